Source: an optimization exercise on an open RTL-to-GDS flow (aim: small area). Production flows keep margins and buffers that such runs may drop.
RTL that was checked went through simulation tests only; none was proved equivalent to the original.
Order is by start time. A run may have started before the one above it ended, and the first run may already hold edits.
Not every run is shown, and edits may drop behaviour that the tests do not exercise.
Only the layout flow was run in run 3; the RTL was not checked for function there.
Power figures rest on the tool's default switching activity, not on a simulated workload.

$ cat design/flow/design.v
module NoTone(clk, wave);
	input clk;
	output reg wave;
	 always@ (posedge clk)
		begin
			wave <= 1'b0;
		end
endmodule
module A(clk, rst, wave);
	 input clk;
	 input rst;
	 output reg wave;
	 reg [10:0] count;
	 always@ (posedge clk)
	 begin
		if (rst)
		begin
			wave <= 1'b0;
			count <= 0;
		end
		else
		begin
		count <= count + 1'b1;
		if (count == 1135)
		begin
			wave <= !wave;
			count <= 0;
		end
		end
	 end
endmodule
module B(clk, rst, wave);
	 input clk;
	 input rst;
	 output reg wave;
	 reg [10:0] count;
	 always@ (posedge clk)
	 begin
		if (rst)
		begin
			wave <= 1'b0;
			count <= 0;
		end
		else
		begin
		count <= count + 1'b1;
		if (count == 1011)
		begin
			wave <= !wave;
			count <= 0;
		end
		end
	 end
endmodule
module C(clk, rst, wave);
	 input clk;
	 input rst;
	 output reg wave;
	 reg [10:0] count;
	 always@ (posedge clk)
	 begin
		if (rst)
		begin
			wave <= 1'b0;
			count <= 0;
		end
		else
		begin
		count <= count + 1'b1;
		if (count == 1910)
		begin
			wave <= !wave;
			count <= 0;
		end
		end
	 end
endmodule
module D(clk, rst, wave);
	 input clk;
	 input rst;
	 output reg wave;
	 reg [10:0] count;
	 always@ (posedge clk)
	 begin
		if (rst)
		begin
			wave <= 1'b0;
			count <= 0;
		end
		else
		begin
		count <= count + 1'b1;
		if (count == 1702)
		begin
			wave <= !wave;
			count <= 0;
		end
		end
	 end
endmodule
module E(clk, rst, wave);
	 input clk;
	 input rst;
	 output reg wave;
	 reg [10:0] count;
	 always@ (posedge clk)
	 begin
		if (rst)
		begin
			wave <= 1'b0;
			count <= 0;
		end
		else
		begin
		count <= count + 1'b1;
		if (count == 1516)
		begin
			wave <= !wave;
			count <= 0;
		end
		end
	 end
endmodule
module F(clk, rst, wave);
	 input clk;
	 input rst;
	 output reg wave;
	 reg [10:0] count;
	 always@ (posedge clk)
	 begin
		if (rst)
		begin
			wave <= 1'b0;
			count <= 0;
		end
		else
		begin
		count <= count + 1'b1;
		if (count == 1431)
		begin
			wave <= !wave;
			count <= 0;
		end
		end
	 end
endmodule
module G(clk, rst, wave);
    input clk;
	 input rst;
	 output reg wave;
	 reg [10:0] count;
	 always@ (posedge clk)
	 begin
		if (rst)
		begin
			wave <= 1'b0;
			count <= 0;
		end
		else
		begin
		count <= count + 1'b1;
		if (count == 1275)
		begin
			wave <= !wave;
			count <= 0;
		end
		end
	 end
endmodule
module B4F(clk, rst, wave);
	 input clk;
	 input rst;
	 output reg wave;
	 reg [10:0] count;
	 always@ (posedge clk)
	 begin
		if (rst)
		begin
			wave <= 1'b0;
			count <= 0;
		end
		else
		begin
		count <= count + 1'b1;
		if (count == 1072)
		begin
			wave <= !wave;
			count <= 0;
		end
		end
	 end
endmodule
module C5(clk, rst, wave);
    input clk;
	 input rst;
	 output reg wave;
	 reg [10:0] count;
	 always@ (posedge clk)
	 begin
		if (rst)
		begin
			wave <= 1'b0;
			count <= 0;
		end
		else
		begin
		count <= count + 1'b1;
		if (count == 955)
		begin
			wave <= !wave;
			count <= 0;
		end
		end
	 end
endmodule
module C5S(clk, rst, wave);
    input clk;
	 input rst;
	 output reg wave;
	 reg [10:0] count;
	 always@ (posedge clk)
	 begin
		if (rst)
		begin
			wave <= 1'b0;
			count <= 0;
		end
		else
		begin
		count <= count + 1'b1;
		if (count == 901)
		begin
			wave <= !wave;
			count <= 0;
		end
		end
	 end
endmodule
module D5(clk, rst, wave);
    input clk;
	 input rst;
	 output reg wave;
	 reg [10:0] count;
	 always@ (posedge clk)
	 begin
		if (rst)
		begin
			wave <= 1'b0;
			count <= 0;
		end
		else
		begin
		count <= count + 1'b1;
		if (count == 850)
		begin
			wave <= !wave;
			count <= 0;
		end
		end
	 end
endmodule
module G4S(clk, rst, wave);
    input clk;
	 input rst;
	 output reg wave;
	 reg [10:0] count;
	 always@ (posedge clk)
	 begin
		if (rst)
		begin
			wave <= 1'b0;
			count <= 0;
		end
		else
		begin
		count <= count + 1'b1;
		if (count == 1203)
		begin
			wave <= !wave;
			count <= 0;
		end
		end
	 end
endmodule
module FSM(S, tone, clk, rst, out);
	input clk;
	input rst;
	input [3:0] S;
	input [12:0] tone;
	output reg out;
   reg [5:0]   state;
   reg [19:0]  count;
   always @ (posedge clk)
     begin
	if (rst)
	  begin
	     state <= 6'b1;
	     count <= 20'b0;
	     out <= 1'b0;
	  end
	else if (S[3] == 1'b0)
	  begin
	     case (S)
	       1: out <= tone[1];
	       2: out <= tone[2];
	       3: out <= tone[3];
	       4: out <= tone[4];
	       5: out <= tone[5];
	       6: out <= tone[6];
	       7: out <= tone[7];
	       default: out <= tone[0];
	     endcase  
	  end  
	else
	  begin  
	     case (state)
	       1:  
		 if (count < 20'd1000000)
		   begin
		      count <= count + {19'b0, 1'b1};
		      out <= tone[0]; 
		   end
		 else
		   begin
		      count <= 20'b0;
		      state = 2;
		   end
	       2:  
		 if (count < 20'd500000)
		   begin
		      count <= count + {19'b0, 1'b1};
		      out <= tone[11];
		   end
		 else
		   begin
		      count <= 20'b0;
		      state = 3;
		   end
	       3:  
		 if (count < 20'd500000)
		   begin
		      count <= count + {19'b0, 1'b1};
		      out <= tone[10];
		   end
		 else
		   begin
		      count <= 20'b0;
		      state = 4;
		   end
	       4:  
		 if (count < 20'd1000000)
		   begin
		      count <= count + {19'b0, 1'b1};
		      out <= tone[9];
		   end
		 else
		   begin
		      count <= 20'b0;
		      state = 5;
		   end
	       5:  
		 if (count < 20'd500000)
		   begin
		      count <= count + {19'b0, 1'b1};
		      out <= tone[2];
		   end
		 else
		   begin
		      count <= 20'b0;
		      state = 7;
		   end
	       7:  
		 if (count < 20'd500000)
		   begin
		      count <= count + {19'b0, 1'b1};
		      out <= tone[8];
		   end
		 else
		   begin
		      count <= 20'b0;
		      state = 8;
		   end
	       8:  
		 if (count < 20'd1000000)
		   begin
		      count <= count + {19'b0, 1'b1};
		      out <= tone[1];
		   end
		 else
		   begin
		      count <= 20'b0;
		      state = 9;
		   end
	       9:  
		 if (count < 20'd500000)
		   begin
		      count <= count + {19'b0, 1'b1};
		      out <= tone[12];
		   end
		 else
		   begin
		      count <= 20'b0;
		      state = 10;
		   end
	       10:  
		 if (count < 20'd500000)
		   begin
		      count <= count + {19'b0, 1'b1};
		      out <= tone[7];
		   end
		 else
		   begin
		      count <= 20'b0;
		      state = 11;
		   end
	       11:  
		 if (count < 20'd166667)
		   begin
		      count <= count + {19'b0, 1'b1};
		      out <= tone[6];
		   end
		 else
		   begin
		      count <= 20'b0;
		      state = 12;
		   end
	       12:  
		 if (count < 20'd166667)
		   begin
		      count <= count + {19'b0, 1'b1};
		      out <= tone[7];
		   end
		 else
		   begin
		      count <= 20'b0;
		      state = 13;
		   end
	       13:  
		 if (count < 20'd166667)
		   begin
		      count <= count + {19'b0, 1'b1};
		      out <= tone[6];
		   end
		 else
		   begin
		      count <= 20'b0;
		      state = 14;
		   end
	       14:  
		 if (count < 20'd250000)
		   begin
		      count <= count + {19'b0, 1'b1};
		      out <= tone[5];
		   end
		 else
		   begin
		      count <= 20'b0;
		      state = 15;
		   end
	       15:  
		 if (count < 20'd250000)
		   begin
		      count <= count + {19'b0, 1'b1};
		      out <= tone[6];
		   end
		 else
		   begin
		      count <= 20'b0;
		      state = 16;
		   end
	       16:  
		 if (count < 20'd500000)
		   begin
		      count <= count + {19'b0, 1'b1};
		      out <= tone[7];
		   end
		 else
		   begin
		      count <= 20'b0;
		      state = 17;
		   end
	       17:  
		 if (count < 20'd500000)
		   begin
		      count <= count + {19'b0, 1'b1};
		      out <= tone[6];
		   end
		 else
		   begin
		      count <= 20'b0;
		      state = 18;
		   end
	       18:  
		 if (count < 20'd500000)
		   begin
		      count <= count + {19'b0, 1'b1};
		      out <= tone[5];
		   end
		 else
		   begin
		      count <= 20'b0;
		      state = 19;
		   end
	       19:  
		 if (count < 20'd500000)
		   begin
		      count <= count + {19'b0, 1'b1};
		      out <= tone[0];
		   end
		 else
		   begin
		      count <= 20'b0;
		      state = 20;
		   end
	       20:  
		 if (count < 20'd500000)
		   begin
		      count <= count + {19'b0, 1'b1};
		      out <= tone[11];
		   end
		 else
		   begin
		      count <= 20'b0;
		      state = 21;
		   end
	       21:  
		 if (count < 20'd500000)
		   begin
		      count <= count + {19'b0, 1'b1};
		      out <= tone[10];
		   end
		 else
		   begin
		      count <= 20'b0;
		      state = 22;
		   end
	       22:  
		 if (count < 20'd1000000)
		   begin
		      count <= count + {19'b0, 1'b1};
		      out <= tone[9];
		   end
		 else
		   begin
		      count <= 20'b0;
		      state = 23;
		   end
	       23:  
		 if (count < 20'd500000)
		   begin
		      count <= count + {19'b0, 1'b1};
		      out <= tone[2];
		   end
		 else
		   begin
		      count <= 20'b0;
		      state = 24;
		   end
	       24:  
		 if (count < 20'd500000)
		   begin
		      count <= count + {19'b0, 1'b1};
		      out <= tone[8];
		   end
		 else
		   begin
		      count <= 20'b0;
		      state = 25;
		   end
	       25:  
		 if (count < 20'd500000)
		   begin
		      count <= count + {19'b0, 1'b1};
		      out <= tone[1];
		   end
		 else
		   begin
		      count <= 20'b0;
		      state = 26;
		   end
	       26:  
		 if (count < 20'd250000)
		   begin
		      count <= count + {19'b0, 1'b1};
		      out <= tone[0];
		   end
		 else
		   begin
		      count <= 20'b0;
		      state = 27;
		   end
	       27:  
		 if (count < 20'd250000)
		   begin
		      count <= count + {19'b0, 1'b1};
		      out <= tone[1];
		   end
		 else
		   begin
		      count <= 20'b0;
		      state = 28;
		   end
	       28:  
		 if (count < 20'd500000)
		   begin
		      count <= count + {19'b0, 1'b1};
		      out <= tone[7];
		   end
		 else
		   begin
		      count <= 20'b0;
		      state = 29;
		   end
	       29:  
		 if (count < 20'd500000)
		   begin
		      count <= count + {19'b0, 1'b1};
		      out <= tone[6];
		   end
		 else
		   begin
		      count <= 20'b0;
		      state = 30;
		   end
	       30:  
		 if (count < 20'd166667)
		   begin
		      count <= count + {19'b0, 1'b1};
		      out <= tone[5];
		   end
		 else
		   begin
		      count <= 20'b0;
		      state = 31;
		   end
	       31:  
		 if (count < 20'd166667)
		   begin
		      count <= count + {19'b0, 1'b1};
		      out <= tone[6];
		   end
		 else
		   begin
		      count <= 20'b0;
		      state = 32;
		   end
	       32:  
		 if (count < 20'd166667)
		   begin
		      count <= count + {19'b0, 1'b1};
		      out <= tone[5];
		   end
		 else
		   begin
		      count <= 20'b0;
		      state = 33;
		   end
	       33:  
		 if (count < 20'd250000)
		   begin
		      count <= count + {19'b0, 1'b1};
		      out <= tone[4];
		   end
		 else
		   begin
		      count <= 20'b0;
		      state = 34;
		   end
	       34:  
		 if (count < 20'd250000)
		   begin
		      count <= count + {19'b0, 1'b1};
		      out <= tone[5];
		   end
		 else
		   begin
		      count <= 20'b0;
		      state = 35;
		   end
	       35:  
		 if (count < 20'd500000)
		   begin
		      count <= count + {19'b0, 1'b1};
		      out <= tone[6];
		   end
		 else
		   begin
		      count <= 20'b0;
		      state = 36;
		   end
	       36:  
		 if (count < 20'd500000)
		   begin
		      count <= count + {19'b0, 1'b1};
		      out <= tone[5];
		   end
		 else
		   begin
		      count <= 20'b0;
		      state = 37;
		   end
	       37:  
		 if (count < 20'd1000000)
		   begin
		      count <= count + {19'b0, 1'b1};
		      out <= tone[4];
		   end
		 else
		   begin
		      count <= 20'b0;
		      state = 1;
		   end
	       default: out <= tone[0];
	     endcase  
	  end  
     end  
endmodule  
module ToneGenerator (S, clk, rst, out);
   input [3:0] S;
   input       clk;
   input       rst;
   output 	  out;
   wire [12:0] tone;
   NoTone U0(.clk(clk),.wave(tone[0]));
   A	U1(.clk(clk),.rst(rst),.wave(tone[1]));
   B 	U2(.clk(clk),.rst(rst),.wave(tone[2]));
   C 	U3(.clk(clk),.rst(rst),.wave(tone[3]));
   D 	U4(.clk(clk),.rst(rst),.wave(tone[4]));
   E 	U5(.clk(clk),.rst(rst),.wave(tone[5]));
   F 	U6(.clk(clk),.rst(rst),.wave(tone[6]));
   G 	U7(.clk(clk),.rst(rst),.wave(tone[7]));
   B4F 	U8(.clk(clk),.rst(rst),.wave(tone[8]));
   C5		U9(.clk(clk),.rst(rst),.wave(tone[9]));
   C5S	U10(.clk(clk),.rst(rst),.wave(tone[10]));
   D5 	U11(.clk(clk),.rst(rst),.wave(tone[11]));
   G4S 	U12(.clk(clk),.rst(rst),.wave(tone[12]));
	FSM U14 (.S(S),.clk(clk),.rst(rst),.tone(tone),.out(out));
endmodule  
$ cat design/flow/run.sh
#!/bin/bash
# synth_recipe.tcl (not shown) runs the flow's synth.tcl, then flattens the netlist and writes it again
# the make line also repeats each setting of config.mk as NAME=value (left out here)
make -C /OpenROAD-flow-scripts/flow DESIGN_CONFIG=/design/flow/config.mk WORK_HOME=/design/flow/orfs CLKGATE_MAP_FILE= SYNTH_SCRIPT=/design/flow/synth_recipe.tcl finish
$ cat design/flow/config.mk
export PLATFORM = sky130hd
export DESIGN_NAME = ToneGenerator
export DESIGN_NICKNAME = ToneGenerator
export VERILOG_FILES = /design/flow/design.v
export SDC_FILE = /design/flow/constraint.sdc
export NUM_CORES = 4
export LEC_CHECK = 0
export CAP_MARGIN = 20
export CORE_MARGIN = 2
export CORE_UTILIZATION = 40
export SLEW_MARGIN = 20
$ cat design/flow/constraint.sdc
create_clock -name core_clock -period 20.0 [get_ports {clk}]
set_input_delay 4.0000 -clock core_clock [delete_from_list [all_inputs] [get_ports {clk}]]
set_output_delay 4.0000 -clock core_clock [all_outputs]
set_load 0.01 [all_outputs]
==> summary.txt, run 1 <==
- H-tree depth: 4
- Post_cts resized: 0
- CTS tree: yes
- GP Congestion: 0.7877
- Pre-CTS WS: 13.98 ns
- Slew @ Worst Pin: 0.9468 ns
- CTS buffer count: 17
- Total track usage: 0.1486
- Initial antenna violation count: 0
- PwrDens: 77.83 mW/mm^2
- First-pass GRT wire length: 27.42 mm
- Worst vdd ir: 0.04192 mV
- Asr flop ratio synth: 0
- WL per Instance: 12.58 um
- Post-DP HPWL: 10.33 mm
- Post-Synth Simple-Gate Area: 0.2799
- Critical Path Sink Type: flip-flop
- Finished Layout Cells: 1250
- Worst Slack Setup Final: 14.45 ns
- Max-slew violations: 0
- Antenna Nets Post-Route: 0
- Final setup violating endpoints: 0
- Die Wd: 149.0 um
- Compound-Gate Fraction of Synth Area: 0.1068
- Outcome: no timing/DRC/antenna violations
- DRC: 0
- Final #Nets: 987
- Largest family of logic cells by synthesized area: simple AND/OR/NAND/NOR gates
- Worst EP arrival: 5.83 ns
- DR vias: 6383
- Gr ovfl total: 0
- Core area: 0.02082 mm^2
- Post-Syn Instances: 981
- Synth unique cells: 80
- Via density: 5.106
- F_max: 180.3 MHz
- Crit path max fanout: 11
- Sequential share of the synthesized area: 0.4071
- # diodes: 0
- Clk buf depth: 2
- Starting DRT DRC Count: 385
- Type of the most critical hold path: reg2reg
- Vias in the first global route: 5911
- Pin count of the biggest net entering global routing: 45
- Full die area: 0.02220 mm^2
- Detailed Routing Iterations Pass 1: 5
- Port Buffers: 6
- P&R area growth vs syn: 9.048%
- Xor/xnor share of the synthesized area: 0.1271
- Starting density of the core: 0.4038
- Ys flop type: dfxtp_1
- Most frequent cells in the layout: nor2_1 (185), dfxtp_1 (171), nand3_1 (73)
- FILL cells: 2066
- Row count: 53
- Worst-skew pair later-pin latency: 0.43 ns
- Inst Count DP: 1218
- Setup tns final: 0 ns
- IO Pins: 7
- Mux cell area share after synthesis: 0.01220
- Adder-Cell Fraction of Synth Area: 0.02827
- Clock-pin slew on the worst setup and hold paths: 0.07 ns
- Skew final: 0.01120 ns
- Final Util: 0.4403
- DIE HEIGHT: 149.0 um
- Sink Count: 171
- Routed wire length: 15.72 mm
- Number of enable flip-flop cells after synthesis: 0
- Max-slew headroom: 0.3679
- Postcts setup bufs: 0
- Final clock period utilization by the worst path: 0.2773
- Unrepaired setup endpoints after global routing: no
- Syn nets: 1006
- Syn Std Cell Area: 0.008408 mm^2
- Pleak: 3.232 nW
- Hold Vio Cnt, Final: 0
- Crit path required time: 20.28 ns
- Max Cap Violations: 0
- Avg Cell Area, Syn: 8.571 um^2
- Commonest non-fill, non-tap cell in the layout: nor2_1
- Share of cells above drive strength 1: 0.06462
- Hold Buf Count CTS: 0
- Tmin final: 5.547 ns
- Crit Path Class: in2reg
- #FFs+latches synth: 171
- Root buf cell: clkbuf_16
- Setup crit start kind: primary input
- Yosys warning count: 14
-- kinds of logic (layout without fill, tap and decap cells) --
logic type,Yosys count,after routing
buffers and inverters,71,65
DFF,171,171
xor gates and xnor gates,122,122
and+or+nand+nor,471,471
AOI/OAI and AO/OA,118,118
adders and majority gates,19,19
muxes,9,9
-- area by class of cell --
class	count	area, um^2	share of cell area
Clock inverter	15	155.1	0.01692
Clock buffer	17	425.4	0.04640
Tap cell	275	344.1	0.03753
Sequential cell	171	3423	0.3734
Multi-Input combinational cell	739	4661	0.5083
Inverter	26	97.59	0.01064
Timing Repair Buffer	7	62.56	0.006823
-- metal layers --
layer	vias to the layer above	wire, um	global-route usage
met4	0	206	0.04714
met5	-	0	0
li1	3354	-	-
met2	87	7132	0.2376
met1	2926	7831	0.1978
met3	16	549	0.03670
-- path summary, 6_finish.rpt --
path | end | start | depth (start not counted) | slack [ns]
hold reg to reg | U7.count[0]$_SDFF_PP0_ | U7.count[0]$_SDFF_PP0_ | 1 | 0.44
hold / removal | U7.count[0]$_SDFF_PP0_ | U7.count[0]$_SDFF_PP0_ | 1 | 0.44
setup reg to reg | U14.state[0]$_SDFFE_PP1P_ | U14.state[0]$_SDFFE_PP1P_ | 6 | 17.03
setup / recovery | U14.count[8]$_SDFFE_PP0P_ | S[3] | 4 | 14.45
-- cells in the mapped netlist (all sizes together) (4+ instances only) --
library cell | number | area (um^2)
nand3 | 73 | 365.4
and2 | 5 | 31.28
and3 | 33 | 206.5
xor2 | 72 | 630.6
nand3b | 6 | 45.04
nand4 | 14 | 87.58
nor4bb | 4 | 40.04
o31ai | 8 | 65.06
xnor2 | 50 | 437.9
ha | 19 | 237.7
o21a | 6 | 45.04
nand2 | 48 | 182.7
or2 | 9 | 56.31
o21ai | 30 | 168.9
nor2b | 7 | 43.79
nor3b | 4 | 30.03
nor4b | 5 | 43.79
buf | 23 | 143.9
nand2b | 18 | 112.6
or3 | 11 | 68.82
a21oi | 25 | 125.1
inv | 26 | 97.59
or4 | 4 | 30.03
mux2i | 8 | 80.08
clkbuf | 22 | 82.58
dfxtp | 171 | 3423
nor4 | 9 | 71.32
o211ai | 9 | 67.56
nor3 | 21 | 110.1
and4 | 5 | 43.79
nor2 | 186 | 700.7
-- power breakdown --
group          total (mW)  switching (mW)  internal (mW)
clock               0.320           0.154          0.166
sequential          0.357         0.00979          0.348
combinational      0.0362          0.0211         0.0151
-- flip-flops by register name (all words and copies together), names as in the netlist, 6 cells and up --
signal and count:
U7.count 11, U2.count 11, U9.count 11, U14.state 6, U6.count 11, U10.count 11, U14.count 20, U5.count 11
U12.count 11, U11.count 11, U3.count 11, U8.count 11, U1.count 11, U4.count 11
-- critical path: stages --
cell and delay, ns:
clkdlybuf4s50_1 0.76, o211ai_1 0.22, o21ai_1 0.73, nor2_1 0.11
-- through the flow --
step,power (mW),hold WS (ns),cell area [um^2]
5_1_grt,0.7465,0.4570,9169
3_5_place_dp,0.4018,0.4310,8588
6_report,0.7136,0.4374,9169
2_1_floorplan,0.3938,0.4132,8408
3_3_place_gp,0.4014,0.4272,8588
4_1_cts,0.7242,0.4424,9169
==> run 2: changes to the inputs <==
==> design/flow/design.v (replaced) <==
module ToneGenerator (S, clk, rst, out);
   input [3:0] S;
   input       clk;
   input       rst;
   output reg  out;
   reg [3:0] c16;
   always @(posedge clk) c16 <= rst ? 4'd0 : c16 + 4'd1;
   wire w2  = c16[0];
   wire w4  = &c16[1:0];
   wire w8  = &c16[2:0];
   wire w16 = &c16;
   reg [2:0] c7a, c7b;
   wire w7a = c7a[2] & c7a[1];             
   wire w7b = c7b[2] & c7b[1];
   always @(posedge clk) begin
      c7a <= (rst | w7a) ? 3'd0 : c7a + 3'd1;
      if (rst | (w7a & w7b)) c7b <= 3'd0;
      else if (w7a) c7b <= c7b + 3'd1;
   end
   reg [1:0] c3;   wire w3   = c3[1];
   reg [3:0] c11;  wire w11  = c11[3] & c11[1];
   reg [3:0] c13;  wire w13  = c13[3] & c13[2];
   reg [4:0] c23;  wire w23  = c23[4] & c23[2] & c23[1];
   reg [4:0] c29;  wire w29  = &c29[4:2];
   reg [5:0] c37;  wire w37  = c37[5] & c37[2];
   reg [5:0] c41;  wire w41  = c41[5] & c41[3];
   reg [5:0] c43;  wire w43  = c43[5] & c43[3] & c43[1];
   reg [6:0] c71;  wire w71  = c71[6] & c71[2] & c71[1];
   reg [7:0] c131; wire w131 = c131[7] & c131[1];
   reg [7:0] c179; wire w179 = c179[7] & c179[5] & c179[4] & c179[1];
   reg [7:0] c239; wire w239 = c239[7] & c239[6] & c239[5] & c239[3] & c239[2] & c239[1];
   always @(posedge clk) begin
      c3   <= (rst | w3  ) ? 2'd0 : c3   + 2'd1;
      c11  <= (rst | w11 ) ? 4'd0 : c11  + 4'd1;
      c13  <= (rst | w13 ) ? 4'd0 : c13  + 4'd1;
      c23  <= (rst | w23 ) ? 5'd0 : c23  + 5'd1;
      c29  <= (rst | w29 ) ? 5'd0 : c29  + 5'd1;
      c37  <= (rst | w37 ) ? 6'd0 : c37  + 6'd1;
      c41  <= (rst | w41 ) ? 6'd0 : c41  + 6'd1;
      c43  <= (rst | w43 ) ? 6'd0 : c43  + 6'd1;
      c71  <= (rst | w71 ) ? 7'd0 : c71  + 7'd1;
      c131 <= (rst | w131) ? 8'd0 : c131 + 8'd1;
      c179 <= (rst | w179) ? 8'd0 : c179 + 8'd1;
      c239 <= (rst | w239) ? 8'd0 : c239 + 8'd1;
   end
   wire [12:1] tick;
   assign tick[1]  = w16 & w71;                  
   assign tick[2]  = w4 & w11 & w23;             
   assign tick[3]  = w3 & w7a & w7b & w13;       
   assign tick[4]  = w13 & w131;                 
   assign tick[5]  = w37 & w41;                  
   assign tick[6]  = w8 & w179;                  
   assign tick[7]  = w4 & w11 & w29;             
   assign tick[8]  = w29 & w37;                  
   assign tick[9]  = w4 & w239;                  
   assign tick[10] = w2 & w11 & w41;             
   assign tick[11] = w23 & w37;                  
   assign tick[12] = w4 & w7a & w43;             
   reg [12:1] wave;
   always @(posedge clk) wave <= rst ? 12'd0 : wave ^ tick;
   wire [15:0] tone = {3'b000, wave, 1'b0};
   reg [5:0]  note;
   reg [19:0] count;
   reg [3:0]  ntone;
   reg [1:0]  ncls;
   always @(*)
     case (note)
       0:  begin ntone = 0;  ncls = 0; end
       1:  begin ntone = 11; ncls = 1; end
       2:  begin ntone = 10; ncls = 1; end
       3:  begin ntone = 9;  ncls = 0; end
       4:  begin ntone = 2;  ncls = 1; end
       5:  begin ntone = 8;  ncls = 1; end
       6:  begin ntone = 1;  ncls = 0; end
       7:  begin ntone = 12; ncls = 1; end
       8:  begin ntone = 7;  ncls = 1; end
       9:  begin ntone = 6;  ncls = 3; end
       10: begin ntone = 7;  ncls = 3; end
       11: begin ntone = 6;  ncls = 3; end
       12: begin ntone = 5;  ncls = 2; end
       13: begin ntone = 6;  ncls = 2; end
       14: begin ntone = 7;  ncls = 1; end
       15: begin ntone = 6;  ncls = 1; end
       16: begin ntone = 5;  ncls = 1; end
       17: begin ntone = 0;  ncls = 1; end
       18: begin ntone = 11; ncls = 1; end
       19: begin ntone = 10; ncls = 1; end
       20: begin ntone = 9;  ncls = 0; end
       21: begin ntone = 2;  ncls = 1; end
       22: begin ntone = 8;  ncls = 1; end
       23: begin ntone = 1;  ncls = 1; end
       24: begin ntone = 0;  ncls = 2; end
       25: begin ntone = 1;  ncls = 2; end
       26: begin ntone = 7;  ncls = 1; end
       27: begin ntone = 6;  ncls = 1; end
       28: begin ntone = 5;  ncls = 3; end
       29: begin ntone = 6;  ncls = 3; end
       30: begin ntone = 5;  ncls = 3; end
       31: begin ntone = 4;  ncls = 2; end
       32: begin ntone = 5;  ncls = 2; end
       33: begin ntone = 6;  ncls = 1; end
       34: begin ntone = 5;  ncls = 1; end
       35: begin ntone = 4;  ncls = 0; end
       default: begin ntone = 4'bxxxx; ncls = 2'bxx; end
     endcase
   reg last;
   always @(*)
     case (ncls)
       0: last = &{count[19:16], count[14], count[9], count[6]};           
       1: last = &{count[18:15], count[13], count[8], count[5]};           
       2: last = &{count[17:14], count[12], count[7], count[4]};           
       default: last = &{count[17], count[15], count[11], count[9:8], count[3], count[1:0]};  
     endcase
   wire [3:0] sel = S[3] ? ntone : {1'b0, S[2:0]};
   always @(posedge clk) begin
      if (rst) begin
         note  <= 6'd0;
         count <= 20'd0;
         out   <= 1'b0;
      end else if (S[3] & last) begin
         count <= 20'd0;
         note  <= (note == 6'd35) ? 6'd0 : note + 6'd1;
      end else begin
         if (S[3]) count <= count + 20'd1;
         out <= tone[sel];
      end
   end
endmodule
==> run 2 against run 1 <==
Non-clock buffer count unchanged; synthesized area down 34%; clock skew down 0.0045 ns; sequential power down 26%; register-to-register slack better by 0.05 ns; sequential share of layout area up 1.1 points; global-route usage up 0.47 points; power down 10%; critical path depth up 6; worst hold slack worse by 0.011 ns; highest routed layer unchanged.
==> summary.txt, run 2 <==
- Seq pwr share: 0.411 (-0.090)
- Synth area leader: dfxtp_1
- R2R cell count: 12 (+6)
- Root buf cell: clkbuf_16
- Clock-pin slew on the worst setup and hold paths: 0.05 ns (-0.02 ns)
- Final #Nets: 643 (-35%)
- Met2 usage in global routing: 0.2552 (+0.01768)
- Synth unique cells: 69 (-14%)
- Sink Count: 124 (-27%)
- Initial antenna violation count: 0 (unchanged)
- Max FFs per register: 20 (unchanged)
- Top cells by count, synth: dfxtp_1 (124), nor2_1 (112), xor2_1 (40), nand2_1 (32), a21oi_1 (31)
- Worst-skew pair later-pin latency: 0.41 ns (-0.02 ns)
- Pin count of the biggest net entering global routing: 63 (+40%)
- Combinational share of power: 0.035 (-0.016)
- Pleak: 2.486 nW (-23%)
- Postcts setup bufs: 0 (unchanged)
- Hold Vio Cnt, Final: 0 (unchanged)
- Vias in the first global route: 4072 (-31%)
- Share of the synthesized area in the top cell type: 0.4449 (+0.03780)
- Most numerous cell in the Yosys netlist: dfxtp_1
- Unrepaired setup endpoints after global routing: no
- Die Wd: 122.1 um (-18%)
- Antenna Nets Post-Route: 0 (unchanged)
- Row count: 43 (-19%)
- Final hold slack: 0.4268 ns (-0.01065 ns)
- WL per Instance: 12.50 um (-0.62%)
- Starting density of the core: 0.4051 (+0.001271)
- Tmin final: 6.820 ns (+1.274 ns)
- Clock power frac: 0.554 (+0.106)
- Asr flop ratio synth: 0 (unchanged)
- Met1 Track Usage GR: 0.1806 (-0.01722)
- Largest Register: count
- Outcome: no timing/DRC/antenna violations
- #FFs+latches synth: 124 (-27%)
- DRC: 0 (unchanged)
- Setup crit start kind: primary input
- Most frequent cells in the layout: dfxtp_1 (124), nor2_1 (112), xor2_1 (40)
- Core area: 0.01377 mm^2 (-34%)
- Yosys warning count: 1 (-13)
- Worst EP arrival: 7.16 ns (+1.33 ns)
- Gr ovfl total: 0 (unchanged)
- Int Power: 0.5112 mW (-3.3%)
- Hold Buf Count CTS: 0 (unchanged)
- Total track usage: 0.1533 (+0.004652)
- GP Congestion: 0.7844 (-0.42%)
- Area contributors post-synth: dfxtp_1 (44%), nor2_1 (7.5%), xor2_1 (6.3%)
- CTS tree: yes
- Number of enable flip-flop cells after synthesis: 0 (unchanged)
- Clk buf depth: 2 (unchanged)
- Syn Std Cell Area: 0.005579 mm^2 (-34%)
- Busiest layer in global routing: met2
- Worst setup endpoint: ntone[0]$_DFF_P_
- Via density: 5.042 (-1.3%)
- Setup tns final: 0 ns (unchanged)
- Detailed Routing Iterations Pass 1: 4 (-1)
- Critical Path Sink Type: flip-flop
- First-pass GRT wire length: 18.16 mm (-34%)
- Full die area: 0.01491 mm^2 (-33%)
- DIE HEIGHT: 122.1 um (-18%)
- Ys flop type: dfxtp_1
- Critical path origin: S[3]
- Max-slew violations: 0 (unchanged)
- Reg2reg start: count[0]$_SDFFE_PP0P_
- Worst vdd ir: 0.07031 mV (+68%)
- Crit Path Class: in2reg
- Switching Share: 0.1999 (-0.05894)
- Final setup violating endpoints: 0 (unchanged)
- PwrDens: 99.01 mW/mm^2 (+27%)
- F_max: 146.6 MHz (-19%)
- Type of the most critical hold path: reg2reg
- Avg Cell Area, Syn: 9.176 um^2 (+7.1%)
- Sequential share of the synthesized area: 0.4449 (+0.03780)
- R2R Setup Slk: 17.08 ns (+0.05 ns)
- P&R area growth vs syn: 15.68%
- Largest registers: count x20, wave x12
- Crit path required time: 20.34 ns (+0.06 ns)
- CP max stage delay: 0.64 ns (-0.12 ns)
- IO Pins: 7 (unchanged)
- Crit-path slowest cell: clkdlybuf4s50_1
- Syn nets: 636 (-37%)
- P_sw: 0.1277 mW (-31%)
- DR vias: 4074 (-36%)
- Share of cells above drive strength 1: 0.08917 (+0.02456)
- Post-Syn Instances: 608 (-38%)
- Post_cts resized: 0 (unchanged)
- Slew @ Worst Pin: 0.6914 ns (-0.2554 ns)
- Met3 usage in global routing: 0.04448 (+0.007778)
- Crit path max fanout: 11 (unchanged)
- CP cell instances: clkdlybuf4s50_1, a21boi_2, o21bai_2, a32oi_4, mux2i_1, or2_1, ha_1, mux2_1, a221o_1, o211ai_2
- H-tree depth: 4 (unchanged)
- Post-DP HPWL: 6.824 mm (-34%)
- Skew final: 0.006685 ns (-0.004518 ns)
- # diodes: 0 (unchanged)
- Port Buffers: 6 (unchanged)
- R2R Path End: ntone[3]$_SDFF_PP0_
- Max-slew headroom: 0.5391 (+0.1711)
- Starting DRT DRC Count: 128 (-67%)
- CTS buffer count: 17 (unchanged)
- Routed wire length: 10.10 mm (-36%)
- Max Cap Violations: 0 (unchanged)
- Commonest non-fill, non-tap cell in the layout: dfxtp_1
- Final clock period utilization by the worst path: 0.3410 (+0.06369)
run 2: cell count changes after synthesis, moves of 13 or more:
cell     previous run  this run
xnor2_1            50        19
o21ai_0            24        11
nor2_1            185       112
buf_2              16         2
nand2_1            47        32
nand3_1            73        30
xor2_1             72        40
and3_1             33        14
dfxtp_1           171       124
run 2: final cells by class:
type	instances	area, um^2
fill	1305	7320
multi-input combinational	442	2918
sequential	124	2482
clock buffer	20	436.7
clock inverter	12	242.7
tap	180	225.2
inverter	23	86.33
timing repair buffer	7	62.56
run 2: critical path, delay by kind of cell:
kind                       cells  cell delay (ns)
AOI/OAI and AO/OA              5             1.31
buffers and inverters          1             0.64
muxes                          2             0.57
adders and majority gates      1             0.33
and+or+nand+nor                1             0.30
run 2: cells by family (layout without fill, tap and decap cells):
group / count (synthesis) / in the layout / share of synthesized area
adder cells (fa/ha/maj): 22 / 22 / 0.04934
XOR/XNOR: 59 / 59 / 0.09262
AND/OR/NAND/NOR: 270 / 270 / 0.2429
AO/OA/AOI/OAI: 76 / 76 / 0.1041
flip-flops: 124 / 124 / 0.4449
buffers and inverters: 42 / 62 / 0.03207
multiplexers: 15 / 15 / 0.03409
run 2: through the flow:
step / power [mW] / utilization / area [um^2] / std cells / worst slack, ns
3_5_place_dp: 0.2905 / 0.4192 / 5774 / 776 / 12.78
5_1_grt: 0.6632 / 0.4686 / 6454 / 808 / 12.96
4_1_cts: 0.6464 / 0.4686 / 6454 / 808 / 13.17
2_1_floorplan: 0.2844 / - / 5579 / 608 / 13.71
3_3_place_gp: 0.2886 / 0.4192 / 5774 / 776 / 12.87
6_report: 0.6389 / 0.4686 / 6454 / 808 / 13.18
run 2: worst min-delay path by stage:
stage                                  from  slack, ns           endpoint  depth (start not counted)
after CTS                  c3[0]$_SDFF_PP0_       0.43   c3[0]$_SDFF_PP0_                          1
final                      c3[0]$_SDFF_PP0_       0.43   c3[0]$_SDFF_PP0_                          1
after floorplan            c3[0]$_SDFF_PP0_       0.39   c3[0]$_SDFF_PP0_                          1
after detailed placement   c3[0]$_SDFF_PP0_       0.41   c3[0]$_SDFF_PP0_                          1
after global routing      c7a[0]$_SDFF_PP0_       0.45  c7a[0]$_SDFF_PP0_                          1
after global placement     c3[0]$_SDFF_PP0_       0.40   c3[0]$_SDFF_PP0_                          1
run 2: power groups by stage:
| stage | logic, mW | clock network, mW | registers [mW] |
|---|---|---|---|
| 3_5_place_dp | 0.0224 | 0 | 0.268 |
| 2_1_floorplan | 0.0183 | 0 | 0.266 |
| 4_1_cts | 0.0226 | 0.361 | 0.263 |
| 5_1_grt | 0.0258 | 0.373 | 0.264 |
| 6_report | 0.0222 | 0.354 | 0.263 |
| 3_3_place_gp | 0.0213 | 0 | 0.267 |
run 2: per-layer routing:
metal | wire length (um) | up-vias
li1 | - | 2113
met1 | 4735 | 1894
met2 | 4794 | 46
met3 | 316 | 21
met4 | 251 | 0
met5 | 0 | -
==> run 3: changes to the inputs <==
--- a/design/flow/design.v
+++ b/design/flow/design.v
@@ -11,36 +11,44 @@
    wire w16 = &c16;
-   reg [2:0] c7a, c7b;
-   wire w7a = c7a[2] & c7a[1];             
-   wire w7b = c7b[2] & c7b[1];
-   always @(posedge clk) begin
-      c7a <= (rst | w7a) ? 3'd0 : c7a + 3'd1;
-      if (rst | (w7a & w7b)) c7b <= 3'd0;
-      else if (w7a) c7b <= c7b + 3'd1;
-   end
-   reg [1:0] c3;   wire w3   = c3[1];
-   reg [3:0] c11;  wire w11  = c11[3] & c11[1];
-   reg [3:0] c13;  wire w13  = c13[3] & c13[2];
-   reg [4:0] c23;  wire w23  = c23[4] & c23[2] & c23[1];
-   reg [4:0] c29;  wire w29  = &c29[4:2];
-   reg [5:0] c37;  wire w37  = c37[5] & c37[2];
-   reg [5:0] c41;  wire w41  = c41[5] & c41[3];
-   reg [5:0] c43;  wire w43  = c43[5] & c43[3] & c43[1];
-   reg [6:0] c71;  wire w71  = c71[6] & c71[2] & c71[1];
-   reg [7:0] c131; wire w131 = c131[7] & c131[1];
-   reg [7:0] c179; wire w179 = c179[7] & c179[5] & c179[4] & c179[1];
-   reg [7:0] c239; wire w239 = c239[7] & c239[6] & c239[5] & c239[3] & c239[2] & c239[1];
-   always @(posedge clk) begin
-      c3   <= (rst | w3  ) ? 2'd0 : c3   + 2'd1;
-      c11  <= (rst | w11 ) ? 4'd0 : c11  + 4'd1;
-      c13  <= (rst | w13 ) ? 4'd0 : c13  + 4'd1;
-      c23  <= (rst | w23 ) ? 5'd0 : c23  + 5'd1;
-      c29  <= (rst | w29 ) ? 5'd0 : c29  + 5'd1;
-      c37  <= (rst | w37 ) ? 6'd0 : c37  + 6'd1;
-      c41  <= (rst | w41 ) ? 6'd0 : c41  + 6'd1;
-      c43  <= (rst | w43 ) ? 6'd0 : c43  + 6'd1;
-      c71  <= (rst | w71 ) ? 7'd0 : c71  + 7'd1;
-      c131 <= (rst | w131) ? 8'd0 : c131 + 8'd1;
-      c179 <= (rst | w179) ? 8'd0 : c179 + 8'd1;
-      c239 <= (rst | w239) ? 8'd0 : c239 + 8'd1;
-   end
+   reg  [1:0] c3;
+   wire w3 = c3[1];
+   always @(posedge clk) c3 <= (rst | w3) ? 2'd0 : {c3[0], ~c3[0]};
+   reg  [3:0] c11;
+   wire w11 = c11[2] & ~c11[3];
+   always @(posedge clk) c11 <= (rst | w11) ? 4'd0 : {~c11[2], c11[1], ~c11[0], (~c11[2] & ~c11[3]) | (c11[2] & ~c11[3]) | (c11[2] & c11[3])};
+   reg  [3:0] c13;
+   wire w13 = c13[0] & c13[1] & c13[3];
+   always @(posedge clk) c13 <= (rst | w13) ? 4'd0 : {~c13[2], ~c13[1], ~c13[0], (~c13[0] & c13[3]) | (c13[0] & ~c13[3])};
+   reg  [4:0] c23;
+   wire w23 = ~c23[1] & c23[2] & c23[4];
+   always @(posedge clk) c23 <= (rst | w23) ? 5'd0 : {~c23[3], ~c23[2], ~c23[1], ~c23[0], (~c23[1] & c23[4]) | (c23[1] & ~c23[4])};
+   reg  [4:0] c29;
+   wire w29 = c29[0] & c29[1] & c29[2] & c29[4];
+   always @(posedge clk) c29 <= (rst | w29) ? 5'd0 : {~c29[3], ~c29[2], ~c29[1], ~c29[0], (~c29[1] & c29[4]) | (c29[1] & ~c29[4])};
+   reg  [5:0] c37;
+   wire w37 = ~c37[0] & ~c37[1] & ~c37[2] & ~c37[3] & c37[5];
+   always @(posedge clk) c37 <= (rst | w37) ? 6'd0 : {~c37[4], ~c37[3], ~c37[2], ~c37[1], ~c37[0], (~c37[0] & c37[5]) | (c37[0] & ~c37[5])};
+   reg  [5:0] c41;
+   wire w41 = ~c41[1] & c41[2] & ~c41[3] & ~c41[5];
+   always @(posedge clk) c41 <= (rst | w41) ? 6'd0 : {~c41[4], ~c41[3], ~c41[2], ~c41[1], ~c41[0], (~c41[0] & c41[5]) | (c41[0] & ~c41[5])};
+   reg  [5:0] c43;
+   wire w43 = c43[0] & ~c43[3] & c43[4] & ~c43[5];
+   always @(posedge clk) c43 <= (rst | w43) ? 6'd0 : {~c43[4], ~c43[3], ~c43[2], ~c43[1], ~c43[0], (~c43[0] & c43[5]) | (c43[0] & ~c43[5])};
+   reg  [6:0] c71;
+   wire w71 = ~c71[0] & ~c71[1] & ~c71[3] & c71[6];
+   always @(posedge clk) c71 <= (rst | w71) ? 7'd0 : {~c71[5], ~c71[4], ~c71[3], ~c71[2], ~c71[1], ~c71[0], (~c71[1] & c71[6]) | (c71[1] & ~c71[6])};
+   reg  [7:0] c131;
+   wire w131 = ~c131[0] & ~c131[1] & c131[2] & c131[4] & c131[5] & c131[6];
+   always @(posedge clk) c131 <= (rst | w131) ? 8'd0 : {~c131[6], ~c131[5], ~c131[4], ~c131[3], ~c131[2], ~c131[1], ~c131[0], (~c131[2] & c131[7]) | (c131[2] & ~c131[7])};
+   reg  [7:0] c179;
+   wire w179 = ~c179[0] & c179[1] & c179[2] & c179[3] & c179[4] & ~c179[5] & c179[7];
+   always @(posedge clk) c179 <= (rst | w179) ? 8'd0 : {~c179[6], ~c179[5], ~c179[4], ~c179[3], ~c179[2], ~c179[1], ~c179[0], (~c179[2] & c179[7]) | (c179[2] & ~c179[7])};
+   reg  [7:0] c239;
+   wire w239 = c239[0] & c239[1] & ~c239[2] & ~c239[3] & ~c239[5] & ~c239[7];
+   always @(posedge clk) c239 <= (rst | w239) ? 8'd0 : {~c239[6], ~c239[5], ~c239[4], ~c239[3], ~c239[2], c239[1], ~c239[0], ~(c239[1] ^ c239[6] ^ c239[7])};
+   reg  [2:0] c7a;
+   wire w7a = c7a[1] & ~c7a[2];
+   always @(posedge clk) c7a <= (rst | w7a) ? 3'd0 : {~c7a[1], ~c7a[0], (~c7a[1] & ~c7a[2]) | (c7a[1] & ~c7a[2]) | (c7a[1] & c7a[2])};
+   reg  [2:0] c7b;
+   wire w7b = c7b[1] & ~c7b[2];
+   always @(posedge clk) if (rst | (w7a & w7b)) c7b <= 3'd0; else if (w7a) c7b <= {~c7b[1], ~c7b[0], (~c7b[1] & ~c7b[2]) | (c7b[1] & ~c7b[2]) | (c7b[1] & c7b[2])};
    wire [12:1] tick;
--- a/design/flow/config.mk
+++ b/design/flow/config.mk
@@ -7,2 +7,3 @@
 export LEC_CHECK = 0
+export ABC_AREA = 1
 export CAP_MARGIN = 20
==> run 3 against run 2 <==
First-iteration DRC count rose by 76%; non-clock buffer count up 1; global-route usage grew 0.27 points; sequential power grew 3%; design area shrank 11%; power decreased by 3.2%; still clean; synthesized area shrank 12%; register-to-register slack improved by 0.36 ns.
==> summary.txt, run 3 <==
- Area of the multi-input gates: 0.002115 mm^2 (-28%)
- Root buf cell: clkbuf_16
- Outcome: no timing/DRC/antenna violations
- DIE HEIGHT: 114.6 um (-6.2%)
- Commonest non-fill, non-tap cell in the layout: nor2_1
- Syn Std Cell Area: 0.004888 mm^2 (-12%)
- Type of the most critical hold path: reg2reg
- Synth unique cells: 34 (-51%)
- PwrDens: 107.8 mW/mm^2 (+8.9%)
- Final std cell area, no fill: 0.005741 mm^2 (-11%)
- Sink Count: 124 (unchanged)
- Port Buffers: 6 (unchanged)
- CP max stage delay: 0.74 ns (+0.10 ns)
- Hold Buf Count CTS: 0 (unchanged)
- Busiest layer in global routing: met2
- First-pass GRT wire length: 16.15 mm (-11%)
- Max FFs per register: 20 (unchanged)
- Full die area: 0.01312 mm^2 (-12%)
- Largest registers: count x20, wave x12
- Synth area leader: dfxtp_1
- Post_cts resized: 0 (unchanged)
- Skew final: 0.005030 ns (-0.001654 ns)
- CTS tree: yes
- Hold Vio Cnt, Final: 0 (unchanged)
- Ys flop type: dfxtp_1
- Met2 usage in global routing: 0.2363 (-0.01895)
- Met1 Track Usage GR: 0.1980 (+0.01738)
- Clock power frac: 0.518 (-0.036)
- Worst EP arrival: 6.61 ns (-0.55 ns)
- Switching Share: 0.2114 (+0.01144)
- Setup tns final: 0 ns (unchanged)
- Routed wire length: 9.335 mm (-7.6%)
- P&R area growth vs syn: 17.43%
- #FFs+latches synth: 124 (unchanged)
- Avg Cell Area, Syn: 7.872 um^2 (-14%)
- Placed Area: 0.005116 mm^2 (-11%)
- Worst-skew pair later-pin latency: 0.41 ns (about the same)
- IO Pins: 7 (unchanged)
- Final #Nets: 655 (+1.9%)
- Clock-pin slew on the worst setup and hold paths: 0.06 ns (about the same)
- Post-Syn Instances: 621 (+2.1%)
- Total track usage: 0.1559 (+0.002652)
- Clk buf depth: 2 (unchanged)
- Die Wd: 114.6 um (-6.2%)
- Crit path max fanout: 12 (+1)
- DRC: 0 (unchanged)
- P_sw: 0.1308 mW (+2.4%)
- WP buf/inv: 3 (+2)
- Critical path's top delay family: simple AND/OR/NAND/NOR gates
- Combinational share of power: 0.043 (+0.008)
- WL per Instance: 11.68 um (-6.5%)
- Post-DP HPWL: 6.613 mm (-3.1%)
- Max-slew headroom: 0.5488 (+0.009737)
- Seq pwr share: 0.439 (+0.028)
- Starting density of the core: 0.4087 (+0.003613)
- Setup crit start kind: primary input
- CTS buffer count: 17 (unchanged)
- Area contributors post-synth: dfxtp_1 (51%), nor2_1 (10%), nand2_1 (8.1%)
- Share of cells above drive strength 1: 0.08589 (-0.003282)
- Vias in the first global route: 3570 (-12%)
- Asr flop ratio synth: 0 (unchanged)
- Met3 usage in global routing: 0.05770 (+0.01323)
- Most frequent cells in the layout: nor2_1 (135), dfxtp_1 (124), nand2_1 (106)
- H-tree depth: 4 (unchanged)
- Largest Register: count
- # diodes: 0 (unchanged)
- Final setup violating endpoints: 0 (unchanged)
- Yosys warning count: 1 (unchanged)
- Crit path required time: 20.31 ns (-0.03 ns)
- Int Power: 0.4879 mW (-4.5%)
- Via density: 4.817 (-4.5%)
- F_max: 158.8 MHz (+8.3%)
- DR vias: 3849 (-5.5%)
- Max-slew violations: 0 (unchanged)
- Most used cell, CP: nand2_1
- Share of the synthesized area in the top cell type: 0.5078 (+0.06286)
- Pleak: 2.376 nW (-4.4%)
- Postcts setup bufs: 0 (unchanged)
- Slew @ Worst Pin: 0.6751 ns (-0.01624 ns)
- Sequential share of the synthesized area: 0.5078 (+0.06286)
- Critical Path Sink Type: flip-flop
- Detailed Routing Iterations Pass 1: 4 (unchanged)
- Unrepaired setup endpoints after global routing: no
- Final clock period utilization by the worst path: 0.3148 (-0.02620)
- Gr ovfl total: 0 (unchanged)
- Pin count of the biggest net entering global routing: 27 (-57%)
- CP cell instances: clkdlybuf4s50_1, inv_2, a21oi_4, nand2_4, nand2_1, nand3_1, ha_1, nor2_1, inv_1, nand4_1, nand2_1, nand2_1, nand3_1, nand3_1, nand2_1
- Worst vdd ir: 0.07678 mV (+9.2%)
- Antenna Nets Post-Route: 0 (unchanged)
- Final hold slack: 0.3797 ns (-0.04712 ns)
- GP Congestion: 0.8539 (+8.9%)
- Number of enable flip-flop cells after synthesis: 0 (unchanged)
- Row count: 40 (-7.0%)
- Initial antenna violation count: 0 (unchanged)
- Register Area: 0.002482 mm^2 (unchanged)
- Crit-path slowest cell: clkdlybuf4s50_1
- Syn nets: 636 (unchanged)
- Crit Path Class: in2reg
- Starting DRT DRC Count: 225 (+76%)
- Core area: 0.01196 mm^2 (-13%)
- Top cells by count, synth: nor2_1 (135), dfxtp_1 (124), nand2_1 (106), inv_1 (62), nand3_1 (31)
- Most numerous cell in the Yosys netlist: nor2_1
- FILL cells: 1142 (-12%)
- Tmin final: 6.296 ns (-0.5240 ns)
- Max Cap Violations: 0 (unchanged)
run 3: cell types whose count changed after synthesis, sizes merged, moves of 7 or more:
cell / change
nand2: +76
inv: +45
xor2: -29
nor2: +22
o21ai: +17
and3: -13
ha: -13
mux2i: -10
nand2b: -9
nand4b: -7
run 3: final cells by class:
class	count	area share
repair buffers	8	0.01308
clock inverters	11	0.02921
clock buffers	20	0.07956
multi-input cells	420	0.3684
inverters	69	0.04534
flip-flops and latches	124	0.4324
well taps	147	0.03204
run 3: path summary, 6_finish.rpt:
path	depth (start not counted)	slack (ns)	endpoint	from
max	15	13.70	ntone[0]$_DFF_P_	S[3]
min	1	0.38	c23[4]$_SDFF_PP0_	c23[3]$_SDFF_PP0_
max reg2reg	17	17.44	ntone[0]$_DFF_P_	count[0]$_SDFFE_PP0P_
min reg2reg	1	0.38	c23[4]$_SDFF_PP0_	c23[3]$_SDFF_PP0_
run 3: metrics by stage:
step	util	std cells	worst slack, ns	power (mW)
after CTS	0.4799	799	13.74	0.6268
after floorplan	-	621	14.43	0.2954
after global routing	0.4799	799	13.45	0.6441
after global placement	0.4277	768	13.42	0.3019
final	0.4799	799	13.70	0.6187
after detailed placement	0.4277	768	13.32	0.3036
run 3: power by group through the flow:
stage / registers, mW / logic (mW) / clock network, mW
4_1_cts: 0.272 / 0.0271 / 0.328
6_report: 0.272 / 0.0266 / 0.321
3_3_place_gp: 0.276 / 0.0258 / 0
2_1_floorplan: 0.275 / 0.0207 / 0
3_5_place_dp: 0.277 / 0.0270 / 0
5_1_grt: 0.273 / 0.0312 / 0.340
run 3: cell families (layout without fill, tap and decap cells):
| logic type | count (synthesis) | after routing | share of synthesized area |
|---|---|---|---|
| xor gates and xnor gates | 28 | 28 | 0.05017 |
| DFF | 124 | 124 | 0.5078 |
| and+or+nand+nor | 322 | 322 | 0.2874 |
| adders and majority gates | 9 | 9 | 0.02304 |
| buffers and inverters | 77 | 108 | 0.05963 |
| AOI/OAI and AO/OA | 61 | 61 | 0.07192 |
run 3: metal layers:
metal	share of wire	wire length [um]
met4	0.018	172
met3	0.043	405
met2	0.44	4101
met5	0	0
met1	0.50	4656
==> run 4: changes to the inputs <==
--- a/design/flow/design.v
+++ b/design/flow/design.v
@@ -71,44 +71,7 @@
    reg [19:0] count;
-   reg [3:0]  ntone;
-   reg [1:0]  ncls;
-   always @(*)
-     case (note)
-       0:  begin ntone = 0;  ncls = 0; end
-       1:  begin ntone = 11; ncls = 1; end
-       2:  begin ntone = 10; ncls = 1; end
-       3:  begin ntone = 9;  ncls = 0; end
-       4:  begin ntone = 2;  ncls = 1; end
-       5:  begin ntone = 8;  ncls = 1; end
-       6:  begin ntone = 1;  ncls = 0; end
-       7:  begin ntone = 12; ncls = 1; end
-       8:  begin ntone = 7;  ncls = 1; end
-       9:  begin ntone = 6;  ncls = 3; end
-       10: begin ntone = 7;  ncls = 3; end
-       11: begin ntone = 6;  ncls = 3; end
-       12: begin ntone = 5;  ncls = 2; end
-       13: begin ntone = 6;  ncls = 2; end
-       14: begin ntone = 7;  ncls = 1; end
-       15: begin ntone = 6;  ncls = 1; end
-       16: begin ntone = 5;  ncls = 1; end
-       17: begin ntone = 0;  ncls = 1; end
-       18: begin ntone = 11; ncls = 1; end
-       19: begin ntone = 10; ncls = 1; end
-       20: begin ntone = 9;  ncls = 0; end
-       21: begin ntone = 2;  ncls = 1; end
-       22: begin ntone = 8;  ncls = 1; end
-       23: begin ntone = 1;  ncls = 1; end
-       24: begin ntone = 0;  ncls = 2; end
-       25: begin ntone = 1;  ncls = 2; end
-       26: begin ntone = 7;  ncls = 1; end
-       27: begin ntone = 6;  ncls = 1; end
-       28: begin ntone = 5;  ncls = 3; end
-       29: begin ntone = 6;  ncls = 3; end
-       30: begin ntone = 5;  ncls = 3; end
-       31: begin ntone = 4;  ncls = 2; end
-       32: begin ntone = 5;  ncls = 2; end
-       33: begin ntone = 6;  ncls = 1; end
-       34: begin ntone = 5;  ncls = 1; end
-       35: begin ntone = 4;  ncls = 0; end
-       default: begin ntone = 4'bxxxx; ncls = 2'bxx; end
-     endcase
+   localparam [35:0] T0 = 36'h55695554a, T1 = 36'h22c2cef16,
+                     T2 = 36'hffc01ff80, T3 = 36'h0005c00ae,
+                     K0 = 36'h67cefcfb6, K1 = 36'h1f3003e00;
+   wire [3:0] ntone = {T3[note], T2[note], T1[note], T0[note]};
+   wire [1:0] ncls  = {K1[note], K0[note]};
    reg last;
==> design/flow/flow/run.sh (new file) <==
#!/bin/bash
# Own layout flow. The standard synthesis runs unchanged; then the
# combinational cells of its netlist are re-mapped for area with ABC while
# every register instance is kept as it is (same names and cells). Floorplan,
# placement, CTS and routing are the standard ones, with smaller clock-tree
# buffers, no dummy clock loads and buf_1 port buffers.
set -euo pipefail
W=$(pwd)
F=$W/flow
R=$W/orfs/results/$FLOW_PLATFORM/ToneGenerator/base
LIB=$FLOW_HOME/platforms/$FLOW_PLATFORM/lib/sky130_fd_sc_hd__tt_025C_1v80.lib
YOSYS=$(command -v yosys || echo /OpenROAD-flow-scripts/tools/install/yosys/bin/yosys)

bash standard.sh synth > $W/1_standard_synth.log 2>&1
cp $R/1_2_yosys.v $W/standard_netlist.v

sed -e "s|@LIB@|$LIB|g" -e "s|@IN@|$W/standard_netlist.v|" -e "s|@OUT@|$W/reopt_netlist.v|" \
    -e "s|@ABC@|$F/area.abc|" $F/reopt.ys > $W/reopt_run.ys
$YOSYS -s $W/reopt_run.ys > $W/2_reopt.log 2>&1
cp $W/reopt_netlist.v $R/1_2_yosys.v
rm -f $R/1_synth.odb $R/1_synth.sdc
bash standard.sh synth > $W/3_synth_odb.log 2>&1

export CTS_ARGS="$(cat $F/cts_args)"
export BUFFER_PORTS_ARGS="-buffer_cell sky130_fd_sc_hd__buf_1"
bash standard.sh finish > $W/4_finish.log 2>&1
==> design/flow/flow/area.abc (new file) <==
strash; balance -l; resub -K 6 -l; rewrite -l; resub -K 6 -N 2 -l; refactor -l; resub -K 8 -l; balance -l; resub -K 8 -N 2 -l; rewrite -l; resub -K 10 -l; rewrite -z -l; resub -K 10 -N 2 -l; balance -l; resub -K 12 -l; refactor -z -l; resub -K 12 -N 2 -l; rewrite -z -l; balance -l; dch -f; amap
==> design/flow/flow/cts_args (new file) <==
-sink_clustering_enable -repair_clock_nets -dont_use_dummy_load -buf_list sky130_fd_sc_hd__clkbuf_4 -sink_clustering_size 20
==> design/flow/flow/reopt.ys (new file) <==
read_liberty -ignore_miss_func @LIB@
blackbox sky130_fd_sc_hd__*df* sky130_fd_sc_hd__*dl* sky130_fd_sc_hd__*probe* sky130_fd_sc_hd__*lpflow*
read_verilog @IN@
hierarchy -top ToneGenerator
flatten
opt_clean
abc -liberty @LIB@ -dont_use *lpflow* -dont_use *probe* -script @ABC@
opt_clean -purge
hilomap -singleton -hicell sky130_fd_sc_hd__conb_1 HI -locell sky130_fd_sc_hd__conb_1 LO
splitnets
opt_clean -purge
hierarchy -top ToneGenerator
stat -liberty @LIB@
write_verilog -noattr -noexpr -nohex -nodec @OUT@
==> design/flow/standard.sh (new file) <==
#!/bin/bash
# synth_recipe.tcl (not shown) runs the flow's synth.tcl, then flattens the netlist and writes it again
# the make line also repeats each setting of config.mk as NAME=value (left out here)
make -C /OpenROAD-flow-scripts/flow DESIGN_CONFIG=/design/flow/config.mk WORK_HOME=/design/flow/orfs CLKGATE_MAP_FILE= SYNTH_SCRIPT=/design/flow/synth_recipe.tcl "${@:-finish}"
--- a/design/flow/config.mk
+++ b/design/flow/config.mk
@@ -7,3 +7,2 @@
 export LEC_CHECK = 0
-export ABC_AREA = 1
 export CAP_MARGIN = 20
removed: design/flow/run.sh
==> run 4 against run 3 <==
Synthesized area is 16% lower; worst hold slack worse by 0.0097 ns; critical path type unchanged; largest power group is now sequential cells; via count is 16% lower; highest routed layer unchanged; sequential share of layout area is 10 points higher; still clean on timing, DRC and antenna; largest cell class unchanged.
==> summary.txt, run 4 <==
- Hold Buf Count CTS: 0 (unchanged)
- Gr ovfl total: 0 (unchanged)
- Unrepaired setup endpoints after global routing: no
- Syn nets: 485 (-24%)
- PwrDens: 87.48 mW/mm^2 (-19%)
- Crit path max fanout: 4 (-8)
- Postcts setup bufs: 0 (unchanged)
- Int Power: 0.2971 mW (-39%)
- Seq pwr share: 0.664 (+0.225)
- Worst-skew pair later-pin latency: 0.50 ns (+0.09 ns)
- Clock power frac: 0.279 (-0.239)
- Root buf cell: clkbuf_4
- Outcome: no timing/DRC/antenna violations
- Tmin final: 6.458 ns (+0.1612 ns)
- Pre-CTS WS: 13.07 ns (-0.2431 ns)
- Total track usage: 0.1466 (-0.009321)
- WL per Instance: 11.51 um (-1.5%)
- DRC: 0 (unchanged)
- Avg Cell Area, Syn: 8.562 um^2 (+8.8%)
- Critical Path Sink Type: flip-flop
- Pleak: 1.608 nW (-32%)
- Antenna Nets Post-Route: 0 (unchanged)
- Setup crit start kind: primary input
- Row count: 36 (-10%)
- Switching Share: 0.2328 (+0.02140)
- CP cell instances: buf_1, nand2_1, clkinv_1, and3_1, nand2_1, clkinv_1, and3_1, nand2_1, nor3_1, and3_1, nand2_1, nor2_1, nand2_1, nor2_1, clkinv_1, nor3_1, and2_0, nor3_1
- Routed wire length: 7.318 mm (-22%)
- Max FFs per register: 20 (unchanged)
- Pin count of the biggest net entering global routing: 49 (+81%)
- First-pass GRT wire length: 13.11 mm (-19%)
- Max-slew violations: 0 (unchanged)
- Type of the most critical hold path: reg2reg
- DIE HEIGHT: 105.3 um (-8.1%)
- P_sw: 0.09014 mW (-31%)
- Largest Register: count
- CTS buffer count: 17 (unchanged)
- Worst EP arrival: 6.79 ns (+0.18 ns)
- Clock-pin slew on the worst setup and hold paths: 0.07 ns (about the same)
- Post-DP HPWL: 5.090 mm (-23%)
- Post_cts resized: 0 (unchanged)
- Most frequent cells in the layout: nor2_1 (143), dfxtp_1 (118), clkinv_1 (42)
- Worst Slack Setup Final: 13.54 ns (-0.1612 ns)
- Final #Nets: 511 (-22%)
- Crit Path Class: in2reg
- Initial antenna violation count: 0 (unchanged)
- Syn Std Cell Area: 0.004101 mm^2 (-16%)
- DR vias: 3242 (-16%)
- Detailed Routing Iterations Pass 1: 6 (+2)
- Commonest non-fill, non-tap cell in the layout: nor2_1
- Slew @ Worst Pin: 0.7863 ns (+0.1111 ns)
- P&R area growth vs syn: 7.932%
- Clk buf depth: 2 (unchanged)
- Final hold slack: 0.3700 ns (-0.009709 ns)
- Starting DRT DRC Count: 150 (-33%)
- Post-Syn Instances: 479 (-23%)
- H-tree depth: 4 (unchanged)
- Skew final: 0.02770 ns (+0.02267 ns)
- Combinational share of power: 0.057 (+0.014)
- IO Pins: 7 (unchanged)
- Final total power: 0.3873 mW (-37%)
- # diodes: 0 (unchanged)
- Die Wd: 105.3 um (-8.1%)
- Port Buffers: 6 (unchanged)
- GP Congestion: 0.9133 (+7.0%)
- CTS tree: yes
- Setup tns final: 0 ns (unchanged)
- Max-slew headroom: 0.4690 (-0.07986)
- Final setup violating endpoints: 0 (unchanged)
- Full die area: 0.01108 mm^2 (-16%)
- Max Cap Violations: 0 (unchanged)
- Crit-path slowest cell: nor3_1
- Hold Vio Cnt, Final: 0 (unchanged)
- Via density: 5.097 (+5.8%)
- Most used cell, CP: nand2_1
- Yosys warning count: 1 (unchanged)
- Vias in the first global route: 2946 (-17%)
- Core area: 0.009864 mm^2 (-18%)
- Worst vdd ir: 0.04380 mV (-43%)
- Share of cells above drive strength 1: 0.03777 (-0.04812)
- F_max: 154.9 MHz (-2.5%)
- Sink Count: 118 (-4.8%)
- Final clock period utilization by the worst path: 0.3229 (+0.008060)
- Crit path required time: 20.33 ns (+0.02 ns)
- Starting density of the core: 0.4158 (+0.007097)
- CP max stage delay: 0.35 ns (-0.39 ns)
- Largest registers: count x20, wave x12
-- run 4: changes by cell type in the layout (fill, tap and decap cells not counted), moves of 9 or more --
cell | before | now
clkbuf_4 | 0 | 17
xor2_1 | 11 | 0
xnor2_1 | 17 | 0
a211oi_1 | 0 | 24
inv_1 | 62 | 0
ha_1 | 9 | 0
nand3_1 | 31 | 9
clkbuf_16 | 17 | 0
nand2_1 | 106 | 29
nor3_1 | 12 | 28
a21oi_1 | 23 | 12
nand4_1 | 14 | 4
o21ai_0 | 25 | 14
clkinv_1 | 0 | 42
-- run 4: power groups by stage --
stage | Clock (mW) | Sequential (mW) | Combinational [mW]
after floorplan | 0 | 0.261 | 0.0166
after global placement | 0 | 0.262 | 0.0215
after detailed placement | 0 | 0.262 | 0.0225
after CTS | 0.113 | 0.257 | 0.0225
after global routing | 0.124 | 0.259 | 0.0261
final | 0.108 | 0.257 | 0.0222
-- run 4: per-stage QoR --
stage / utilization / instances / instance area, um^2
after floorplan: - / 479 / 4101
after global placement: 0.4358 / 619 / 4299
final: 0.4488 / 636 / 4427
after global routing: 0.4488 / 636 / 4427
after detailed placement: 0.4358 / 619 / 4299
after CTS: 0.4488 / 636 / 4427
-- run 4: path summary, 6_finish.rpt --
path | depth (start not counted) | to | start | slack, ns
setup / recovery | 18 | count[18]$_SDFFE_PP0P_ | S[3] | 13.54
hold / removal | 1 | c13[3]$_SDFF_PP0_ | c13[2]$_SDFF_PP0_ | 0.37
setup reg to reg | 13 | out$_SDFFE_PP0N_ | note[4]$_SDFFE_PP0P_ | 16.38
hold reg to reg | 1 | c13[3]$_SDFF_PP0_ | c13[2]$_SDFF_PP0_ | 0.37
-- run 4: critical path, delay by kind of cell --
kind	cells	cell delay, ns
buf+inv	4	0.40
simple gates	14	2.37
-- run 4: final cells by class --
class	count	area, um^2
flip-flops and latches	118	2362
well taps	133	166.4
fillers	961	5438
clock buffers	17	127.6
inverters	42	157.7
multi-input cells	319	1582
repair buffers	7	31.28
-- run 4: routing by layer --
layer | vias up | global-route usage | share of wire
met5 | - | 0 | 0
met2 | 78 | 0.2184 | 0.43
met1 | 1444 | 0.1921 | 0.50
met3 | 17 | 0.05999 | 0.061
li1 | 1703 | - | -
met4 | 0 | 0.04952 | 0.014
==> run 5: changes to the inputs <==
--- a/design/flow/design.v
+++ b/design/flow/design.v
@@ -68,10 +68,19 @@
    always @(posedge clk) wave <= rst ? 12'd0 : wave ^ tick;
-   wire [15:0] tone = {3'b000, wave, 1'b0};
    reg [5:0]  note;
    reg [19:0] count;
-   localparam [35:0] T0 = 36'h55695554a, T1 = 36'h22c2cef16,
-                     T2 = 36'hffc01ff80, T3 = 36'h0005c00ae,
-                     K0 = 36'h67cefcfb6, K1 = 36'h1f3003e00;
-   wire [3:0] ntone = {T3[note], T2[note], T1[note], T0[note]};
-   wire [1:0] ncls  = {K1[note], K0[note]};
+   wire [5:0] nnext;
+   assign nnext[0] = (~note[0]);
+   assign nnext[1] = (note[0] & ~note[1]) | (~note[0] & note[1]);
+   assign nnext[2] = (~note[0] & note[2]) | (~note[1] & note[2]) | (note[0] & note[1] & ~note[2] & ~note[5]);
+   assign nnext[3] = (~note[1] & note[3]) | (~note[0] & note[3]) | (~note[2] & note[3]) | (note[0] & note[1] & note[2] & ~note[3]);
+   assign nnext[4] = (~note[3] & note[4]) | (~note[1] & note[4]) | (~note[2] & note[4]) | (~note[0] & note[4]) | (note[0] & note[1] & note[2] & note[3] & ~note[4]);
+   assign nnext[5] = (~note[0] & note[5]) | (~note[1] & note[5]) | (note[0] & note[1] & note[2] & note[3] & note[4]);
+   wire [3:0] nsel;
+   assign nsel[0] = (~note[0] & note[1] & note[3]) | (~note[0] & note[5]) | (~note[0] & note[3] & ~note[4]) | (note[1] & note[2] & ~note[3] & ~note[4]) | (~note[0] & note[2] & note[3]) | (note[0] & note[1] & note[2] & ~note[3]) | (note[0] & ~note[1] & ~note[2] & note[3] & note[4]) | (~note[0] & ~note[1] & ~note[2] & ~note[3] & note[4]);
+   assign nsel[1] = (~note[1] & note[2] & ~note[3]) | (note[1] & note[3] & ~note[4]) | (note[0] & ~note[1] & note[2]) | (note[1] & ~note[2] & note[3]) | (~note[2] & note[3] & ~note[4]) | (note[0] & note[1] & ~note[4] & ~note[5]) | (note[0] & ~note[1] & note[5]) | (~note[0] & note[2] & ~note[3] & note[4]);
+   assign nsel[2] = ~((note[0] & ~note[3] & note[4]) | (~note[0] & ~note[3] & ~note[4] & ~note[5]) | (~note[1] & ~note[2] & note[3] & note[4]) | (note[1] & note[2] & ~note[3] & note[4]) | (note[0] & ~note[1] & note[2] & ~note[3]));
+   assign nsel[3] = (note[1] & ~note[2] & ~note[3] & ~note[5]) | (note[0] & ~note[3] & ~note[4] & ~note[5]) | (~note[0] & note[2] & ~note[3] & note[4]);
+   wire [1:0] ncls;
+   assign ncls[0] = ~((~note[3] & ~note[5]) | (note[1] & note[5]) | (note[1] & note[2] & ~note[4]) | (note[1] & ~note[2] & note[4]) | (note[0] & note[5]) | (~note[0] & ~note[1] & ~note[2] & note[3] & ~note[4]));
+   assign ncls[1] = (~note[1] & note[2] & note[3] & ~note[4]) | (~note[1] & ~note[2] & note[3] & note[4]) | (~note[0] & ~note[1] & ~note[2] & ~note[3] & ~note[4]) | (note[0] & note[1] & ~note[2] & ~note[3] & ~note[4]) | (~note[0] & ~note[1] & note[2] & ~note[3] & note[4]) | (note[0] & note[1] & note[2] & note[3] & note[4]) | (~note[0] & note[1] & note[2] & ~note[3] & ~note[4]);
    reg last;
@@ -79,8 +88,9 @@
      case (ncls)
-       0: last = &{count[19:16], count[14], count[9], count[6]};           
-       1: last = &{count[18:15], count[13], count[8], count[5]};           
-       2: last = &{count[17:14], count[12], count[7], count[4]};           
-       default: last = &{count[17], count[15], count[11], count[9:8], count[3], count[1:0]};  
+       2'd0: last = &{count[18], count[17], count[16], count[15], count[13], count[8], count[5]};  
+       2'd1: last = &{count[17], count[15], count[11], count[9], count[8], count[3], count[1], count[0]};  
+       2'd2: last = &{count[19], count[18], count[17], count[16], count[14], count[9], count[6]};  
+       default: last = &{count[17], count[16], count[15], count[14], count[12], count[7], count[4]};  
      endcase
-   wire [3:0] sel = S[3] ? ntone : {1'b0, S[2:0]};
+   wire [15:0] tmux = {wave[12], wave[9], 1'b0, wave[11], 1'b0, wave[8], 1'b0, wave[10], wave[7], wave[6], wave[5], wave[4], wave[3], wave[2], wave[1], 1'b0};
+   wire [3:0] sel = S[3] ? nsel : {1'b0, S[2:0]};
    always @(posedge clk) begin
@@ -92,6 +102,6 @@
          count <= 20'd0;
-         note  <= (note == 6'd35) ? 6'd0 : note + 6'd1;
+         note  <= nnext;
       end else begin
          if (S[3]) count <= count + 20'd1;
-         out <= tone[sel];
+         out <= tmux[sel];
       end
==> run 5 against run 4 <==
Largest cell class unchanged; wire length down 1.7%; design area fell by 0.57%; critical path type unchanged; clock-buffer cell count unchanged; register-to-register slack improved by 0.08 ns; worst hold slack got worse by 0.014 ns; synthesized area shrank 0.61%; global-route usage fell by 0.54 points; critical endpoint unchanged; clock power about the same.
==> summary.txt, run 5 <==
- Outcome: no timing/DRC/antenna violations
- Pin count of the biggest net entering global routing: 48 (-2.0%)
- H-tree depth: 4 (unchanged)
- R2R Setup Slk: 16.46 ns (+0.08 ns)
- Core area: 0.009819 mm^2 (-0.46%)
- GP Congestion: 0.8831 (-3.3%)
- PwrDens: 87.72 mW/mm^2 (+0.28%)
- Max-slew headroom: 0.4088 (-0.06013)
- Yosys warning count: 1 (unchanged)
- Setup crit start kind: primary input
- Post-Syn Instances: 473 (-1.3%)
- P&R area growth vs syn: 7.980% (about the same)
- Syn Std Cell Area: 0.004076 mm^2 (-0.61%)
- Vias in the first global route: 2859 (-3.0%)
- Slew @ Worst Pin: 0.8786 ns (+0.09238 ns)
- Postcts setup bufs: 0 (unchanged)
- Skew final: 0.04102 ns (+0.01333 ns)
- Max Cap Violations: 0 (unchanged)
- Final hold slack: 0.3559 ns (-0.01408 ns)
- Max-slew violations: 0 (unchanged)
- DRC: 0 (unchanged)
- Hold path start: c37[4]$_SDFF_PP0_
- WL per Instance: 11.42 um (-0.73%)
- Hold Vio Cnt, Final: 0 (unchanged)
- Worst vdd ir: 0.02962 mV (-32%)
- Avg Cell Area, Syn: 8.618 um^2 (+0.65%)
- F_max: 148.8 MHz (-3.9%)
- Starting DRT DRC Count: 131 (-13%)
- IO Pins: 7 (unchanged)
- Commonest non-fill, non-tap cell in the layout: nor2_1
- CTS buffer count: 17 (unchanged)
- Worst hold endpoint: c37[5]$_SDFF_PP0_
- Setup tns final: 0 ns (unchanged)
- First-pass GRT wire length: 12.49 mm (-4.7%)
- Final #Nets: 505 (-1.2%)
- Share of cells above drive strength 1: 0.03823 (+0.0004560)
- Post_cts resized: 0 (unchanged)
- Die Wd: 105.0 um (-0.29%)
- Worst EP arrival: 7.04 ns (+0.25 ns)
- Most frequent cells in the layout: nor2_1 (131), dfxtp_1 (118), clkinv_1 (44)
- Hold Buf Count CTS: 0 (unchanged)
- Root buf cell: clkbuf_4
- Sink Count: 118 (unchanged)
- Clk buf depth: 2 (unchanged)
- Routed wire length: 7.196 mm (-1.7%)
- Syn nets: 479 (-1.2%)
- Crit path required time: 20.32 ns (about the same)
- CTS tree: yes
- Largest registers: count x20, wave x12
- Clock-pin slew on the worst setup and hold paths: 0.10 ns (+0.03 ns)
- Hold depth: 1 (unchanged)
- Type of the most critical hold path: reg2reg
- Full die area: 0.01101 mm^2 (-0.59%)
- Gr ovfl total: 0 (unchanged)
- R2R cell count: 16 (+3)
- Total track usage: 0.1412 (-0.005448)
- Antenna Nets Post-Route: 0 (unchanged)
- Row count: 36 (unchanged)
- Initial antenna violation count: 0 (unchanged)
- Tmin final: 6.719 ns (+0.2618 ns)
- Largest Register: count
- Crit path max fanout: 7 (+3)
- Post-DP HPWL: 5.013 mm (-1.5%)
- Final clock period utilization by the worst path: 0.3360 (+0.01309)
- Starting density of the core: 0.4151 (-0.0006412)
- Via density: 5.019 (-1.5%)
- Crit Path Class: in2reg
- Pleak: 1.583 nW (-1.6%)
- Port Buffers: 6 (unchanged)
- Critical Path Sink Type: flip-flop
- Final setup violating endpoints: 0 (unchanged)
- DIE HEIGHT: 105.0 um (-0.29%)
- # diodes: 0 (unchanged)
- Detailed Routing Iterations Pass 1: 4 (-2)
- Unrepaired setup endpoints after global routing: no
- Max FFs per register: 20 (unchanged)
- DR vias: 3162 (-2.5%)
- Worst-skew pair later-pin latency: 0.47 ns (-0.03 ns)
- R2R Path End: note[5]$_SDFFE_PP0P_
- Reg2reg start: note[0]$_SDFFE_PP0P_
## run 5: cell type report
type | count | area, um^2
Inverter | 44 | 165.2
Tap cell | 133 | 166.4
Fill cell | 1001 | 5418
Timing Repair Buffer | 7 | 31.28
Sequential cell | 118 | 2362
Clock buffer | 17 | 127.6
Multi-Input combinational cell | 311 | 1549
## run 5: critical path: stages
cell and delay [ns]:
buf_1 0.19, clkinv_1 0.21, nor2_1 0.21, nand2_1 0.11
nor2_1 0.16, nand2_1 0.11, nor2_1 0.16, nand2_1 0.10
nor2_1 0.16, nand2_1 0.11, nor2_1 0.16, nand2_1 0.11
nor2_1 0.17, nand2_1 0.12, nor2_1 0.17, nand2_1 0.12
nor2_1 0.18, nand2_1 0.14, nor3_1 0.24, nor3_1 0.09
## run 5: metal layers
metal	routed length, um	up-vias	global-route usage
met2	3161	51	0.2147
met3	272	9	0.05115
met4	79	0	0.06000
met1	3682	1434	0.1805
met5	0	-	0
li1	-	1668	-
## run 5: worst max path at each step
stage                             end  slack, ns  cells past startpoint  from
3_5_place_dp   count[18]$_SDFFE_PP0P_      12.85                     20  S[3]
5_1_grt        count[19]$_SDFFE_PP0P_      12.79                     21  S[3]
4_1_cts        count[18]$_SDFFE_PP0P_      13.35                     20  S[3]
2_1_floorplan  count[18]$_SDFFE_PP0P_      13.55                     19  S[3]
6_report       count[18]$_SDFFE_PP0P_      13.28                     20  S[3]
3_3_place_gp   count[18]$_SDFFE_PP0P_      12.98                     20  S[3]
## run 5: report_power, final
part / internal [mW] / switching [mW] / total [mW]
clock network: 0.0389 / 0.0684 / 0.107
registers: 0.250 / 0.00722 / 0.257
logic: 0.00830 / 0.0135 / 0.0218
total: 0.297 / 0.0891 / 0.386
## run 5: stage by stage
step	power [mW]	setup slack [ns]	std cells	cell area, um^2	util
global placement	0.2835	12.98	613	4274	0.4353
floorplan	0.2771	13.55	473	4076	-
finish	0.3861	13.28	630	4402	0.4483
detailed placement	0.2847	12.85	613	4274	0.4353
global route	0.4072	12.79	630	4402	0.4483
CTS	0.3922	13.35	630	4402	0.4483
==> run 6: changes to the inputs <==
==> design/flow/flow/run.sh (replaced) <==
#!/bin/bash
# Own layout flow. The standard synthesis runs unchanged; then the
# combinational cells of its netlist are re-synthesized for area with ABC
# (three &deepsyn seeds, the smallest result is kept) while every register
# instance stays as it is (same names and cells). Floorplan, placement, CTS
# and routing are the standard ones, with clkbuf_4 clock-tree buffers, no
# dummy clock loads and buf_1 port buffers. Each tool logs to its own file.
set -euo pipefail
W=$(pwd)
F=$W/flow
R=$W/orfs/results/$FLOW_PLATFORM/ToneGenerator/base
LIB=$FLOW_HOME/platforms/$FLOW_PLATFORM/lib/sky130_fd_sc_hd__tt_025C_1v80.lib
YOSYS=$(command -v yosys || echo /OpenROAD-flow-scripts/tools/install/yosys/bin/yosys)

bash standard.sh synth > $W/1_standard_synth.log 2>&1
cp $R/1_2_yosys.v $W/standard_netlist.v

for s in 1 2 3; do
  sed -e "s|@SEED@|$s|" $F/area.abc > $W/area_$s.abc
  sed -e "s|@LIB@|$LIB|g" -e "s|@IN@|$W/standard_netlist.v|" -e "s|@OUT@|$W/reopt_$s.v|" \
      -e "s|@ABC@|$W/area_$s.abc|" $F/reopt.ys > $W/reopt_$s.ys
  $YOSYS -s $W/reopt_$s.ys > $W/2_reopt_$s.log 2>&1 &
done
wait
best=""; besta=""
for s in 1 2 3; do
  a=$(grep "Chip area" $W/2_reopt_$s.log | tail -1 | awk '{print $NF}')
  echo "seed $s: $a" >> $W/2_reopt_choice.log
  if [[ -n "$a" && -s $W/reopt_$s.v ]] && { [[ -z "$besta" ]] || awk -v a="$a" -v b="$besta" 'BEGIN{exit !(a<b)}'; }; then
    best=$s; besta=$a
  fi
done
echo "chosen: seed $best ($besta)" >> $W/2_reopt_choice.log
cp $W/reopt_$best.v $R/1_2_yosys.v
rm -f $R/1_synth.odb $R/1_synth.sdc
bash standard.sh synth > $W/3_synth_odb.log 2>&1

export CTS_ARGS="$(cat $F/cts_args)"
export BUFFER_PORTS_ARGS="-buffer_cell sky130_fd_sc_hd__buf_1"
bash standard.sh finish > $W/4_finish.log 2>&1
==> design/flow/flow/area.abc (replaced) <==
strash; balance -l; resub -K 6 -l; rewrite -l; resub -K 6 -N 2 -l; refactor -l; resub -K 8 -l; balance -l; resub -K 8 -N 2 -l; rewrite -l; resub -K 10 -l; rewrite -z -l; resub -K 10 -N 2 -l; balance -l; resub -K 12 -l; refactor -z -l; resub -K 12 -N 2 -l; rewrite -z -l; balance -l; &get -n; &deepsyn -S @SEED@ -T 120; &put; dch -f; amap
==> run 6 against run 5 <==
Clock skew fell by 0.0044 ns; critical path depth decreased by 3; power about the same; via count fell by 2.7%; worst setup slack better by 0.38 ns; wire length decreased by 1.1%; sequential power barely moved; synthesized area fell by 1.0%; largest power group unchanged; clock power hardly changed; worst hold slack improved by 0.019 ns; design area is 0.97% lower; still clean on timing, DRC and antenna.
==> summary.txt, run 6 <==
- Via density: 4.977 (-0.83%)
- Worst Slack Setup Final: 13.66 ns (+0.3750 ns)
- Crit Path Class: in2reg
- CTS tree: yes
- Skew final: 0.03663 ns (-0.004393 ns)
- Antenna Nets Post-Route: 0 (unchanged)
- Sink Count: 118 (unchanged)
- Max Cap Violations: 0 (unchanged)
- Worst vdd ir: 0.06029 mV (+100%)
- Pleak: 1.587 nW (+0.24%)
- PwrDens: 88.57 mW/mm^2 (+0.96%)
- Clk buf depth: 2 (unchanged)
- Postcts setup bufs: 0 (unchanged)
- Unrepaired setup endpoints after global routing: no
- Largest registers: count x20, wave x12
- Crit path required time: 20.39 ns (+0.07 ns)
- Die Wd: 104.4 um (-0.51%)
- Routed wire length: 7.118 mm (-1.1%)
- Share of cells above drive strength 1: 0.03918 (+0.0009459)
- Slew @ Worst Pin: 1.101 ns (+0.2223 ns)
- Pin count of the biggest net entering global routing: 52 (+8.3%)
- Tmin final: 6.344 ns (-0.3750 ns)
- Avg Cell Area, Syn: 8.750 um^2 (+1.5%)
- Final #Nets: 493 (-2.4%)
- Hold Buf Count CTS: 0 (unchanged)
- Syn nets: 467 (-2.5%)
- CTS buffer count: 17 (unchanged)
- Core area: 0.009774 mm^2 (-0.46%)
- Largest Register: count
- F_max: 157.6 MHz (+5.9%)
- Total track usage: 0.1427 (+0.001546)
- H-tree depth: 4 (unchanged)
- Type of the most critical hold path: reg2reg
- Post-DP HPWL: 4.949 mm (-1.3%)
- Row count: 36 (unchanged)
- Max-slew headroom: 0.2593 (-0.1495)
- Max FFs per register: 20 (unchanged)
- DIE HEIGHT: 104.4 um (-0.51%)
- Most frequent cells in the layout: nor2_1 (126), dfxtp_1 (118), clkinv_1 (39)
- Port Buffers: 6 (unchanged)
- Initial antenna violation count: 0 (unchanged)
- Root buf cell: clkbuf_4
- IO Pins: 7 (unchanged)
- Outcome: no timing/DRC/antenna violations
- Post-Syn Instances: 461 (-2.5%)
- Max-slew violations: 0 (unchanged)
- DRC: 0 (unchanged)
- WL per Instance: 11.52 um (+0.84%)
- Starting DRT DRC Count: 160 (+22%)
- First-pass GRT wire length: 12.51 mm (+0.16%)
- Worst EP arrival: 6.73 ns (-0.31 ns)
- Crit path max fanout: 4 (-3)
- Final Util: 0.4460 (-0.002286)
- # diodes: 0 (unchanged)
- Yosys warning count: 1 (unchanged)
- DR vias: 3076 (-2.7%)
- Critical Path Sink Type: flip-flop
- Worst-skew pair later-pin latency: 0.49 ns (+0.02 ns)
- Final setup violating endpoints: 0 (unchanged)
- Setup crit start kind: primary input
- Gr ovfl total: 0 (unchanged)
- Pre-CTS WS: 13.19 ns (+0.3392 ns)
- P&R area growth vs syn: 8.064% (about the same)
- Vias in the first global route: 2861 (+0.070%)
- Commonest non-fill, non-tap cell in the layout: nor2_1
- Clock-pin slew on the worst setup and hold paths: 0.10 ns (about the same)
- Setup tns final: 0 ns (unchanged)
- Final clock period utilization by the worst path: 0.3172 (-0.01875)
- Detailed Routing Iterations Pass 1: 4 (unchanged)
- GP Congestion: 0.9420 (+6.7%)
- Full die area: 0.01090 mm^2 (-1.0%)
- Starting density of the core: 0.4127 (-0.002439)
- Hold Vio Cnt, Final: 0 (unchanged)
- Syn Std Cell Area: 0.004034 mm^2 (-1.0%)
- Post_cts resized: 0 (unchanged)
[run 6: path summary, 6_finish.rpt]
path / cells past startpoint / endpoint / slack [ns] / startpoint
min reg2reg: 1 / c71[5]$_SDFF_PP0_ / 0.38 / c71[4]$_SDFF_PP0_
max: 17 / count[18]$_SDFFE_PP0P_ / 13.66 / S[3]
min: 1 / c71[5]$_SDFF_PP0_ / 0.38 / c71[4]$_SDFF_PP0_
max reg2reg: 15 / count[18]$_SDFFE_PP0P_ / 16.52 / note[1]$_SDFFE_PP0P_
[run 6: report_power, final]
group | internal, mW | switching, mW
combinational | 0.00813 | 0.0129
sequential | 0.250 | 0.00740
clock | 0.0388 | 0.0691
total | 0.297 | 0.0894
[run 6: critical path, cell delays in order]
cell and delay, ns:
buf_1 0.14, and3_1 0.22, nand2_1 0.09, nor2_1 0.18
and3_1 0.25, and3_1 0.21, nand2_1 0.11, nor2_1 0.17
nand2_1 0.11, nor2_1 0.17, and2_0 0.20, nand2_1 0.09
nor2_1 0.17, nand2_1 0.13, nor3_1 0.25, nor2_1 0.06
nor3_1 0.17
[run 6: cell type report]
| cell class | count | area, um^2 |
|---|---|---|
| Fill cell | 973 | 5415 |
| Sequential cell | 118 | 2362 |
| Multi-Input combinational cell | 304 | 1525 |
| Tap cell | 133 | 166.4 |
| Inverter | 39 | 146.4 |
| Clock buffer | 17 | 127.6 |
| Timing Repair Buffer | 7 | 31.28 |
[run 6: per-layer routing]
layer	global-route usage	wire, um
met5	0	0
met4	0.05695	97
met3	0.06203	422
met2	0.2166	3090
met1	0.1777	3509
[run 6: per-stage QoR]
stage                     total power, mW  cells  hold slack, ns  cell area (um^2)
final                              0.3861    618          0.3750              4359
after global routing               0.4073    618          0.3862              4359
after CTS                          0.3929    618          0.3786              4359
after detailed placement           0.2842    601          0.3707              4232
after global placement             0.2828    601          0.3693              4232
after floorplan                    0.2766    461          0.3671              4034
==> run 7: changes to the inputs <==
--- a/design/flow/flow/run.sh
+++ b/design/flow/flow/run.sh
@@ -3,3 +3,3 @@
 # combinational cells of its netlist are re-synthesized for area with ABC
-# (three &deepsyn seeds, the smallest result is kept) while every register
+# (three &deepsyn seeds run one after another, the smallest result is kept) while every register
 # instance stays as it is (same names and cells). Floorplan, placement, CTS
@@ -21,5 +21,4 @@
       -e "s|@ABC@|$W/area_$s.abc|" $F/reopt.ys > $W/reopt_$s.ys
-  $YOSYS -s $W/reopt_$s.ys > $W/2_reopt_$s.log 2>&1 &
+  $YOSYS -s $W/reopt_$s.ys > $W/2_reopt_$s.log 2>&1
 done
-wait
 best=""; besta=""
==> design/flow/flow/area.abc (replaced) <==
strash; balance -l; resub -K 6 -l; rewrite -l; resub -K 6 -N 2 -l; refactor -l; resub -K 8 -l; balance -l; resub -K 8 -N 2 -l; rewrite -l; resub -K 10 -l; rewrite -z -l; resub -K 10 -N 2 -l; balance -l; resub -K 12 -l; refactor -z -l; resub -K 12 -N 2 -l; rewrite -z -l; balance -l; &get -n; &deepsyn -S @SEED@ -T 100; &put; dch -f; amap
==> run 7 against run 6 <==
Critical path depth unchanged; first-iteration DRC count unchanged; clock power about the same; non-clock buffer count unchanged; final cell count unchanged; global-route usage unchanged; power unchanged; critical endpoint unchanged; largest cell class unchanged.
==> summary.txt, run 7 <==
- Unrepaired setup endpoints after global routing: no
- Max layer used: met4
- GP Congestion: 0.9420 (unchanged)
- IO Pins: 7 (unchanged)
- Postcts setup bufs: 0 (unchanged)
- Met2 routed wirelength: 3.090 mm (unchanged)
- Type of the most critical hold path: reg2reg
- DRT met1 WL: 3.509 mm (unchanged)
- Commonest non-fill, non-tap cell in the layout: nor2_1
- Gr ovfl total: 0 (unchanged)
- Crit-path slowest cell: and3_1
- Vias in the first global route: 2861 (unchanged)
- Port Buffers: 6 (unchanged)
- WP buf/inv: 1 (unchanged)
- Worst EP arrival: 6.73 ns (about the same)
- Hold Vio Cnt, Final: 0 (unchanged)
- Antenna Nets Post-Route: 0 (unchanged)
- Pre-CTS WS: 13.19 ns (unchanged)
- CTS tree: yes
- Pleak: 1.587 nW (unchanged)
- # diodes: 0 (unchanged)
- F_max: 157.6 MHz (unchanged)
- PwrDens: 88.57 mW/mm^2 (unchanged)
- Finished Layout Cells: 618 (unchanged)
- Critical path's top delay family: simple AND/OR/NAND/NOR gates
- Hold path start: c71[4]$_SDFF_PP0_
- Largest Register: count
- Initial antenna violation count: 0 (unchanged)
- Most frequent cells in the layout: nor2_1 (126), dfxtp_1 (118), clkinv_1 (39)
- Detailed Routing Iterations Pass 1: 4 (unchanged)
- Outcome: no timing/DRC/antenna violations
- Slew @ Worst Pin: 1.101 ns (unchanged)
- Share of cells above drive strength 1: 0.03918 (unchanged)
- Pin count of the biggest net entering global routing: 52 (unchanged)
- Final std cell area, no fill: 0.004359 mm^2 (unchanged)
- Post-DP HPWL: 4.949 mm (unchanged)
- Critical Path Sink Type: flip-flop
- Final Util: 0.4460 (unchanged)
- Crit path max fanout: 4 (unchanged)
- Largest registers: count x20, wave x12
- CTS buffer count: 17 (unchanged)
- Total track usage: 0.1427 (unchanged)
- Worst vdd ir: 0.06029 mV (unchanged)
- WL per Instance: 11.52 um (unchanged)
- Syn nets: 467 (unchanged)
- Full die area: 0.01090 mm^2 (unchanged)
- DIE HEIGHT: 104.4 um (unchanged)
- H-tree depth: 4 (unchanged)
- Post_cts resized: 0 (unchanged)
- Tmin final: 6.344 ns (unchanged)
- CP cell instances: buf_1, and3_1, nand2_1, nor2_1, and3_1, and3_1, nand2_1, nor2_1, nand2_1, nor2_1, and2_0, nand2_1, nor2_1, nand2_1, nor3_1, nor2_1, nor3_1
- Die Wd: 104.4 um (unchanged)
- Max Cap Violations: 0 (unchanged)
- Routed wire length: 7.118 mm (unchanged)
- Avg Cell Area, Syn: 8.750 um^2 (unchanged)
- Clk buf depth: 2 (unchanged)
- First-pass GRT wire length: 12.51 mm (unchanged)
- Post-Syn Instances: 461 (unchanged)
- Clock-pin slew on the worst setup and hold paths: 0.10 ns (about the same)
- Reg2reg start: note[1]$_SDFFE_PP0P_
- Root buf cell: clkbuf_4
- Worst-skew pair later-pin latency: 0.49 ns (about the same)
- Max-slew violations: 0 (unchanged)
- Setup crit start kind: primary input
- Final setup violating endpoints: 0 (unchanged)
- Worst Slack Setup Final: 13.66 ns (unchanged)
- Yosys warning count: 1 (unchanged)
- Via density: 4.977 (unchanged)
- Final #Nets: 493 (unchanged)
- Crit Path Class: in2reg
- DRC: 0 (unchanged)
- Skew final: 0.03663 ns (unchanged)
- Max-slew headroom: 0.2593 (unchanged)
- Syn Std Cell Area: 0.004034 mm^2 (unchanged)
- Max FFs per register: 20 (unchanged)
- CP max stage delay: 0.25 ns (about the same)
- DR vias: 3076 (unchanged)
- Critical path origin: S[3]
- Starting density of the core: 0.4127 (unchanged)
- Core area: 0.009774 mm^2 (unchanged)
- Final clock period utilization by the worst path: 0.3172 (unchanged)
- Starting DRT DRC Count: 160 (unchanged)
- Row count: 36 (unchanged)
- Inst Count DP: 601 (unchanged)
- Sink Count: 118 (unchanged)
- Crit path required time: 20.39 ns (about the same)
- Met3 wire length: 422 um (unchanged)
- P&R area growth vs syn: 8.064% (unchanged)
- Setup tns final: 0 ns (unchanged)
- Hold Buf Count CTS: 0 (unchanged)
- Placed Area: 0.004232 mm^2 (unchanged)
-- run 7: metal layers --
layer,vias to the layer above,track usage
met2,66,0.2166
met1,1367,0.1777
li1,1633,-
met4,0,0.05695
met3,10,0.06203
met5,-,0
-- run 7: worst paths after layout --
kind / depth (start not counted) / to / slack [ns]
min reg2reg: 1 / c71[5]$_SDFF_PP0_ / 0.38
max: 17 / count[18]$_SDFFE_PP0P_ / 13.66
min: 1 / c71[5]$_SDFF_PP0_ / 0.38
max reg2reg: 15 / count[18]$_SDFFE_PP0P_ / 16.52
-- run 7: final cells by class --
class / count / area [um^2]
sequential: 118 / 2362
multi-input combinational: 304 / 1525
tap: 133 / 166.4
clock buffer: 17 / 127.6
inverter: 39 / 146.4
timing repair buffer: 7 / 31.28
fill: 973 / 5415
-- run 7: power breakdown --
part	leakage, nW	switching, mW	internal (mW)
registers	0.975	0.00740	0.250
logic	0.534	0.0129	0.00813
clock network	0.0782	0.0691	0.0388
-- run 7: per-stage QoR --
stage               hold WS (ns)  total power [mW]
global route              0.3862            0.4073
finish                    0.3750            0.3861
global placement          0.3693            0.2828
detailed placement        0.3707            0.2842
floorplan                 0.3671            0.2766
CTS                       0.3786            0.3929
==> run 8: changes to the inputs <==
--- a/design/flow/flow/run.sh
+++ b/design/flow/flow/run.sh
@@ -3,3 +3,3 @@
 # combinational cells of its netlist are re-synthesized for area with ABC
-# (three &deepsyn seeds run one after another, the smallest result is kept) while every register
+# (twelve &deepsyn seeds, four at a time; the smallest result is kept) while every register
 # instance stays as it is (same names and cells). Floorplan, placement, CTS
@@ -17,3 +17,5 @@
 
-for s in 1 2 3; do
+SEEDS="0 1 2 3 4 5 6 7 8 9 10 11"
+n=0
+for s in $SEEDS; do
   sed -e "s|@SEED@|$s|" $F/area.abc > $W/area_$s.abc
@@ -21,7 +23,10 @@
       -e "s|@ABC@|$W/area_$s.abc|" $F/reopt.ys > $W/reopt_$s.ys
-  $YOSYS -s $W/reopt_$s.ys > $W/2_reopt_$s.log 2>&1
+  $YOSYS -s $W/reopt_$s.ys > $W/2_reopt_$s.log 2>&1 &
+  n=$((n + 1))
+  if (( n % 4 == 0 )); then wait || true; fi
 done
+wait || true
 best=""; besta=""
-for s in 1 2 3; do
-  a=$(grep "Chip area" $W/2_reopt_$s.log | tail -1 | awk '{print $NF}')
+for s in $SEEDS; do
+  a=$(grep "Chip area" $W/2_reopt_$s.log | tail -1 | awk '{print $NF}' || true)
   echo "seed $s: $a" >> $W/2_reopt_choice.log
--- a/design/flow/config.mk
+++ b/design/flow/config.mk
@@ -7,5 +7,5 @@
 export LEC_CHECK = 0
-export CAP_MARGIN = 20
+export CAP_MARGIN = 0
 export CORE_MARGIN = 2
 export CORE_UTILIZATION = 40
-export SLEW_MARGIN = 20
+export SLEW_MARGIN = 0
==> run 8 against run 7 <==
Still clean; synthesized cell count fell by 0.22%; worst hold slack got worse by 0.032 ns; critical path depth rose by 3; wire length fell by 0.66%; first-iteration DRC count fell by 2.5%; sequential share of layout area rose by 0.33 points; design area fell by 0.60%; utilization fell by 0.27 points; flip-flop and latch count did not move; critical path type unchanged; largest power group unchanged; highest routed layer unchanged.
==> summary.txt, run 8 <==
- Critical path origin: S[3]
- Routed wire length: 7.071 mm (-0.66%)
- Worst Slack Setup Final: 13.22 ns (-0.4308 ns)
- P_sw: 0.08849 mW (-1.0%)
- Pin count of the biggest net entering global routing: 45 (-13%)
- Crit Path Class: in2reg
- CTS tree: yes
- Crit path required time: 20.30 ns (-0.09 ns)
- Combinational share of power: 0.055 (about the same)
- Switching Share: 0.2297 (-0.001868)
- WL per Instance: 11.48 um (-0.34%)
- Largest Register: count
- IO Pins: 7 (unchanged)
- Pre-CTS WS: 12.83 ns (-0.3556 ns)
- Starting density of the core: 0.4108 (-0.001920)
- Most frequent cells in the layout: nor2_1 (135), dfxtp_1 (118), clkinv_1 (38)
- Sink Count: 118 (unchanged)
- Hold Vio Cnt, Final: 0 (unchanged)
- Commonest non-fill, non-tap cell in the layout: nor2_1
- First-pass GRT wire length: 12.60 mm (+0.72%)
- Initial antenna violation count: 0 (unchanged)
- Final setup violating endpoints: 0 (unchanged)
- Tmin final: 6.775 ns (+0.4308 ns)
- PwrDens: 88.90 mW/mm^2 (+0.37%)
- Worst EP arrival: 7.07 ns (+0.34 ns)
- Final hold slack: 0.3431 ns (-0.03191 ns)
- Share of cells above drive strength 1: 0.03727 (-0.001908)
- Syn nets: 466 (-0.21%)
- Core area: 0.009774 mm^2 (unchanged)
- DRC: 0 (unchanged)
- Max Cap Violations: 0 (unchanged)
- Gr ovfl total: 0 (unchanged)
- Postcts setup bufs: 0 (unchanged)
- Type of the most critical hold path: reg2reg
- Row count: 36 (unchanged)
- H-tree depth: 4 (unchanged)
- Placed Area: 0.004205 mm^2 (-0.62%)
- Final #Nets: 491 (-0.41%)
- Post-Syn Instances: 460 (-0.22%)
- Clock-pin slew on the worst setup and hold paths: 0.12 ns (+0.02 ns)
- Int Power: 0.2967 mW (about the same)
- Skew final: 0.04590 ns (+0.009274 ns)
- CP cell instances: buf_1, clkinv_1, nor2_1, nand2_1, nor2_1, nand2_1, nor2_1, nand2_1, nor2_1, nand2_1, nor2_1, nand2_1, nor2_1, nand2_1, nor2_1, nand2_1, nor2_1, nand2_1, nor3_1, nor3_1
- F_max: 147.6 MHz (-6.4%)
- Vias in the first global route: 2852 (-0.31%)
- Clock power frac: 0.278 (about the same)
- Avg Cell Area, Syn: 8.728 um^2 (-0.25%)
- GP Congestion: 0.8588 (-8.8%)
- Root buf cell: clkbuf_4
- Via density: 4.951 (-0.52%)
- Max FFs per register: 20 (unchanged)
- Largest registers: count x20, wave x12
- Reg2reg start: note[4]$_SDFFE_PP0P_
- Final clock period utilization by the worst path: 0.3388 (+0.02154)
- Max-slew violations: 0 (unchanged)
- Starting DRT DRC Count: 156 (-2.5%)
- Max-slew headroom: 0.4139 (+0.1546)
- Clk buf depth: 2 (unchanged)
- Worst vdd ir: 0.03724 mV (-38%)
- Finished Layout Cells: 616 (-0.32%)
- Final Util: 0.4433 (-0.002689)
- Hold Buf Count CTS: 0 (unchanged)
- Hold path start: c29[3]$_SDFF_PP0_
- Slew @ Worst Pin: 0.8792 ns (-0.2217 ns)
- DIE HEIGHT: 104.2 um (-0.22%)
- Crit-path slowest cell: nor3_1
- Final std cell area, no fill: 0.004333 mm^2 (-0.60%)
- CP max stage delay: 0.24 ns (about the same)
- Setup tns final: 0 ns (unchanged)
- Seq pwr share: 0.667 (about the same)
- Post_cts resized: 0 (unchanged)
- DR vias: 3050 (-0.85%)
- # diodes: 0 (unchanged)
- Detailed Routing Iterations Pass 1: 4 (unchanged)
- Outcome: no timing/DRC/antenna violations
- Die Wd: 104.2 um (-0.22%)
- CTS buffer count: 17 (unchanged)
- Inst Count DP: 599 (-0.33%)
- Post-DP HPWL: 5.014 mm (+1.3%)
- Critical path's top delay family: simple AND/OR/NAND/NOR gates
- Pleak: 1.567 nW (-1.3%)
- Port Buffers: 6 (unchanged)
- Crit path max fanout: 7 (+3)
- Total track usage: 0.1430 (+0.0002659)
- Setup crit start kind: primary input
- FILL cells: 969 (-0.41%)
- Unrepaired setup endpoints after global routing: no
- Syn Std Cell Area: 0.004015 mm^2 (-0.47%)
- P&R area growth vs syn: 7.915%
- Full die area: 0.01086 mm^2 (-0.44%)
- Yosys warning count: 1 (unchanged)
- Final total power: 0.3852 mW (-0.23%)
- WP buf/inv: 2 (+1)
- Critical Path Sink Type: flip-flop
- Antenna Nets Post-Route: 0 (unchanged)
- Worst-skew pair later-pin latency: 0.48 ns (about the same)
-- run 8: final timing paths --
path	end	slack, ns	cells after the start
hold reg to reg	c29[4]$_SDFF_PP0_	0.34	1
hold / removal	c29[4]$_SDFF_PP0_	0.34	1
setup reg to reg	note[5]$_SDFFE_PP0P_	16.25	18
setup / recovery	count[18]$_SDFFE_PP0P_	13.22	20
-- run 8: final cells by class --
| class | count | area (um^2) | share of cell area |
|---|---|---|---|
| inverters | 38 | 142.6 | 0.03292 |
| well taps | 133 | 166.4 | 0.03841 |
| clock buffers | 17 | 127.6 | 0.02945 |
| multi-input cells | 304 | 1510 | 0.3485 |
| repair buffers | 6 | 23.77 | 0.005487 |
| flip-flops and latches | 118 | 2362 | 0.5452 |
-- run 8: power by group through the flow --
stage,registers (mW),logic [mW],clock network (mW)
after floorplan,0.261,0.0158,0
final,0.257,0.0210,0.107
after global routing,0.259,0.0248,0.122
after detailed placement,0.262,0.0215,0
after global placement,0.262,0.0206,0
after CTS,0.257,0.0216,0.113
-- run 8: routing by layer --
layer | routed length, um | track usage | share of wire | up-vias
met5 | 0 | 0 | 0 | -
met4 | 129 | 0.05695 | 0.018 | 0
met3 | 328 | 0.04762 | 0.046 | 12
met2 | 3025 | 0.2166 | 0.43 | 65
met1 | 3589 | 0.1882 | 0.51 | 1352
li1 | - | - | - | 1621
-- run 8: worst register-to-register path, cell delays in order (launching register included) --
cell	delay [ns]
dfxtp_1	0.43
clkinv_1	0.20
nor2_1	0.14
clkinv_1	0.11
o21ai_0	0.14
nor2_1	0.11
o21ai_0	0.27
a21oi_1	0.11
nor3_1	0.42
o2111ai_1	0.18
a21oi_1	0.16
a41oi_1	0.07
or3_1	0.39
or3_1	0.38
nor2_1	0.18
nand2_1	0.09
nor2_1	0.14
a21oi_1	0.06
nor2_1	0.09
==> run 9: changes to the inputs <==
--- a/design/flow/config.mk
+++ b/design/flow/config.mk
@@ -7,5 +7,5 @@
 export LEC_CHECK = 0
-export CAP_MARGIN = 0
+export CAP_MARGIN = 20
 export CORE_MARGIN = 2
 export CORE_UTILIZATION = 40
-export SLEW_MARGIN = 0
+export SLEW_MARGIN = 20
==> run 9 against run 8 <==
Critical path depth did not move; synthesized cell count did not move; power did not move; die area did not move; via count did not move; clock power barely moved; synthesized area did not move.
==> summary.txt, run 9 <==
- First-pass GRT wire length: 12.60 mm (unchanged)
- # diodes: 0 (unchanged)
- Final hold slack: 0.3431 ns (unchanged)
- Yosys warning count: 1 (unchanged)
- Max-slew violations: 0 (unchanged)
- Most frequent cells in the layout: nor2_1 (135), dfxtp_1 (118), clkinv_1 (38)
- Placed Area: 0.004205 mm^2 (unchanged)
- Syn nets: 466 (unchanged)
- Max FFs per register: 20 (unchanged)
- Switching Share: 0.2297 (unchanged)
- Via density: 4.951 (unchanged)
- Port Buffers: 6 (unchanged)
- F_max: 147.6 MHz (unchanged)
- Int Power: 0.2967 mW (unchanged)
- Share of cells above drive strength 1: 0.03727 (unchanged)
- Hold Vio Cnt, Final: 0 (unchanged)
- Critical path's top delay family: simple AND/OR/NAND/NOR gates
- Postcts setup bufs: 0 (unchanged)
- IO Pins: 7 (unchanged)
- Commonest non-fill, non-tap cell in the layout: nor2_1
- Final clock period utilization by the worst path: 0.3388 (unchanged)
- Final #Nets: 491 (unchanged)
- Full die area: 0.01086 mm^2 (unchanged)
- Slew @ Worst Pin: 0.8792 ns (unchanged)
- CP max stage delay: 0.24 ns (about the same)
- Finished Layout Cells: 616 (unchanged)
- DIE HEIGHT: 104.2 um (unchanged)
- Setup crit start kind: primary input
- Worst EP arrival: 7.07 ns (about the same)
- Largest registers: count x20, wave x12
- Avg Cell Area, Syn: 8.728 um^2 (unchanged)
- Setup tns final: 0 ns (unchanged)
- Root buf cell: clkbuf_4
- H-tree depth: 4 (unchanged)
- DR vias: 3050 (unchanged)
- Crit-path slowest cell: nor3_1
- Inst Count DP: 599 (unchanged)
- PwrDens: 88.90 mW/mm^2 (unchanged)
- Max-slew headroom: 0.4139 (unchanged)
- GP Congestion: 0.8588 (unchanged)
- CP cell instances: buf_1, clkinv_1, nor2_1, nand2_1, nor2_1, nand2_1, nor2_1, nand2_1, nor2_1, nand2_1, nor2_1, nand2_1, nor2_1, nand2_1, nor2_1, nand2_1, nor2_1, nand2_1, nor3_1, nor3_1
- Gr ovfl total: 0 (unchanged)
- Hold Buf Count CTS: 0 (unchanged)
- Crit Path Class: in2reg
- Max Cap Violations: 0 (unchanged)
- WP buf/inv: 2 (unchanged)
- Unrepaired setup endpoints after global routing: no
- DRC: 0 (unchanged)
- CTS tree: yes
- Final std cell area, no fill: 0.004333 mm^2 (unchanged)
- Vias in the first global route: 2852 (unchanged)
- Combinational share of power: 0.055 (about the same)
- Final setup violating endpoints: 0 (unchanged)
- Worst vdd ir: 0.03724 mV (unchanged)
- Die Wd: 104.2 um (unchanged)
- WL per Instance: 11.48 um (unchanged)
- Row count: 36 (unchanged)
- Post_cts resized: 0 (unchanged)
- Skew final: 0.04590 ns (unchanged)
- Core area: 0.009774 mm^2 (unchanged)
- Clock power frac: 0.278 (about the same)
- Starting density of the core: 0.4108 (unchanged)
- Worst-skew pair later-pin latency: 0.48 ns (about the same)
- Pleak: 1.567 nW (unchanged)
- Post-Syn Instances: 460 (unchanged)
- P_sw: 0.08849 mW (unchanged)
- Syn Std Cell Area: 0.004015 mm^2 (unchanged)
- Initial antenna violation count: 0 (unchanged)
- Post-DP HPWL: 5.014 mm (unchanged)
- Critical Path Sink Type: flip-flop
- Detailed Routing Iterations Pass 1: 4 (unchanged)
- Sink Count: 118 (unchanged)
- Clock-pin slew on the worst setup and hold paths: 0.12 ns (about the same)
- Crit path max fanout: 7 (unchanged)
- CTS buffer count: 17 (unchanged)
- Type of the most critical hold path: reg2reg
- Crit path required time: 20.30 ns (about the same)
- Antenna Nets Post-Route: 0 (unchanged)
- Tmin final: 6.775 ns (unchanged)
- Starting DRT DRC Count: 156 (unchanged)
- Clk buf depth: 2 (unchanged)
- Largest Register: count
- P&R area growth vs syn: 7.915% (unchanged)
- Outcome: no timing/DRC/antenna violations
- Routed wire length: 7.071 mm (unchanged)
- Total track usage: 0.1430 (unchanged)
- Pin count of the biggest net entering global routing: 45 (unchanged)
- Seq pwr share: 0.667 (about the same)
[run 9: layout make-up]
cell class / count / area, um^2
fillers: 969 / 5441
repair buffers: 6 / 23.77
well taps: 133 / 166.4
clock buffers: 17 / 127.6
inverters: 38 / 142.6
flip-flops and latches: 118 / 2362
multi-input cells: 304 / 1510
[run 9: metal layers]
metal	GRT usage	up-vias	part of all wire
li1	-	1621	-
met1	0.1882	1352	0.51
met2	0.2166	65	0.43
met3	0.04762	12	0.046
met4	0.05695	0	0.018
met5	0	-	0
[run 9: worst paths after layout]
check,from,slack (ns),end,cells after the start
min reg2reg,c29[3]$_SDFF_PP0_,0.34,c29[4]$_SDFF_PP0_,1
max reg2reg,note[4]$_SDFFE_PP0P_,16.25,note[5]$_SDFFE_PP0P_,18
max,S[3],13.22,count[18]$_SDFFE_PP0P_,20
min,c29[3]$_SDFF_PP0_,0.34,c29[4]$_SDFF_PP0_,1
[run 9: power groups by stage]
stage,logic [mW],clock network [mW],registers [mW]
4_1_cts,0.0216,0.113,0.257
3_5_place_dp,0.0215,0,0.262
5_1_grt,0.0248,0.122,0.259
6_report,0.0210,0.107,0.257
2_1_floorplan,0.0158,0,0.261
3_3_place_gp,0.0206,0,0.262
[run 9: metrics by stage]
step	util	power [mW]	setup slack [ns]
CTS	0.4433	0.3919	13.30
global placement	0.4302	0.2828	13.04
finish	0.4433	0.3852	13.22
global route	0.4433	0.4061	12.68
floorplan	-	0.2765	13.57
detailed placement	0.4302	0.2840	12.83
[run 9: worst reg2reg max path: cells and delay by family (launching register included)]
family          cells  cell delay, ns
simple gates        9            1.94
buf+inv             2            0.31
flops               1            0.43
compound gates      7            0.99
==> run 10: changes to the inputs <==
--- a/design/flow/flow/run.sh
+++ b/design/flow/flow/run.sh
@@ -3,3 +3,4 @@
 # combinational cells of its netlist are re-synthesized for area with ABC
-# (twelve &deepsyn seeds, four at a time; the smallest result is kept) while every register
+# (24 runs: twelve &deepsyn seeds, each with and without a Yosys opt
+# pass first, four at a time; the smallest result is kept) while every register
 # instance stays as it is (same names and cells). Floorplan, placement, CTS
@@ -17,8 +18,11 @@
 
-SEEDS="0 1 2 3 4 5 6 7 8 9 10 11"
+# a run is PREP.SEED: PREP a (plain) or b (opt -full first), SEED the &deepsyn seed
+SEEDS=""
+for p in a b; do for k in 0 1 2 3 4 5 6 7 8 9 10 11; do SEEDS="$SEEDS $p$k"; done; done
 n=0
 for s in $SEEDS; do
-  sed -e "s|@SEED@|$s|" $F/area.abc > $W/area_$s.abc
+  sed -e "s|@SEED@|${s:1}|" $F/area.abc > $W/area_$s.abc
+  ys=$F/reopt.ys; [[ ${s:0:1} == b ]] && ys=$F/reopt_full.ys
   sed -e "s|@LIB@|$LIB|g" -e "s|@IN@|$W/standard_netlist.v|" -e "s|@OUT@|$W/reopt_$s.v|" \
-      -e "s|@ABC@|$W/area_$s.abc|" $F/reopt.ys > $W/reopt_$s.ys
+      -e "s|@ABC@|$W/area_$s.abc|" $ys > $W/reopt_$s.ys
   $YOSYS -s $W/reopt_$s.ys > $W/2_reopt_$s.log 2>&1 &
==> design/flow/flow/reopt_full.ys (new file) <==
read_liberty -ignore_miss_func @LIB@
blackbox sky130_fd_sc_hd__*df* sky130_fd_sc_hd__*dl* sky130_fd_sc_hd__*probe* sky130_fd_sc_hd__*lpflow*
read_verilog @IN@
hierarchy -top ToneGenerator
flatten
opt -full
abc -liberty @LIB@ -dont_use *lpflow* -dont_use *probe* -script @ABC@
opt_clean -purge
hilomap -singleton -hicell sky130_fd_sc_hd__conb_1 HI -locell sky130_fd_sc_hd__conb_1 LO
splitnets
opt_clean -purge
hierarchy -top ToneGenerator
stat -liberty @LIB@
write_verilog -noattr -noexpr -nohex -nodec @OUT@
==> run 10 against run 9 <==
Sequential share of layout area unchanged; combinational power barely moved; still clean; global-route usage unchanged; wire length is the same; design area unchanged; non-clock buffer count did not move; via count unchanged; worst hold slack unchanged; clock power about the same; synthesized area unchanged; largest power group unchanged; critical path type unchanged; critical endpoint unchanged.
==> summary.txt, run 10 <==
- Commonest non-fill, non-tap cell in the layout: nor2_1
- Final hold slack: 0.3431 ns (unchanged)
- # diodes: 0 (unchanged)
- Die Wd: 104.2 um (unchanged)
- F_max: 147.6 MHz (unchanged)
- Port Buffers: 6 (unchanged)
- Via density: 4.951 (unchanged)
- Setup tns final: 0 ns (unchanged)
- Postcts setup bufs: 0 (unchanged)
- Worst vdd ir: 0.03724 mV (unchanged)
- Worst EP arrival: 7.07 ns (about the same)
- Post-DP HPWL: 5.014 mm (unchanged)
- CTS buffer count: 17 (unchanged)
- Final clock period utilization by the worst path: 0.3388 (unchanged)
- Largest Register: count
- Type of the most critical hold path: reg2reg
- Initial antenna violation count: 0 (unchanged)
- Hold Vio Cnt, Final: 0 (unchanged)
- PwrDens: 88.90 mW/mm^2 (unchanged)
- Max FFs per register: 20 (unchanged)
- FILL cells: 969 (unchanged)
- Largest registers: count x20, wave x12
- Crit path required time: 20.30 ns (about the same)
- Full die area: 0.01086 mm^2 (unchanged)
- Setup crit start kind: primary input
- Max-slew headroom: 0.4139 (unchanged)
- Final std cell area, no fill: 0.004333 mm^2 (unchanged)
- Skew final: 0.04590 ns (unchanged)
- CTS tree: yes
- Clk buf depth: 2 (unchanged)
- Clock-pin slew on the worst setup and hold paths: 0.12 ns (about the same)
- Post-Syn Instances: 460 (unchanged)
- Max Cap Violations: 0 (unchanged)
- GP Congestion: 0.8588 (unchanged)
- Avg Cell Area, Syn: 8.728 um^2 (unchanged)
- Routed wire length: 7.071 mm (unchanged)
- H-tree depth: 4 (unchanged)
- Row count: 36 (unchanged)
- Yosys warning count: 1 (unchanged)
- Hold Buf Count CTS: 0 (unchanged)
- P&R area growth vs syn: 7.915% (unchanged)
- Most frequent cells in the layout: nor2_1 (135), dfxtp_1 (118), clkinv_1 (38)
- Unrepaired setup endpoints after global routing: no
- Crit Path Class: in2reg
- Starting DRT DRC Count: 156 (unchanged)
- Vias in the first global route: 2852 (unchanged)
- Antenna Nets Post-Route: 0 (unchanged)
- Syn nets: 466 (unchanged)
- Gr ovfl total: 0 (unchanged)
- Crit path max fanout: 7 (unchanged)
- Tmin final: 6.775 ns (unchanged)
- Final Util: 0.4433 (unchanged)
- Syn Std Cell Area: 0.004015 mm^2 (unchanged)
- Starting density of the core: 0.4108 (unchanged)
- Slew @ Worst Pin: 0.8792 ns (unchanged)
- Outcome: no timing/DRC/antenna violations
- Final #Nets: 491 (unchanged)
- Pleak: 1.567 nW (unchanged)
- Sink Count: 118 (unchanged)
- Total track usage: 0.1430 (unchanged)
- Detailed Routing Iterations Pass 1: 4 (unchanged)
- Final setup violating endpoints: 0 (unchanged)
- DIE HEIGHT: 104.2 um (unchanged)
- Post_cts resized: 0 (unchanged)
- IO Pins: 7 (unchanged)
- Max-slew violations: 0 (unchanged)
- DRC: 0 (unchanged)
- Pin count of the biggest net entering global routing: 45 (unchanged)
- First-pass GRT wire length: 12.60 mm (unchanged)
- Core area: 0.009774 mm^2 (unchanged)
- Share of cells above drive strength 1: 0.03727 (unchanged)
- Critical Path Sink Type: flip-flop
- Worst-skew pair later-pin latency: 0.48 ns (about the same)
- Placed Area: 0.004205 mm^2 (unchanged)
- Root buf cell: clkbuf_4
- DR vias: 3050 (unchanged)
- WL per Instance: 11.48 um (unchanged)
## run 10: cell counts in the layout (fill, tap and decap cells not counted)
No cell type changed its count.
## run 10: layout make-up
| cell class | count | area (um^2) | area share |
|---|---|---|---|
| timing repair buffer | 6 | 23.77 | 0.005487 |
| multi-input combinational | 304 | 1510 | 0.3485 |
| sequential | 118 | 2362 | 0.5452 |
| inverter | 38 | 142.6 | 0.03292 |
| tap | 133 | 166.4 | 0.03841 |
| clock buffer | 17 | 127.6 | 0.02945 |
## run 10: critical path, cell delays in order
cell and delay [ns]:
buf_1 0.19, clkinv_1 0.22, nor2_1 0.21, nand2_1 0.10, nor2_1 0.17, nand2_1 0.11, nor2_1 0.17, nand2_1 0.11
nor2_1 0.17, nand2_1 0.10, nor2_1 0.17, nand2_1 0.11, nor2_1 0.18, nand2_1 0.11, nor2_1 0.17, nand2_1 0.12
nor2_1 0.19, nand2_1 0.13, nor3_1 0.24, nor3_1 0.10
## run 10: metrics by stage
step | worst slack [ns] | cells | total power, mW
2_1_floorplan | 13.57 | 460 | 0.2765
3_5_place_dp | 12.83 | 599 | 0.2840
3_3_place_gp | 13.04 | 599 | 0.2828
6_report | 13.22 | 616 | 0.3852
4_1_cts | 13.30 | 616 | 0.3919
5_1_grt | 12.68 | 616 | 0.4061
## run 10: worst paths after layout
check / start / end / slack (ns) / depth (start not counted)
max: S[3] / count[18]$_SDFFE_PP0P_ / 13.22 / 20
min: c29[3]$_SDFF_PP0_ / c29[4]$_SDFF_PP0_ / 0.34 / 1
max reg2reg: note[4]$_SDFFE_PP0P_ / note[5]$_SDFFE_PP0P_ / 16.25 / 18
min reg2reg: c29[3]$_SDFF_PP0_ / c29[4]$_SDFF_PP0_ / 0.34 / 1
## run 10: layer usage
| layer | track usage | up-vias | wire length, um |
|---|---|---|---|
| met5 | 0 | - | 0 |
| met4 | 0.05695 | 0 | 129 |
| met3 | 0.04762 | 12 | 328 |
| met2 | 0.2166 | 65 | 3025 |
| met1 | 0.1882 | 1352 | 3589 |
| li1 | - | 1621 | - |
## run 10: where the power goes
group | switching (mW) | total (mW) | internal (mW) | leakage (nW)
clock network | 0.0682 | 0.107 | 0.0389 | 0.0782
logic | 0.0130 | 0.0210 | 0.00801 | 0.514
registers | 0.00727 | 0.257 | 0.250 | 0.975
total | 0.0885 | 0.385 | 0.297 | 1.57
==> run 11: changes to the inputs <==
--- a/design/flow/design.v
+++ b/design/flow/design.v
@@ -13,42 +13,42 @@
    wire w3 = c3[1];
-   always @(posedge clk) c3 <= (rst | w3) ? 2'd0 : {c3[0], ~c3[0]};
+   always @(posedge clk) c3 <= (rst | w3) ? 2'd1 : {~c3[0], c3[0] & c3[1]};
    reg  [3:0] c11;
-   wire w11 = c11[2] & ~c11[3];
-   always @(posedge clk) c11 <= (rst | w11) ? 4'd0 : {~c11[2], c11[1], ~c11[0], (~c11[2] & ~c11[3]) | (c11[2] & ~c11[3]) | (c11[2] & c11[3])};
+   wire w11 = c11[0] & ~c11[3];
+   always @(posedge clk) c11 <= (rst | w11) ? 4'd13 : {~c11[2], ~c11[1], ~c11[0], c11[3] & ~c11[0]};
    reg  [3:0] c13;
    wire w13 = c13[0] & c13[1] & c13[3];
-   always @(posedge clk) c13 <= (rst | w13) ? 4'd0 : {~c13[2], ~c13[1], ~c13[0], (~c13[0] & c13[3]) | (c13[0] & ~c13[3])};
+   always @(posedge clk) c13 <= (rst | w13) ? 4'd0 : {~c13[2], ~c13[1], ~c13[0], c13[0] ^ c13[3]};
    reg  [4:0] c23;
    wire w23 = ~c23[1] & c23[2] & c23[4];
-   always @(posedge clk) c23 <= (rst | w23) ? 5'd0 : {~c23[3], ~c23[2], ~c23[1], ~c23[0], (~c23[1] & c23[4]) | (c23[1] & ~c23[4])};
+   always @(posedge clk) c23 <= (rst | w23) ? 5'd3 : {~c23[3], ~c23[2], ~c23[1], ~c23[0], ~(c23[2] ^ c23[4])};
    reg  [4:0] c29;
-   wire w29 = c29[0] & c29[1] & c29[2] & c29[4];
-   always @(posedge clk) c29 <= (rst | w29) ? 5'd0 : {~c29[3], ~c29[2], ~c29[1], ~c29[0], (~c29[1] & c29[4]) | (c29[1] & ~c29[4])};
+   wire w29 = c29[0] & c29[1] & c29[3] & ~c29[4];
+   always @(posedge clk) c29 <= (rst | w29) ? 5'd0 : {~c29[3], ~c29[2], ~c29[1], ~c29[0], ~(c29[1] ^ c29[4])};
    reg  [5:0] c37;
-   wire w37 = ~c37[0] & ~c37[1] & ~c37[2] & ~c37[3] & c37[5];
-   always @(posedge clk) c37 <= (rst | w37) ? 6'd0 : {~c37[4], ~c37[3], ~c37[2], ~c37[1], ~c37[0], (~c37[0] & c37[5]) | (c37[0] & ~c37[5])};
+   wire w37 = c37[0] & c37[4] & ~c37[5];
+   always @(posedge clk) c37 <= (rst | w37) ? 6'd5 : {~c37[4], ~c37[3], ~c37[2], ~c37[1], ~c37[0], c37[0] ^ c37[5]};
    reg  [5:0] c41;
    wire w41 = ~c41[1] & c41[2] & ~c41[3] & ~c41[5];
-   always @(posedge clk) c41 <= (rst | w41) ? 6'd0 : {~c41[4], ~c41[3], ~c41[2], ~c41[1], ~c41[0], (~c41[0] & c41[5]) | (c41[0] & ~c41[5])};
+   always @(posedge clk) c41 <= (rst | w41) ? 6'd0 : {~c41[4], ~c41[3], ~c41[2], ~c41[1], ~c41[0], c41[0] ^ c41[5]};
    reg  [5:0] c43;
-   wire w43 = c43[0] & ~c43[3] & c43[4] & ~c43[5];
-   always @(posedge clk) c43 <= (rst | w43) ? 6'd0 : {~c43[4], ~c43[3], ~c43[2], ~c43[1], ~c43[0], (~c43[0] & c43[5]) | (c43[0] & ~c43[5])};
+   wire w43 = c43[0] & ~c43[2] & c43[4] & c43[5];
+   always @(posedge clk) c43 <= (rst | w43) ? 6'd0 : {~c43[4], ~c43[3], ~c43[2], ~c43[1], ~c43[0], c43[4] ^ c43[5]};
    reg  [6:0] c71;
-   wire w71 = ~c71[0] & ~c71[1] & ~c71[3] & c71[6];
-   always @(posedge clk) c71 <= (rst | w71) ? 7'd0 : {~c71[5], ~c71[4], ~c71[3], ~c71[2], ~c71[1], ~c71[0], (~c71[1] & c71[6]) | (c71[1] & ~c71[6])};
+   wire w71 = ~c71[0] & ~c71[1] & ~c71[2] & ~c71[4];
+   always @(posedge clk) c71 <= (rst | w71) ? 7'd1 : {~c71[5], ~c71[4], ~c71[3], ~c71[2], ~c71[1], ~c71[0], ~(c71[1] ^ c71[6])};
    reg  [7:0] c131;
-   wire w131 = ~c131[0] & ~c131[1] & c131[2] & c131[4] & c131[5] & c131[6];
-   always @(posedge clk) c131 <= (rst | w131) ? 8'd0 : {~c131[6], ~c131[5], ~c131[4], ~c131[3], ~c131[2], ~c131[1], ~c131[0], (~c131[2] & c131[7]) | (c131[2] & ~c131[7])};
+   wire w131 = ~c131[3] & ~c131[4] & ~c131[5] & c131[6] & c131[7];
+   always @(posedge clk) c131 <= (rst | w131) ? 8'd8 : {~c131[6], ~c131[5], ~c131[4], ~c131[3], ~c131[2], ~c131[1], ~c131[0], c131[2] ^ c131[7]};
    reg  [7:0] c179;
-   wire w179 = ~c179[0] & c179[1] & c179[2] & c179[3] & c179[4] & ~c179[5] & c179[7];
-   always @(posedge clk) c179 <= (rst | w179) ? 8'd0 : {~c179[6], ~c179[5], ~c179[4], ~c179[3], ~c179[2], ~c179[1], ~c179[0], (~c179[2] & c179[7]) | (c179[2] & ~c179[7])};
+   wire w179 = c179[0] & c179[1] & c179[2] & c179[4] & c179[5] & c179[7];
+   always @(posedge clk) c179 <= (rst | w179) ? 8'd5 : {~c179[6], ~c179[5], ~c179[4], ~c179[3], ~c179[2], ~c179[1], ~c179[0], ~(c179[2] ^ c179[7])};
    reg  [7:0] c239;
-   wire w239 = c239[0] & c239[1] & ~c239[2] & ~c239[3] & ~c239[5] & ~c239[7];
-   always @(posedge clk) c239 <= (rst | w239) ? 8'd0 : {~c239[6], ~c239[5], ~c239[4], ~c239[3], ~c239[2], c239[1], ~c239[0], ~(c239[1] ^ c239[6] ^ c239[7])};
+   wire w239 = c239[0] & c239[1] & c239[2] & ~c239[3] & c239[4] & ~c239[5] & ~c239[6];
+   always @(posedge clk) c239 <= (rst | w239) ? 8'd7 : {~c239[6], ~c239[5], ~c239[4], ~c239[3], ~c239[2], ~c239[1], ~c239[0], ~(c239[3] ^ c239[6] ^ c239[7])};
    reg  [2:0] c7a;
-   wire w7a = c7a[1] & ~c7a[2];
-   always @(posedge clk) c7a <= (rst | w7a) ? 3'd0 : {~c7a[1], ~c7a[0], (~c7a[1] & ~c7a[2]) | (c7a[1] & ~c7a[2]) | (c7a[1] & c7a[2])};
+   wire w7a = ~c7a[0] & ~c7a[2];
+   always @(posedge clk) c7a <= (rst | w7a) ? 3'd6 : {~c7a[1], ~c7a[0], ~c7a[0] | ~c7a[2]};
    reg  [2:0] c7b;
-   wire w7b = c7b[1] & ~c7b[2];
-   always @(posedge clk) if (rst | (w7a & w7b)) c7b <= 3'd0; else if (w7a) c7b <= {~c7b[1], ~c7b[0], (~c7b[1] & ~c7b[2]) | (c7b[1] & ~c7b[2]) | (c7b[1] & c7b[2])};
+   wire w7b = ~c7b[0] & ~c7b[2];
+   always @(posedge clk) if (rst | (w7a & w7b)) c7b <= 3'd6; else if (w7a) c7b <= {~c7b[1], ~c7b[0], ~c7b[0] | ~c7b[2]};
    wire [12:1] tick;
@@ -88,6 +88,6 @@
      case (ncls)
-       2'd0: last = &{count[18], count[17], count[16], count[15], count[13], count[8], count[5]};  
-       2'd1: last = &{count[17], count[15], count[11], count[9], count[8], count[3], count[1], count[0]};  
-       2'd2: last = &{count[19], count[18], count[17], count[16], count[14], count[9], count[6]};  
-       default: last = &{count[17], count[16], count[15], count[14], count[12], count[7], count[4]};  
+       2'd0: last = &{count[19], count[13], count[8], count[5]};  
+       2'd1: last = &{count[17], count[16], count[11], count[9], count[8], count[3], count[1], count[0]};  
+       2'd2: last = &{count[19], count[18], count[17], count[16], count[15], count[14], count[9], count[6]};  
+       default: last = &{count[18], count[14], count[12], count[7], count[4]};  
      endcase
@@ -98,6 +98,6 @@
          note  <= 6'd0;
-         count <= 20'd0;
+         count <= 20'd32768;
          out   <= 1'b0;
       end else if (S[3] & last) begin
-         count <= 20'd0;
+         count <= 20'd32768;
          note  <= nnext;
==> run 11 against run 10 <==
Synthesized area is 1.3% lower; sequential power hardly changed; worst hold slack better by 0.025 ns; sequential share of layout area is 0.48 points higher; utilization hardly changed; non-clock buffer count is 2 higher; register-to-register slack better by 0.09 ns; worst setup slack worse by 0.11 ns; power is 0.11% higher; flip-flop and latch count stayed put; clock skew is 0.0053 ns lower; largest cell class unchanged.
==> summary.txt, run 11 <==
- Outcome: no timing/DRC/antenna violations
- DR vias: 3011 (-1.3%)
- F_max: 145.3 MHz (-1.6%)
- Clk buf depth: 2 (unchanged)
- Via density: 4.993 (+0.85%)
- Commonest non-fill, non-tap cell in the layout: dfxtp_1
- Port Buffers: 6 (unchanged)
- Starting density of the core: 0.4090 (-0.001734)
- Sink Count: 118 (unchanged)
- Worst EP arrival: 7.26 ns (+0.19 ns)
- Gr ovfl total: 0 (unchanged)
- FILL cells: 970 (+0.10%)
- Final setup violating endpoints: 0 (unchanged)
- Share of cells above drive strength 1: 0.04255 (+0.005286)
- Avg Cell Area, Syn: 8.902 um^2 (+2.0%)
- Hold Vio Cnt, Final: 0 (unchanged)
- Starting DRT DRC Count: 101 (-35%)
- Type of the most critical hold path: reg2reg
- Critical Path Sink Type: flip-flop
- GP Congestion: 0.7720 (-10%)
- Setup crit start kind: primary input
- Pleak: 1.567 nW (about the same)
- First-pass GRT wire length: 12.42 mm (-1.4%)
- Final Util: 0.4435 (about the same)
- Skew final: 0.04060 ns (-0.005306 ns)
- P&R area growth vs syn: 8.433%
- Yosys warning count: 1 (unchanged)
- PwrDens: 89.78 mW/mm^2 (+0.99%)
- Initial antenna violation count: 0 (unchanged)
- Worst-skew pair later-pin latency: 0.49 ns (about the same)
- Syn nets: 451 (-3.2%)
- Core area: 0.009684 mm^2 (-0.92%)
- CTS tree: yes
- Total track usage: 0.1433 (+0.0003647)
- Vias in the first global route: 2906 (+1.9%)
- CTS buffer count: 17 (unchanged)
- Max FFs per register: 20 (unchanged)
- Crit path required time: 20.38 ns (+0.08 ns)
- Row count: 36 (unchanged)
- # diodes: 0 (unchanged)
- Largest Register: count
- Antenna Nets Post-Route: 0 (unchanged)
- Crit path max fanout: 8 (+1)
- Post_cts resized: 0 (unchanged)
- Max Cap Violations: 0 (unchanged)
- Crit Path Class: in2reg
- IO Pins: 7 (unchanged)
- Postcts setup bufs: 0 (unchanged)
- Syn Std Cell Area: 0.003961 mm^2 (-1.3%)
- Hold Buf Count CTS: 0 (unchanged)
- WL per Instance: 11.64 um (+1.4%)
- Final total power: 0.3856 mW (+0.11%)
- Most frequent cells in the layout: dfxtp_1 (118), nor2_1 (112), nand2_1 (35)
- Full die area: 0.01072 mm^2 (-1.3%)
- Setup tns final: 0 ns (unchanged)
- Max-slew headroom: 0.4498 (+0.03597)
- Final #Nets: 478 (-2.6%)
- Detailed Routing Iterations Pass 1: 4 (unchanged)
- Post-DP HPWL: 4.852 mm (-3.2%)
- Die Wd: 103.5 um (-0.65%)
- Max-slew violations: 0 (unchanged)
- Final hold slack: 0.3679 ns (+0.02483 ns)
- H-tree depth: 4 (unchanged)
- Final std cell area, no fill: 0.004295 mm^2 (-0.87%)
- Routed wire length: 7.016 mm (-0.78%)
- Unrepaired setup endpoints after global routing: no
- Largest registers: count x20, wave x12
- Clock-pin slew on the worst setup and hold paths: 0.12 ns (about the same)
- Pin count of the biggest net entering global routing: 51 (+13%)
- DRC: 0 (unchanged)
- DIE HEIGHT: 103.5 um (-0.65%)
- Worst vdd ir: 0.05527 mV (+48%)
- Post-Syn Instances: 445 (-3.3%)
- Root buf cell: clkbuf_4
- Placed Area: 0.004167 mm^2 (-0.92%)
- Slew @ Worst Pin: 0.8232 ns (-0.05603 ns)
- Tmin final: 6.882 ns (+0.1067 ns)
- Final clock period utilization by the worst path: 0.3441 (+0.005335)
[run 11: cell types whose count changed in the layout (fill, tap and decap cells not counted), moves of 3 or more]
cell      previous run  this run
nor2_1             135       112
nor3_1              13        25
a211oi_1            24        18
o21ai_0             22        16
a311oi_1             3         7
a31oi_1              0         4
and3_1               4         8
clkinv_1            38        34
o21a_1               5         1
a21oi_1             12        15
a22oi_1              0         3
or3_1                4         1
[run 11: layout make-up]
| class | instances | area (um^2) | share of cell area |
|---|---|---|---|
| inverters | 34 | 127.6 | 0.02971 |
| repair buffers | 8 | 38.79 | 0.009030 |
| multi-input cells | 293 | 1473 | 0.3428 |
| clock buffers | 17 | 127.6 | 0.02971 |
| flip-flops and latches | 118 | 2362 | 0.5500 |
| well taps | 133 | 166.4 | 0.03874 |
[run 11: report_power, final]
group	leakage [nW]	total [mW]	switching, mW	internal, mW
combinational	0.516	0.0201	0.0123	0.00778
clock	0.0782	0.108	0.0694	0.0388
sequential	0.973	0.257	0.00818	0.249
[run 11: per-layer routing]
| layer | share of wire | routed length (um) | GRT usage | up-vias |
|---|---|---|---|---|
| li1 | - | - | - | 1603 |
| met1 | 0.51 | 3549 | 0.1746 | 1369 |
| met2 | 0.45 | 3135 | 0.2271 | 27 |
| met3 | 0.035 | 247 | 0.05916 | 12 |
| met4 | 0.012 | 83 | 0.05502 | 0 |
| met5 | 0 | 0 | 0 | - |
[run 11: stage by stage]
step	setup slack (ns)	std cells
3_3_place_gp	12.94	586
3_5_place_dp	12.71	586
6_report	13.12	603
4_1_cts	13.19	603
5_1_grt	12.74	603
2_1_floorplan	13.51	445
[run 11: critical path, stage by stage]
cell and delay (ns):
buf_1 0.27, clkinv_1 0.22, nor2b_1 0.21, and3_1 0.23
and2_0 0.18, nand2_1 0.10, nor2_1 0.16, nand2_1 0.10
nor2_1 0.16, and2_0 0.22, and3_1 0.22, nand2_1 0.09
nor2_1 0.17, nand2_1 0.12, nor2_1 0.20, and3_1 0.25
nand2_1 0.09, nor2_1 0.13, nor2_1 0.06, nor2_1 0.07
[run 11: worst paths after layout]
path                         from                      to  slack (ns)  cells past startpoint
max reg2reg  note[4]$_SDFFE_PP0P_  count[18]$_SDFFE_PP0P_       16.34                     15
min reg2reg     c11[2]$_SDFF_PP1_       c11[3]$_SDFF_PP1_        0.37                      1
min             c11[2]$_SDFF_PP1_       c11[3]$_SDFF_PP1_        0.37                      1
max                          S[3]  count[19]$_SDFFE_PP0P_       13.12                     20
==> run 12: changes to the inputs <==
--- a/design/flow/flow/run.sh
+++ b/design/flow/flow/run.sh
@@ -3,3 +3,3 @@
 # combinational cells of its netlist are re-synthesized for area with ABC
-# (24 runs: twelve &deepsyn seeds, each with and without a Yosys opt
+# (36 runs: eighteen &deepsyn seeds, each with and without a Yosys opt
 # pass first, four at a time; the smallest result is kept) while every register
@@ -20,3 +20,3 @@
 SEEDS=""
-for p in a b; do for k in 0 1 2 3 4 5 6 7 8 9 10 11; do SEEDS="$SEEDS $p$k"; done; done
+for p in a b; do for k in 0 1 2 3 4 5 6 7 8 9 10 11 12 13 14 15 16 17; do SEEDS="$SEEDS $p$k"; done; done
 n=0
==> run 12 against run 11 <==
Flip-flop and latch count did not move; clock power barely moved; clock-buffer cell count did not move; non-clock buffer count did not move; design area did not move; sequential power barely moved; largest cell class unchanged.
==> summary.txt, run 12 <==
- CTS buffer count: 17 (unchanged)
- Outcome: no timing/DRC/antenna violations
- Final clock period utilization by the worst path: 0.3441 (unchanged)
- P&R area growth vs syn: 8.433% (unchanged)
- Placed Area: 0.004167 mm^2 (unchanged)
- IO Pins: 7 (unchanged)
- Post-Syn Instances: 445 (unchanged)
- Final std cell area, no fill: 0.004295 mm^2 (unchanged)
- Largest Register: count
- H-tree depth: 4 (unchanged)
- Skew final: 0.04060 ns (unchanged)
- Critical Path Sink Type: flip-flop
- R2R cell count: 15 (unchanged)
- Hold depth: 1 (unchanged)
- Syn nets: 451 (unchanged)
- Worst-skew pair later-pin latency: 0.49 ns (about the same)
- Crit Path Class: in2reg
- Max-slew violations: 0 (unchanged)
- Clock-pin slew on the worst setup and hold paths: 0.12 ns (about the same)
- WL per Instance: 11.64 um (unchanged)
- Pleak: 1.567 nW (unchanged)
- Antenna Nets Post-Route: 0 (unchanged)
- Register Area: 0.002362 mm^2 (unchanged)
- Final Util: 0.4435 (unchanged)
- # diodes: 0 (unchanged)
- Final #Nets: 478 (unchanged)
- Unrepaired setup endpoints after global routing: no
- Core area: 0.009684 mm^2 (unchanged)
- Hold Buf Count CTS: 0 (unchanged)
- Gr ovfl total: 0 (unchanged)
- Die Wd: 103.5 um (unchanged)
- Tmin final: 6.882 ns (unchanged)
- Max-slew headroom: 0.4498 (unchanged)
- Type of the most critical hold path: reg2reg
- Worst vdd ir: 0.05527 mV (unchanged)
- Commonest non-fill, non-tap cell in the layout: dfxtp_1
- Detailed Routing Iterations Pass 1: 4 (unchanged)
- Initial antenna violation count: 0 (unchanged)
- Worst Slack Setup Final: 13.12 ns (unchanged)
- Pin count of the biggest net entering global routing: 51 (unchanged)
- Syn Std Cell Area: 0.003961 mm^2 (unchanged)
- Root buf cell: clkbuf_4
- Share of cells above drive strength 1: 0.04255 (unchanged)
- R2R Setup Slk: 16.34 ns (about the same)
- Post_cts resized: 0 (unchanged)
- Slew @ Worst Pin: 0.8232 ns (unchanged)
- Vias in the first global route: 2906 (unchanged)
- Crit path required time: 20.38 ns (about the same)
- Max FFs per register: 20 (unchanged)
- Final setup violating endpoints: 0 (unchanged)
- Crit path max fanout: 8 (unchanged)
- Worst hold endpoint: c11[3]$_SDFF_PP1_
- Pre-CTS WS: 12.71 ns (unchanged)
- DRC: 0 (unchanged)
- Routed wire length: 7.016 mm (unchanged)
- Full die area: 0.01072 mm^2 (unchanged)
- Hold path start: c11[2]$_SDFF_PP1_
- Most frequent cells in the layout: dfxtp_1 (118), nor2_1 (112), nand2_1 (35)
- Avg Cell Area, Syn: 8.902 um^2 (unchanged)
- Inst Count DP: 586 (unchanged)
- Area of the multi-input gates: 0.001473 mm^2 (unchanged)
- Clk buf depth: 2 (unchanged)
- Row count: 36 (unchanged)
- Via density: 4.993 (unchanged)
- DIE HEIGHT: 103.5 um (unchanged)
- Setup tns final: 0 ns (unchanged)
- FILL cells: 970 (unchanged)
- Reg2reg start: note[4]$_SDFFE_PP0P_
- Worst EP arrival: 7.26 ns (about the same)
- Max Cap Violations: 0 (unchanged)
- Port Buffers: 6 (unchanged)
- Post-DP HPWL: 4.852 mm (unchanged)
- Hold Vio Cnt, Final: 0 (unchanged)
- GP Congestion: 0.7720 (unchanged)
- Largest registers: count x20, wave x12
- DR vias: 3011 (unchanged)
- Total track usage: 0.1433 (unchanged)
- R2R Path End: count[18]$_SDFFE_PP0P_
- Sink Count: 118 (unchanged)
- F_max: 145.3 MHz (unchanged)
- Postcts setup bufs: 0 (unchanged)
- First-pass GRT wire length: 12.42 mm (unchanged)
- Final hold slack: 0.3679 ns (unchanged)
- CTS tree: yes
- Yosys warning count: 1 (unchanged)
- Setup crit start kind: primary input
- Final total power: 0.3856 mW (unchanged)
- PwrDens: 89.78 mW/mm^2 (unchanged)
- Finished Layout Cells: 603 (unchanged)
- Starting density of the core: 0.4090 (unchanged)
- Starting DRT DRC Count: 101 (unchanged)
[run 12: cell counts in the layout (fill, tap and decap cells not counted)]
Identical to the previous run, type by type.
[run 12: power breakdown]
part,switching [mW],internal [mW]
Clock,0.0694,0.0388
Combinational,0.0123,0.00778
Sequential,0.00818,0.249
[run 12: how the worst max path moves through the flow]
| stage | from | to | depth (start not counted) |
|---|---|---|---|
| floorplan | S[3] | count[19]$_SDFFE_PP0P_ | 19 |
| global placement | S[3] | count[19]$_SDFFE_PP0P_ | 20 |
| detailed placement | S[3] | count[19]$_SDFFE_PP0P_ | 20 |
| CTS | S[3] | count[19]$_SDFFE_PP0P_ | 20 |
| global route | S[3] | count[19]$_SDFFE_PP0P_ | 20 |
| finish | S[3] | count[19]$_SDFFE_PP0P_ | 20 |
[run 12: routing by layer]
metal  vias up  track usage  wire, um
met5         -            0         0
met4         0      0.05502        83
met3        12      0.05916       247
met2        27       0.2271      3135
met1      1369       0.1746      3549
li1       1603            -         -
[run 12: final cells by class]
| cell class | count | area share |
|---|---|---|
| clock buffer | 17 | 0.02971 |
| multi-input combinational | 293 | 0.3428 |
| tap | 133 | 0.03874 |
| timing repair buffer | 8 | 0.009030 |
| sequential | 118 | 0.5500 |
| inverter | 34 | 0.02971 |
[run 12: worst max-delay path: stages]
cell      delay [ns]
buf_1           0.27
clkinv_1        0.22
nor2b_1         0.21
and3_1          0.23
and2_0          0.18
nand2_1         0.10
nor2_1          0.16
nand2_1         0.10
nor2_1          0.16
and2_0          0.22
and3_1          0.22
nand2_1         0.09
nor2_1          0.17
nand2_1         0.12
nor2_1          0.20
and3_1          0.25
nand2_1         0.09
nor2_1          0.13
nor2_1          0.06
nor2_1          0.07

what the ideal ports hide:
No port has a modelled driver above. Below, the same layouts with a new extraction and two added sets of constraints. Step 1: set_driving_cell puts a clkbuf_16 on clk and a buf_2 on each other input, an assumption about the parent block. Step 2, shift: input delay + t, output delay - t, t = (earliest + latest rising clock arrival at the registers) / 2. This alone moves slack from input paths to output paths. a / b / c = ideal ports / drivers / drivers and shift; a / b = the first two.
run	shift t [ns]	slack for setup (ns)	clock arrival spread, ns	cell pins on the clock port's net
run 1	0.474	14.453 / 14.475 / 14.001	0.013 / 0.012	1
run 2	0.452	13.180 / 13.198 / 12.746	0.009 / 0.009	1
run 3	0.447	13.704 / 13.714 / 13.267	0.006 / 0.006	1
run 4	0.508	13.542 / 13.552 / 13.044	0.041 / 0.041	1
run 5	0.480	13.281 / 13.285 / 12.805	0.042 / 0.042	1
run 6	0.503	13.656 / 13.661 / 13.158	0.038 / 0.038	1
run 7	0.503	13.656 / 13.661 / 13.158	0.038 / 0.038	1
run 8	0.487	13.225 / 13.227 / 12.740	0.053 / 0.052	1
run 9	0.487	13.225 / 13.227 / 12.740	0.053 / 0.052	1
run 10	0.487	13.225 / 13.227 / 12.740	0.053 / 0.052	1
run 11	0.510	13.118 / 13.119 / 12.609	0.056 / 0.056	1
run 12	0.510	13.118 / 13.119 / 12.609	0.056 / 0.056	1
After both steps setup and hold are still met in every run listed.
